From an optimization exercise on the open Yosys and OpenROAD flow, aimed at small area and a short achievable clock period; shortcuts taken in it are not production practice. Function was checked by simulation only, so behaviour that the tests miss may differ from the original. Order is by start time. A run may have started before the one above it ended, and the first run may already hold edits. Not every run is shown, and edits may drop behaviour that the tests do not exercise. Power and IR drop assume default switching activity.

$ cat flow/config.mk
export PLATFORM = sky130hd
export DESIGN_NAME = alu_top
export DESIGN_NICKNAME = alu_top
export VERILOG_FILES = /design/flow/design.v
export SDC_FILE = /design/flow/constraint.sdc
export NUM_CORES = 4
export LEC_CHECK = 0
export CAP_MARGIN = 20
export CORE_MARGIN = 2
export CORE_UTILIZATION = 40
export SLEW_MARGIN = 20
$ cat flow/constraint.sdc
create_clock -name core_clock -period 6.0 [get_ports {clk}]
set_input_delay 1.2000 -clock core_clock [delete_from_list [all_inputs] [get_ports {clk}]]
set_output_delay 1.2000 -clock core_clock [all_outputs]
set_load 0.01 [all_outputs]
$ cat flow/design.v
module alu_top (
  input clk,
  input [2:0] op_code,
  input [31:0] a,
  input [31:0] b,
  output reg [31:0] y
);
  wire [31:0] alu_y;
  ALU alu_inst (
    .Op_code(op_code),
    .A(a),
    .B(b),
    .Y(alu_y)
  );
  always @(posedge clk)
    y <= alu_y;
endmodule

module ALU ( 
  input [2:0] Op_code,
  input [31:0] A, B,
  output reg [31:0] Y
);
always @(Op_code or A or B)
begin
case(Op_code) 
0 : Y <= A; 
1 : Y <= A+B; 
2 : Y <= A-B; 
3 : Y <= A&B; 
4 : Y <= A|B; 
5 : Y <= A+1; 
6 : Y <= A-1; 
7 : Y <=B; 
endcase 
end 
endmodule 
$ cat flow/run.sh
#!/bin/bash
# synth_recipe.tcl (not shown) runs the flow's synth.tcl, then flattens the netlist and writes it again
# the make line also repeats each setting of config.mk as NAME=value (left out here)
make -C /OpenROAD-flow-scripts/flow DESIGN_CONFIG=/design/flow/config.mk WORK_HOME=/design/flow/orfs CLKGATE_MAP_FILE= SYNTH_SCRIPT=/design/flow/synth_recipe.tcl finish
==> results.txt, run 1 <==
Rel. slew slack=0.3011; most frequent cells in the layout=clkdlybuf4s50_1 (99), nand2_1 (86), o21ai_0 (50), nor2_1 (50), a21oi_1 (44); CTS tree=built; Yosys reg bits=32; DIE HEIGHT=105.4 um; Hold Path Class=input pin to register; max incr delay on CP=0.49 ns; detailed-route via count=4868; Total Routing Usage GR=0.2560; Die ar.=11100 um2; DRC=0; worst setup path class=input pin to register; Total Wirelength=14.49 mm; Initial Util=0.4054; share of cells above drive strength 1=0.04790; Leak Pwr=2.221 nW; status=complete, no violations; GPL Wtd Cong=0.9270; commonest non-fill, non-tap cell in the layout=clkdlybuf4s50_1; Max Cap Viol=0; Finished Layout Cells=825; largest net degree at the start of global routing=36; Sink Count=32; cell mode on critical path=or3_1; Die X=105.4 um; Final min period=5.542 ns; post-CTS setup buffers=0; Synth cell types=54; Row Count=37; Max FO, Critical Path=6; Yosys warnings=2; RSZ-0062 raised after global routing=no; CTS HTree Levels=2; Buffers on Ports=99; Root Driver=clkbuf_8; hold buffer count at CTS=0; Worst Tran Pin Value=1.044 ns; drt first pass iters=6; Cell Area, Synth=4110 um2; PD cells=207.2 nW/um2; CP startpoint kind=input pin; Syn Inst Count=605; initial antenna violation count=0; first-pass GRT wire length=22.98 mm; clock buffer depth=2; Max Slew Vio Count=0; Largest Register=y; Detail Route Antenna Nets=0; vias per cell=5.901; HPWL after detailed placement=10.96 mm; post-synthesis sequential area ratio=0.1559; CP Cell Sequence=clkdlybuf4s50_1 -> nor4_2 -> nand2_1 -> or3_1 -> or3_1 -> or3_1 -> o21ai_0 -> a221oi_1 -> ha_1 -> and2_4 -> a21o_1 -> a31o_1 -> a221o_1 -> a211oi_2 -> xnor2_1 -> a222oi_1 -> inv_1; Worst Path Required=6.19 ns; slowest cell on the critical path=clkdlybuf4s50_1; setup ws final=0.4581 ns; Final Hold Fails=0; IR Drop Worst-Case VDD=0.0001053 V; DRT iter0 DRCs=425; period utilisation layout=0.9237; Top Registers=y x32; Post-synth EDFFs=0; Nets=793; CTS clk-pin slew, worst paths=0.09 ns; antenna cells=0; ys async rst share=0; io pins=100; max reg flops=32; # fillers=1038; via count of the first global-routing pass=4505; TNS Setup=0 ns; Final Setup Violations=0; Post-Syn Area per Cell=6.794 um2; syn nets=710; Worst Path Arrival=5.73 ns; ys flop type=dfxtp_1; P&R area growth vs syn=30.47%; Post-CTS Resized=0; grt total ovfl=0; Num CTS Buffers=5; Routed WL per cell=17.56 um; Cells after DPL=817; CP Capture Type=register; fmax=180.4 MHz; post-place setup slack=0.1969 ns; core area=10140 um2
[Yosys cell counts, types with 2 or more instances]
master	n	area, um2
o41ai_1	2	17.52
a221o_1	2	20.02
o31ai_1	4	30.03
or4_1	2	15.01
a221oi_1	26	227.7
nand4_1	10	62.56
nor4_1	4	25.02
ha_1	36	450.4
a222oi_1	19	190.2
o211ai_1	2	15.01
dfxtp_1	32	640.6
a31oi_1	3	18.77
or3_1	13	81.33
nand2_1	86	322.8
o21a_1	4	30.03
clkbuf_1	38	142.6
o21ai_1	7	35.03
a21o_1	15	112.6
xor2_1	6	52.55
a211oi_1	8	60.06
o21ai_0	50	250.2
nor3_1	17	85.08
a31o_1	2	17.52
nand3b_1	2	15.01
nor2_1	50	187.7
xnor2_1	21	183.9
inv_1	36	135.1
a21oi_1	44	220.2
nand3_1	20	100.1
o21bai_1	8	60.06
nand2b_1	5	31.28
a22oi_1	8	60.06
nor4_2	2	25.02
[layout make-up]
type,instances,area [um2],area share
clock buffers,6,72.57,0.01353
clock inverters,2,35.03,0.006533
inverters,36,135.1,0.02520
multi-input cells,497,3191,0.5950
flip-flops and latches,32,640.6,0.1195
well taps,136,170.2,0.03173
repair buffers,116,1119,0.2086
[layer usage]
metal	track usage	vias up	routed length, um	share of wire
met5	0	-	0	0
met4	0.04190	0	78	0.0054
met3	0.03711	8	1099	0.076
met2	0.4037	207	6288	0.43
met1	0.3734	2242	7020	0.48
li1	-	2411	-	-
[where the power goes]
group / total [mW] / internal [mW] / switching [mW]
Sequential: 0.274 / 0.260 / 0.0134
Clock: 0.223 / 0.124 / 0.0999
Combinational: 0.614 / 0.293 / 0.321
[metrics by stage]
step | hold WS (ns) | utilization | power, mW | cell area [um2]
2_1_floorplan | 1.315 | - | 0.6354 | 4110
3_3_place_gp | 1.863 | 0.5183 | 0.8814 | 5255
3_5_place_dp | 1.865 | 0.5183 | 0.8854 | 5255
4_1_cts | 1.554 | 0.5289 | 1.114 | 5363
5_1_grt | 1.578 | 0.5289 | 1.184 | 5363
6_report | 1.545 | 0.5289 | 1.111 | 5363
[critical path: cells and delay by family]
| family | cells | cell delay (ns) |
|---|---|---|
| AO/OA/AOI/OAI | 7 | 1.65 |
| AND/OR/NAND/NOR | 6 | 1.78 |
| buffers and inverters | 2 | 0.56 |
| adder cells (fa/ha/maj) | 1 | 0.39 |
| XOR/XNOR | 1 | 0.13 |
[cell families after synthesis]
| family | after synthesis | share of synthesized area |
|---|---|---|
| xor+xnor | 27 | 0.05754 |
| simple gates | 220 | 0.2478 |
| mux | 1 | 0.002435 |
| flops | 32 | 0.1559 |
| compound gates | 212 | 0.3504 |
| buf+inv | 76 | 0.07154 |
| fa+ha+maj | 37 | 0.1145 |
[path summary, 6_finish.rpt]
path | startpoint | slack (ns) | depth (start not counted) | end
setup / recovery | b[8] | 0.46 | 17 | y[19]$_DFF_P_
hold / removal | a[0] | 1.55 | 3 | y[0]$_DFF_P_
==> run 2, diff against run 1 <==
==> flow/design.v (replaced) <==
module alu_top (
  input clk,
  input [2:0] op_code,
  input [31:0] a,
  input [31:0] b,
  output reg [31:0] y
);
  wire [31:0] alu_y;
  ALU alu_inst (
    .Op_code(op_code),
    .A(a),
    .B(b),
    .Y(alu_y)
  );
  always @(posedge clk)
    y <= alu_y;
endmodule

module ALU (
  input [2:0] Op_code,
  input [31:0] A, B,
  output [31:0] Y
);
  reg [3:0] T;
  always @(*) begin
    case (Op_code)
      3'd0: T = 4'b1100;  
      3'd1: T = 4'b0110;  
      3'd2: T = 4'b1001;  
      3'd3: T = 4'b1000;  
      3'd4: T = 4'b1110;  
      3'd5: T = 4'b1100;  
      3'd6: T = 4'b0011;  
      default: T = 4'b1010;  
    endcase
  end
  wire arith = (Op_code == 3'd1) | (Op_code == 3'd2) | (Op_code == 3'd5) | (Op_code == 3'd6);
  wire cin = (Op_code == 3'd2) | (Op_code == 3'd5);
  wire [31:0] p;
  genvar i;
  generate
    for (i = 0; i < 32; i = i + 1) begin : bitwise
      assign p[i] = T[{A[i], B[i]}];
    end
  endgenerate
  wire [31:0] g = A & ~p & {32{arith}};
  wire [32:0] gg = {g, cin};
  wire [32:0] pp = {p, 1'b0};
  wire G_1_0 = gg[1] | (pp[1] & gg[0]);
  wire G_3_2 = gg[3] | (pp[3] & gg[2]);
  wire P_3_2 = pp[3] & pp[2];
  wire G_5_4 = gg[5] | (pp[5] & gg[4]);
  wire P_5_4 = pp[5] & pp[4];
  wire G_7_6 = gg[7] | (pp[7] & gg[6]);
  wire P_7_6 = pp[7] & pp[6];
  wire G_9_8 = gg[9] | (pp[9] & gg[8]);
  wire P_9_8 = pp[9] & pp[8];
  wire G_11_10 = gg[11] | (pp[11] & gg[10]);
  wire P_11_10 = pp[11] & pp[10];
  wire G_13_12 = gg[13] | (pp[13] & gg[12]);
  wire P_13_12 = pp[13] & pp[12];
  wire G_15_14 = gg[15] | (pp[15] & gg[14]);
  wire P_15_14 = pp[15] & pp[14];
  wire G_17_16 = gg[17] | (pp[17] & gg[16]);
  wire P_17_16 = pp[17] & pp[16];
  wire G_19_18 = gg[19] | (pp[19] & gg[18]);
  wire P_19_18 = pp[19] & pp[18];
  wire G_21_20 = gg[21] | (pp[21] & gg[20]);
  wire P_21_20 = pp[21] & pp[20];
  wire G_23_22 = gg[23] | (pp[23] & gg[22]);
  wire P_23_22 = pp[23] & pp[22];
  wire G_25_24 = gg[25] | (pp[25] & gg[24]);
  wire P_25_24 = pp[25] & pp[24];
  wire G_27_26 = gg[27] | (pp[27] & gg[26]);
  wire P_27_26 = pp[27] & pp[26];
  wire G_29_28 = gg[29] | (pp[29] & gg[28]);
  wire P_29_28 = pp[29] & pp[28];
  wire G_31_30 = gg[31] | (pp[31] & gg[30]);
  wire P_31_30 = pp[31] & pp[30];
  wire G_3_0 = G_3_2 | (P_3_2 & G_1_0);
  wire G_7_4 = G_7_6 | (P_7_6 & G_5_4);
  wire P_7_4 = P_7_6 & P_5_4;
  wire G_11_8 = G_11_10 | (P_11_10 & G_9_8);
  wire P_11_8 = P_11_10 & P_9_8;
  wire G_15_12 = G_15_14 | (P_15_14 & G_13_12);
  wire P_15_12 = P_15_14 & P_13_12;
  wire G_19_16 = G_19_18 | (P_19_18 & G_17_16);
  wire P_19_16 = P_19_18 & P_17_16;
  wire G_23_20 = G_23_22 | (P_23_22 & G_21_20);
  wire P_23_20 = P_23_22 & P_21_20;
  wire G_27_24 = G_27_26 | (P_27_26 & G_25_24);
  wire P_27_24 = P_27_26 & P_25_24;
  wire G_31_28 = G_31_30 | (P_31_30 & G_29_28);
  wire P_31_28 = P_31_30 & P_29_28;
  wire G_7_0 = G_7_4 | (P_7_4 & G_3_0);
  wire G_15_8 = G_15_12 | (P_15_12 & G_11_8);
  wire P_15_8 = P_15_12 & P_11_8;
  wire G_23_16 = G_23_20 | (P_23_20 & G_19_16);
  wire P_23_16 = P_23_20 & P_19_16;
  wire G_31_24 = G_31_28 | (P_31_28 & G_27_24);
  wire P_31_24 = P_31_28 & P_27_24;
  wire G_15_0 = G_15_8 | (P_15_8 & G_7_0);
  wire G_31_16 = G_31_24 | (P_31_24 & G_23_16);
  wire P_31_16 = P_31_24 & P_23_16;
  wire G_31_0 = G_31_16 | (P_31_16 & G_15_0);
  wire G_23_0 = G_23_16 | (P_23_16 & G_15_0);
  wire G_11_0 = G_11_8 | (P_11_8 & G_7_0);
  wire G_19_0 = G_19_16 | (P_19_16 & G_15_0);
  wire G_27_0 = G_27_24 | (P_27_24 & G_23_0);
  wire G_5_0 = G_5_4 | (P_5_4 & G_3_0);
  wire G_9_0 = G_9_8 | (P_9_8 & G_7_0);
  wire G_13_0 = G_13_12 | (P_13_12 & G_11_0);
  wire G_17_0 = G_17_16 | (P_17_16 & G_15_0);
  wire G_21_0 = G_21_20 | (P_21_20 & G_19_0);
  wire G_25_0 = G_25_24 | (P_25_24 & G_23_0);
  wire G_29_0 = G_29_28 | (P_29_28 & G_27_0);
  wire G_2_0 = gg[2] | (pp[2] & G_1_0);
  wire G_4_0 = gg[4] | (pp[4] & G_3_0);
  wire G_6_0 = gg[6] | (pp[6] & G_5_0);
  wire G_8_0 = gg[8] | (pp[8] & G_7_0);
  wire G_10_0 = gg[10] | (pp[10] & G_9_0);
  wire G_12_0 = gg[12] | (pp[12] & G_11_0);
  wire G_14_0 = gg[14] | (pp[14] & G_13_0);
  wire G_16_0 = gg[16] | (pp[16] & G_15_0);
  wire G_18_0 = gg[18] | (pp[18] & G_17_0);
  wire G_20_0 = gg[20] | (pp[20] & G_19_0);
  wire G_22_0 = gg[22] | (pp[22] & G_21_0);
  wire G_24_0 = gg[24] | (pp[24] & G_23_0);
  wire G_26_0 = gg[26] | (pp[26] & G_25_0);
  wire G_28_0 = gg[28] | (pp[28] & G_27_0);
  wire G_30_0 = gg[30] | (pp[30] & G_29_0);
  wire G_32_0 = gg[32] | (pp[32] & G_31_0);
  wire [31:0] c = {G_31_0, G_30_0, G_29_0, G_28_0, G_27_0, G_26_0, G_25_0, G_24_0, G_23_0, G_22_0, G_21_0, G_20_0, G_19_0, G_18_0, G_17_0, G_16_0, G_15_0, G_14_0, G_13_0, G_12_0, G_11_0, G_10_0, G_9_0, G_8_0, G_7_0, G_6_0, G_5_0, G_4_0, G_3_0, G_2_0, G_1_0, gg[0]};
  assign Y = p ^ c;
endmodule
==> flow/flow/run.sh (new file) <==
#!/bin/bash
# Standard ORFS layout with two changes:
#  - synthesis uses flow/my_synth.tcl: the standard flow's synthesis script with ABC running flow/abc.script
#    and without full/half-adder extraction (registers, names, flattening unchanged);
#  - port buffers are sky130_fd_sc_hd__buf_1 (every port still gets a buffer).
set -euo pipefail
here=$(pwd)
export MY_ABC_SCRIPT=$here/flow/abc.script
bash standard.sh SYNTH_SCRIPT=$here/flow/my_synth.tcl \
  "BUFFER_PORTS_ARGS=-buffer_cell sky130_fd_sc_hd__buf_1" finish > standard_make.log 2>&1
==> flow/flow/abc.script (new file) <==
strash
dch
map -B 0.9
topo
stime -c
buffer -c
upsize -c
dnsize -c
==> flow/flow/my_synth.tcl (new file) <==
# The standard flow's synthesis (synth_recipe.tcl) with a different ABC script and without full/half-adder extraction
proc synth {args} { yosys synth -nofsm -noshare {*}$args }
proc extract_fa {args} { puts "extract_fa skipped" }
proc abc {args} {
  set i [lsearch -exact $args -script]
  if { $i >= 0 } { set args [lreplace $args $i [expr {$i + 1}] -script $::env(MY_ABC_SCRIPT)] }
  set j [lsearch -exact $args -D]
  if { $j >= 0 && [info exists ::env(MY_ABC_D)] } { set args [lreplace $args $j [expr {$j + 1}] -D $::env(MY_ABC_D)] }
  puts "abc $args"
  yosys abc {*}$args
}
source $::env(SCRIPTS_DIR)/synth.tcl
# left out here: clear keep_hierarchy, flatten, clean up, hide names made inside functions, write 1_2_yosys.v
==> flow/standard.sh (new file) <==
#!/bin/bash
# synth_recipe.tcl (not shown) runs the flow's synth.tcl, then flattens the netlist and writes it again
# the make line also repeats each setting of config.mk as NAME=value (left out here)
make -C /OpenROAD-flow-scripts/flow DESIGN_CONFIG=/design/flow/config.mk WORK_HOME=/design/flow/orfs CLKGATE_MAP_FILE= SYNTH_SCRIPT=/design/flow/synth_recipe.tcl "${@:-finish}"
removed: flow/run.sh
==> run 2 against run 1 <==
Compared with the run above:
- flip-flop and latch count stayed put
- worst hold slack worse by 0.25 ns
- via count is 29% lower
- non-clock buffer count is 16 lower
- global-route usage is 5.5 points lower
- utilization is 5.7 points lower
- clock-buffer cell count is 2 higher
- die area is 23% lower
- critical endpoint is now y[31]$_DFF_P_
==> results.txt, run 2 <==
DIE HEIGHT=92.38 um; IR Drop Worst-Case VDD=0.00008208 V; Largest Register=y; WHS Path Cells=5; Final Setup Violations=0; post-synthesis sequential area ratio=0.2050; Cell Area, Synth=3124 um2; HPWL after detailed placement=6.521 mm; period utilisation layout=0.6452; Post-CTS Resized=0; fmax=258.3 MHz; status=complete, no violations; Die ar.=8533 um2; top cells by area, synth=dfxtp_1 (21%), nand2_1 (14%), inv_1 (9.0%); Yosys warnings=2; ys async rst share=0; Final min period=3.871 ns; Worst Path Required=6.19 ns; ys flop type=dfxtp_1; Post-Syn Area per Cell=6.066 um2; slowest cell on the critical path=inv_1; clock buffer depth=2; CTS clk-pin slew, worst paths=0.07 ns; cell mode on critical path=nand2_2; max reg flops=32; CTS HTree Levels=2; cell taking the most area after synthesis=dfxtp_1; Worst path depth=21; first-pass GRT wire length=13.88 mm; detailed-route via count=3452; count leader, synth=nand2_1; max incr delay on CP=0.54 ns; Die X=92.38 um; drt first pass iters=4; post-layout util=0.4715; Sink Count=32; GPL Wtd Cong=0.8371; most frequent cells in the layout=nand2_1 (118), buf_1 (99), inv_1 (75); antenna cells=0; Yosys reg bits=32; DRT iter0 DRCs=110; syn nets=583; Syn Inst Count=515; vias per cell=4.862; Routed WL per cell=12.28 um; Rel. slew slack=0.6247; Initial Util=0.4085; DRC=0; WP buf/inv=4; Top Registers=y x32; Leak Pwr=1.809 nW; via count of the first global-routing pass=3104; Worst Tran Pin Value=0.5623 ns; worst setup path class=input pin to register; share of the synthesized area in the top cell type=0.2050; Num CTS Buffers=5; cell family with most CP delay=simple AND/OR/NAND/NOR gates; Final Hold Fails=0; Root Driver=clkbuf_8; Worst Path Arrival=4.06 ns; P&R area growth vs syn=15.42%; io pins=100; Max Slew Vio Count=0; grt total ovfl=0; Detail Route Antenna Nets=0; Row Count=32; commonest non-fill, non-tap cell in the layout=nand2_1; CP Cell Sequence=buf_1 -> buf_4 -> inv_4 -> nand2_2 -> nand2_2 -> inv_1 -> nor2_1 -> a21oi_1 -> nand2_1 -> a21oi_2 -> nand2_4 -> nand2_2 -> nand2_2 -> nand2_2 -> nand2_2 -> nand2_2 -> nand2_2 -> nand2_1 -> nand2_1 -> nand2_1 -> nand2_1; Max Cap Viol=0; Post-synth EDFFs=0; hold buffer count at CTS=0; CP startpoint kind=input pin; core area=7647 um2; post-CTS setup buffers=0; share of cells above drive strength 1=0.1118; TNS Setup=0 ns; CP Capture Type=register; Nets=675; RSZ-0062 raised after global routing=no; initial antenna violation count=0; Total Wirelength=8.718 mm; CTS tree=built; top post-synthesis cells by count=nand2_1 (118), inv_1 (75), a21oi_1 (52); PD cells=214.5 nW/um2; # fillers=838; Hold Path Class=input pin to register; Total Routing Usage GR=0.2011; Max FO, Critical Path=21; Buffers on Ports=99; Synth cell types=42; largest net degree at the start of global routing=27
[run 2: worst paths after layout]
path                   endpoint        from  slack (ns)
hold / removal    y[22]$_DFF_P_       a[22]        1.29
setup / recovery  y[31]$_DFF_P_  op_code[1]        2.13
[run 2: layout make-up]
class                   count  area, um2  share of cell area
inverters                  85      321.6             0.08917
repair buffers            100      379.1              0.1051
multi-input cells         383       2047              0.5677
clock buffers               8      90.09             0.02498
flip-flops and latches     32      640.6              0.1777
well taps                 102      127.6             0.03539
[run 2: worst min-delay path, cell delays in order]
cell and delay, ns:
buf_1 0.07, inv_1 0.05, nand3_1 0.09, nand4_1 0.09, nand2_1 0.06
[run 2: cells by family (layout without fill, tap and decap cells)]
kind of cell | Yosys count | in the layout | share of synthesized area
DFF | 32 | 32 | 0.2050
and+or+nand+nor | 235 | 235 | 0.3480
xor gates and xnor gates | 29 | 29 | 0.08130
buffers and inverters | 100 | 193 | 0.1398
AOI/OAI and AO/OA | 119 | 119 | 0.2259
[run 2: metrics by stage]
step / total power, mW / hold slack (ns) / setup WS, ns / std cells / area [um2]
floorplan: 0.5051 / 1.421 / 2.869 / 515 / 3124
global placement: 0.5946 / 1.587 / 1.923 / 702 / 3516
detailed placement: 0.5967 / 1.585 / 1.844 / 702 / 3516
CTS: 0.7782 / 1.299 / 2.153 / 710 / 3606
global route: 0.8298 / 1.356 / 1.841 / 710 / 3606
finish: 0.7735 / 1.291 / 2.129 / 710 / 3606
[run 2: metal layers]
metal / up-vias / global-route usage / wire, um
li1: 1831 / - / -
met3: 6 / 0.03662 / 432
met2: 84 / 0.3564 / 4236
met4: 0 / 0.04726 / 100
met5: - / 0 / 0
met1: 1531 / 0.2520 / 3948
[run 2: power breakdown]
group / leakage [nW] / switching [mW] / internal, mW
sequential: 0.270 / 0.0117 / 0.262
combinational: 1.49 / 0.209 / 0.111
clock: 0.0455 / 0.0866 / 0.0937
total: 1.81 / 0.307 / 0.467
==> run 3, diff against run 2 <==
==> flow/design.v (replaced) <==
module alu_top (
  input clk,
  input [2:0] op_code,
  input [31:0] a,
  input [31:0] b,
  output reg [31:0] y
);
  wire [31:0] alu_y;
  ALU alu_inst (
    .Op_code(op_code),
    .A(a),
    .B(b),
    .Y(alu_y)
  );
  always @(posedge clk)
    y <= alu_y;
endmodule

module ALU (
  input [2:0] Op_code,
  input [31:0] A, B,
  output [31:0] Y
);
  reg [3:0] T;
  always @(*) begin
    case (Op_code)
      3'd0: T = 4'b1100;  
      3'd1: T = 4'b0110;  
      3'd2: T = 4'b1001;  
      3'd3: T = 4'b1000;  
      3'd4: T = 4'b1110;  
      3'd5: T = 4'b1100;  
      3'd6: T = 4'b0011;  
      default: T = 4'b1010;  
    endcase
  end
  wire arith = Op_code[0] ^ Op_code[1];   
  wire cin = arith & (Op_code[1] ^ Op_code[2]);   
  wire [31:0] L;
  genvar i;
  generate
    for (i = 0; i < 32; i = i + 1) begin : bitwise
      assign L[i] = T[{A[i], B[i]}];
    end
  endgenerate
  wire [30:0] g = A[30:0] & ~L[30:0] & {31{arith}};
  wire G_1_0 = g[0] | (L[0] & cin);
  wire G_3_2 = g[2] | (L[2] & g[1]);
  wire P_3_2 = L[2] & L[1];
  wire G_5_4 = g[4] | (L[4] & g[3]);
  wire P_5_4 = L[4] & L[3];
  wire G_7_6 = g[6] | (L[6] & g[5]);
  wire P_7_6 = L[6] & L[5];
  wire G_9_8 = g[8] | (L[8] & g[7]);
  wire P_9_8 = L[8] & L[7];
  wire G_11_10 = g[10] | (L[10] & g[9]);
  wire P_11_10 = L[10] & L[9];
  wire G_13_12 = g[12] | (L[12] & g[11]);
  wire P_13_12 = L[12] & L[11];
  wire G_15_14 = g[14] | (L[14] & g[13]);
  wire P_15_14 = L[14] & L[13];
  wire G_17_16 = g[16] | (L[16] & g[15]);
  wire P_17_16 = L[16] & L[15];
  wire G_19_18 = g[18] | (L[18] & g[17]);
  wire P_19_18 = L[18] & L[17];
  wire G_21_20 = g[20] | (L[20] & g[19]);
  wire P_21_20 = L[20] & L[19];
  wire G_23_22 = g[22] | (L[22] & g[21]);
  wire P_23_22 = L[22] & L[21];
  wire G_25_24 = g[24] | (L[24] & g[23]);
  wire P_25_24 = L[24] & L[23];
  wire G_27_26 = g[26] | (L[26] & g[25]);
  wire P_27_26 = L[26] & L[25];
  wire G_29_28 = g[28] | (L[28] & g[27]);
  wire P_29_28 = L[28] & L[27];
  wire G_31_30 = g[30] | (L[30] & g[29]);
  wire P_31_30 = L[30] & L[29];
  wire G_3_0 = G_3_2 | (P_3_2 & G_1_0);
  wire G_5_2 = G_5_4 | (P_5_4 & G_3_2);
  wire P_5_2 = P_5_4 & P_3_2;
  wire G_7_4 = G_7_6 | (P_7_6 & G_5_4);
  wire P_7_4 = P_7_6 & P_5_4;
  wire G_9_6 = G_9_8 | (P_9_8 & G_7_6);
  wire P_9_6 = P_9_8 & P_7_6;
  wire G_11_8 = G_11_10 | (P_11_10 & G_9_8);
  wire P_11_8 = P_11_10 & P_9_8;
  wire G_13_10 = G_13_12 | (P_13_12 & G_11_10);
  wire P_13_10 = P_13_12 & P_11_10;
  wire G_15_12 = G_15_14 | (P_15_14 & G_13_12);
  wire P_15_12 = P_15_14 & P_13_12;
  wire G_17_14 = G_17_16 | (P_17_16 & G_15_14);
  wire P_17_14 = P_17_16 & P_15_14;
  wire G_19_16 = G_19_18 | (P_19_18 & G_17_16);
  wire P_19_16 = P_19_18 & P_17_16;
  wire G_21_18 = G_21_20 | (P_21_20 & G_19_18);
  wire P_21_18 = P_21_20 & P_19_18;
  wire G_23_20 = G_23_22 | (P_23_22 & G_21_20);
  wire P_23_20 = P_23_22 & P_21_20;
  wire G_25_22 = G_25_24 | (P_25_24 & G_23_22);
  wire P_25_22 = P_25_24 & P_23_22;
  wire G_27_24 = G_27_26 | (P_27_26 & G_25_24);
  wire P_27_24 = P_27_26 & P_25_24;
  wire G_29_26 = G_29_28 | (P_29_28 & G_27_26);
  wire P_29_26 = P_29_28 & P_27_26;
  wire G_31_28 = G_31_30 | (P_31_30 & G_29_28);
  wire P_31_28 = P_31_30 & P_29_28;
  wire G_5_0 = G_5_2 | (P_5_2 & G_1_0);
  wire G_7_0 = G_7_4 | (P_7_4 & G_3_0);
  wire G_9_2 = G_9_6 | (P_9_6 & G_5_2);
  wire P_9_2 = P_9_6 & P_5_2;
  wire G_11_4 = G_11_8 | (P_11_8 & G_7_4);
  wire P_11_4 = P_11_8 & P_7_4;
  wire G_13_6 = G_13_10 | (P_13_10 & G_9_6);
  wire P_13_6 = P_13_10 & P_9_6;
  wire G_15_8 = G_15_12 | (P_15_12 & G_11_8);
  wire P_15_8 = P_15_12 & P_11_8;
  wire G_17_10 = G_17_14 | (P_17_14 & G_13_10);
  wire P_17_10 = P_17_14 & P_13_10;
  wire G_19_12 = G_19_16 | (P_19_16 & G_15_12);
  wire P_19_12 = P_19_16 & P_15_12;
  wire G_21_14 = G_21_18 | (P_21_18 & G_17_14);
  wire P_21_14 = P_21_18 & P_17_14;
  wire G_23_16 = G_23_20 | (P_23_20 & G_19_16);
  wire P_23_16 = P_23_20 & P_19_16;
  wire G_25_18 = G_25_22 | (P_25_22 & G_21_18);
  wire P_25_18 = P_25_22 & P_21_18;
  wire G_27_20 = G_27_24 | (P_27_24 & G_23_20);
  wire P_27_20 = P_27_24 & P_23_20;
  wire G_29_22 = G_29_26 | (P_29_26 & G_25_22);
  wire P_29_22 = P_29_26 & P_25_22;
  wire G_31_24 = G_31_28 | (P_31_28 & G_27_24);
  wire P_31_24 = P_31_28 & P_27_24;
  wire G_9_0 = G_9_2 | (P_9_2 & G_1_0);
  wire G_11_0 = G_11_4 | (P_11_4 & G_3_0);
  wire G_13_0 = G_13_6 | (P_13_6 & G_5_0);
  wire G_15_0 = G_15_8 | (P_15_8 & G_7_0);
  wire G_17_2 = G_17_10 | (P_17_10 & G_9_2);
  wire P_17_2 = P_17_10 & P_9_2;
  wire G_19_4 = G_19_12 | (P_19_12 & G_11_4);
  wire P_19_4 = P_19_12 & P_11_4;
  wire G_21_6 = G_21_14 | (P_21_14 & G_13_6);
  wire P_21_6 = P_21_14 & P_13_6;
  wire G_23_8 = G_23_16 | (P_23_16 & G_15_8);
  wire P_23_8 = P_23_16 & P_15_8;
  wire G_25_10 = G_25_18 | (P_25_18 & G_17_10);
  wire P_25_10 = P_25_18 & P_17_10;
  wire G_27_12 = G_27_20 | (P_27_20 & G_19_12);
  wire P_27_12 = P_27_20 & P_19_12;
  wire G_29_14 = G_29_22 | (P_29_22 & G_21_14);
  wire P_29_14 = P_29_22 & P_21_14;
  wire G_31_16 = G_31_24 | (P_31_24 & G_23_16);
  wire P_31_16 = P_31_24 & P_23_16;
  wire G_17_0 = G_17_2 | (P_17_2 & G_1_0);
  wire G_19_0 = G_19_4 | (P_19_4 & G_3_0);
  wire G_21_0 = G_21_6 | (P_21_6 & G_5_0);
  wire G_23_0 = G_23_8 | (P_23_8 & G_7_0);
  wire G_25_0 = G_25_10 | (P_25_10 & G_9_0);
  wire G_27_0 = G_27_12 | (P_27_12 & G_11_0);
  wire G_29_0 = G_29_14 | (P_29_14 & G_13_0);
  wire G_31_0 = G_31_16 | (P_31_16 & G_15_0);
  wire G_2_0 = g[1] | (L[1] & G_1_0);
  wire G_4_0 = g[3] | (L[3] & G_3_0);
  wire G_6_0 = g[5] | (L[5] & G_5_0);
  wire G_8_0 = g[7] | (L[7] & G_7_0);
  wire G_10_0 = g[9] | (L[9] & G_9_0);
  wire G_12_0 = g[11] | (L[11] & G_11_0);
  wire G_14_0 = g[13] | (L[13] & G_13_0);
  wire G_16_0 = g[15] | (L[15] & G_15_0);
  wire G_18_0 = g[17] | (L[17] & G_17_0);
  wire G_20_0 = g[19] | (L[19] & G_19_0);
  wire G_22_0 = g[21] | (L[21] & G_21_0);
  wire G_24_0 = g[23] | (L[23] & G_23_0);
  wire G_26_0 = g[25] | (L[25] & G_25_0);
  wire G_28_0 = g[27] | (L[27] & G_27_0);
  wire G_30_0 = g[29] | (L[29] & G_29_0);
  wire [31:0] c = {G_31_0, G_30_0, G_29_0, G_28_0, G_27_0, G_26_0, G_25_0, G_24_0, G_23_0, G_22_0, G_21_0, G_20_0, G_19_0, G_18_0, G_17_0, G_16_0, G_15_0, G_14_0, G_13_0, G_12_0, G_11_0, G_10_0, G_9_0, G_8_0, G_7_0, G_6_0, G_5_0, G_4_0, G_3_0, G_2_0, G_1_0, cin};
  assign Y = L ^ c;
endmodule
==> flow/flow/run.sh (replaced) <==
#!/bin/bash
# Layout flow: the standard ORFS flow (standard.sh) with two changes.
#  - Synthesis: flow/net2.py writes the gate-level netlist of alu_top (sky130hd cells, the
#    same parallel-prefix structure as rtl/AAC2M4H1.v, registers named and typed as the
#    standard synthesis names them), which ORFS reads through SYNTH_NETLIST_FILES.
#  - Port buffers are sky130_fd_sc_hd__buf_1 (every port still gets its buffer).
set -euo pipefail
here=$(pwd)
python3 flow/net2.py hc --dup 4 > netlist.v 2> net2.log
bash standard.sh SYNTH_NETLIST_FILES=$here/netlist.v \
  "BUFFER_PORTS_ARGS=-buffer_cell sky130_fd_sc_hd__buf_1" finish > standard_make.log 2>&1
==> flow/flow/net2.py (new file) <==
#!/usr/bin/env python3
"""Gate-level sky130hd netlist of alu_top (ALU + output register), with an explicit prefix adder.
usage: net.py KIND [options]  (KIND: sk, bk, ks, lf, hc, ripple)"""
import sys, argparse
ap = argparse.ArgumentParser()
ap.add_argument("kind")
ap.add_argument("--mux", default="mux4_2")
ap.add_argument("--dup", type=int, default=1)
ap.add_argument("--rtl", action="store_true")
args = ap.parse_args()
N = 32
cells = []
wires = set()
cnt = [0]
def new(pfx="n"):
    cnt[0] += 1
    w = f"{pfx}{cnt[0]}"
    wires.add(w)
    return w
def cell(typ, pins):
    cnt[0] += 1
    cells.append((typ, f"u{cnt[0]}", pins))
def inv(x):
    y = new(); cell("inv_2", dict(A=x, Y=y)); return y

# ---- decode (op_code -> globals), T inverted: Tn[k] = ~T[k]
o0, o1, o2 = "op_code[0]", "op_code[1]", "op_code[2]"
# T3 = ~(op==1 | op==6) -> Tn3 = (op==1)|(op==6)
# T2 = ~op1 -> Tn2 = op1
# T1 = ops{1,4,6,7} ; Tn1 = ops{0,2,3,5}
# T0 = ops{2,6} = op1 & ~op0 ; Tn0 = ~op1 | op0
# arith = op0 ^ op1 ; cin = (op0^op1) & (op1^op2)
def xor_(a, b):
    y = new(); cell("xor2_1", dict(A=a, B=b, X=y)); return y
def xnor_(a, b):
    y = new(); cell("xnor2_1", dict(A=a, B=b, Y=y)); return y
def decode():
    x01 = xor_(o0, o1)          # arith
    x12 = xor_(o1, o2)
    Tn3 = new(); cell("nor2b_1", dict(A=x12, B_N=x01, Y=Tn3))
    t = new(); cell("nor2b_1", dict(A=o1, B_N=o0, Y=t))  # ~o1 & o0
    Tn1 = xnor_(o2, t)
    Tn0 = new(); cell("nand2b_1", dict(A_N=o0, B=o1, Y=Tn0))
    return x01, x12, Tn3, Tn1, Tn0
decs = [decode() for _ in range(args.dup)]
Tn2 = o1
x01, x12 = decs[0][0], decs[0][1]
cin = new(); cell("and2_0", dict(A=x01, B=x12, X=cin))
cinn = new(); cell("nand2_1", dict(A=x01, B=x12, Y=cinn))
Ln = []; gn = []
for i in range(N):
    arith, _, Tn3, Tn1, Tn0 = decs[i * args.dup // N]
    l = new("ln"); cell(args.mux, dict(A0=Tn0, A1=Tn1, A2=Tn2, A3=Tn3, S0=f"b[{i}]", S1=f"a[{i}]", X=l))
    if i == N - 1:
        Ln.append(l); break
    g = new("gn"); cell("nand3_1", dict(A=f"a[{i}]", B=l, C=arith, Y=g))
    Ln.append(l); gn.append(g)

# ---- prefix network over positions 0..32 (0 = carry in), signals carry polarity: (net, inverted)
G = {}; P = {}
G[(0, 0)] = (cinn, True)
for k in range(1, N):
    G[(k, k)] = (gn[k - 1], True)
    P[(k, k)] = (Ln[k - 1], True)
def pol(sig, want_inv):
    net, isinv = sig
    if isinv == want_inv: return net
    return inv(net)
order = []; mids = {}
def combine(hs, ls):
    key = (hs[0], ls[1])
    if key in G: return key
    assert hs[1] == ls[0] + 1
    order.append(key); mids[key] = hs[1]
    gh, ph, gl = G[hs], P[hs], G[ls]
    # choose polarity: majority of inputs
    invs = [gh[1], ph[1], gl[1]]
    if sum(invs) >= 2:
        # inverted inputs -> o21ai (true out); gh may be true -> o21bai
        a1 = pol(ph, True); a2 = pol(gl, True)
        y = new("G")
        if gh[1]:
            cell("o21ai_1", dict(A1=a1, A2=a2, B1=gh[0], Y=y))
        else:
            cell("o21bai_1", dict(A1=a1, A2=a2, B1_N=gh[0], Y=y))
        G[key] = (y, False)
    else:
        a1 = pol(ph, False); a2 = pol(gl, False)
        y = new("G")
        if not gh[1]:
            cell("a21oi_1", dict(A1=a1, A2=a2, B1=gh[0], Y=y))
        else:
            cell("a21boi_1", dict(A1=a1, A2=a2, B1_N=gh[0], Y=y))
        G[key] = (y, True)
    if key[1] > 0:
        pl = P[ls]
        y = new("P")
        if ph[1] and pl[1]:
            cell("nor2_1", dict(A=ph[0], B=pl[0], Y=y)); P[key] = (y, False)
        elif not ph[1] and not pl[1]:
            cell("nand2_1", dict(A=ph[0], B=pl[0], Y=y)); P[key] = (y, True)
        else:
            t_, i_ = (ph, pl) if not ph[1] else (pl, ph)   # t_ true, i_ inverted
            cell("nand2b_1", dict(A_N=i_[0], B=t_[0], Y=y)); P[key] = (y, True)
    return key

M = N
span = {k: (k, k) for k in range(M)}
kind = args.kind
if kind == "ripple":
    for k in range(1, M):
        span[k] = combine(span[k], span[k-1])
elif kind == "ks":
    d = 1
    while d < M:
        new_ = dict(span)
        for k in range(d, M):
            if span[k][1] > 0:
                new_[k] = combine(span[k], span[k-d])
        span = new_; d *= 2
elif kind == "sk":
    d = 1
    while d < M:
        new_ = dict(span)
        for k in range(M):
            if (k // d) % 2 == 1:
                j = (k // d) * d - 1
                new_[k] = combine(span[k], span[j])
        span = new_; d *= 2
elif kind == "bk":
    d = 1
    while d < M:
        for k in range(2*d-1, M, 2*d):
            span[k] = combine(span[k], span[k-d])
        d *= 2
    d //= 2
    while d >= 1:
        for k in range(3*d-1, M, 2*d):
            if span[k][1] > 0:
                span[k] = combine(span[k], span[k-d])
        d //= 2
elif kind == "hc":
    # Han-Carlson: odd positions do KS, then even positions one final step
    for k in range(1, M, 2):
        span[k] = combine(span[k], span[k-1])
    d = 2
    while d < M:
        new_ = dict(span)
        for k in range(1, M, 2):
            if span[k][1] > 0 and k - d >= 0:
                new_[k] = combine(span[k], span[k-d])
        span = new_; d *= 2
    for k in range(2, M, 2):
        span[k] = combine(span[k], span[k-1])
else:
    raise SystemExit("unknown kind")
for k in range(M):
    assert span[k][1] == 0, (k, span[k])

if args.rtl:
    r = []
    w = r.append
    w("// 32-bit ALU: one shared parallel-prefix adder for +, -, +1 and -1.")
    w("// Generated by gen/net2.py (" + " ".join(sys.argv[1:]) + "); see gen/README.md.")
    w("module ALU (")
    w("  input [2:0] Op_code,")
    w("  input [31:0] A, B,")
    w("  output [31:0] Y")
    w(");")
    w("  // Bitwise part L[i] = T[{A[i], B[i]}], a truth table chosen by the op code.")
    w("  // For the arithmetic ops L is the adder's propagate A ^ bx, with bx = B, ~B, 0 or all ones.")
    w("  reg [3:0] T;")
    w("  always @(*) begin")
    w("    case (Op_code)")
    w("      3'd0: T = 4'b1100; // A")
    w("      3'd1: T = 4'b0110; // A + B : A ^ B")
    w("      3'd2: T = 4'b1001; // A - B : A ^ ~B, carry in 1")
    w("      3'd3: T = 4'b1000; // A & B")
    w("      3'd4: T = 4'b1110; // A | B")
    w("      3'd5: T = 4'b1100; // A + 1 : A ^ 0, carry in 1")
    w("      3'd6: T = 4'b0011; // A - 1 : A ^ 1")
    w("      default: T = 4'b1010; // B")
    w("    endcase")
    w("  end")
    w("  wire arith = Op_code[0] ^ Op_code[1];  // ops 1, 2, 5, 6")
    w("  wire cin = arith & (Op_code[1] ^ Op_code[2]);  // ops 2, 5")
    w("  wire [31:0] L;")
    w("  genvar i;")
    w("  generate")
    w("    for (i = 0; i < 32; i = i + 1) begin : bitwise")
    w("      assign L[i] = T[{A[i], B[i]}];")
    w("    end")
    w("  endgenerate")
    w("  // Adder generate: A & bx = A & ~(A ^ bx); zero for the bitwise ops, so every carry is 0 there.")
    w("  wire [30:0] g = A[30:0] & ~L[30:0] & {31{arith}};")
    w("  // Prefix network: position 0 is the carry in, position k (1..31) is bit k-1.")
    w("  // G_h_l / P_h_l: generate / propagate of positions l..h.")
    names = {}
    names[(0,0)] = ("cin", None)
    for k in range(1, M):
        names[(k,k)] = (f"g[{k-1}]", f"L[{k-1}]")
    for (h, l) in order:
        mid = mids[(h, l)]
        gh, ph = names[(h, mid)]; gl, pl = names[(mid - 1, l)]
        gn_ = f"G_{h}_{l}"
        w(f"  wire {gn_} = {gh} | ({ph} & {gl});")
        pn_ = None
        if l > 0:
            pn_ = f"P_{h}_{l}"
            w(f"  wire {pn_} = {ph} & {pl};")
        names[(h, l)] = (gn_, pn_)
    w("  // carry into bit i = generate of positions 0..i")
    w("  wire [31:0] c = {" + ", ".join(names[span[k]][0] for k in range(M - 1, -1, -1)) + "};")
    w("  assign Y = L ^ c;")
    w("endmodule")
    print("\n".join(r))
    sys.exit(0)

# ---- sum: Y[i] = L[i] ^ c[i], c[i] = G[i:0] (position i covers bits below i)
for i in range(N):
    c = G[span[i]]
    y = f"alu_Y{i}"
    wires.add(y)
    # L = ~Ln
    if c[1]:
        cell("xor2_1", dict(A=Ln[i], B=c[0], X=y))   # ~L ^ ~c = L ^ c
    else:
        cell("xnor2_1", dict(A=Ln[i], B=c[0], Y=y))  # ~(~L ^ c) = L ^ c
    cells.append(("dfxtp_1", f"\\y[{i}]$_DFF_P_ ", dict(CLK="clk", D=y, Q=f"y[{i}]")))

out = []
out.append("module alu_top (clk, op_code, a, b, y);")
out.append("  input clk;\n  input [2:0] op_code;\n  input [31:0] a;\n  input [31:0] b;\n  output [31:0] y;")
for w in sorted(wires):
    out.append(f"  wire {w};")
for typ, name, pins in cells:
    pl = ", ".join(f".{p}({n})" for p, n in pins.items())
    out.append(f"  sky130_fd_sc_hd__{typ} {name} ({pl});")
out.append("endmodule")
print("\n".join(out))
area = {}
--- a/flow/config.mk
+++ b/flow/config.mk
@@ -10,2 +10,3 @@
 export CORE_UTILIZATION = 40
+export SETUP_SLACK_MARGIN = 2.5
 export SLEW_MARGIN = 20
removed: flow/flow/abc.script
removed: flow/flow/my_synth.tcl
==> run 3 against run 2 <==
Compared with the run above:
- worst setup slack better by 0.49 ns
- area after synthesis down 16%
- sequential power is 7% higher
- worst hold slack got worse by 0.015 ns
- total power increased by 13%
- sequential share of layout area up 0.099 points
- synthesized cell count down 43%
- flip-flop and latch count is the same
- cell count shrank 31%
- via count down 22%
- global-route usage is 0.85 points higher
- largest cell class unchanged
==> results.txt, run 3 <==
placement-stage cell area=3113 um2; max reg flops=32; Root Driver=clkbuf_8; drt first pass iters=4; Top Registers=y x32; most frequent cells in the layout=buf_1 (96), o21ai_1 (42), mux4_2 (32), dfxtp_1 (32), nand3_1 (31); Final Setup Violations=0; Routed WL per cell=15.41 um; first-pass GRT wire length=12.07 mm; CTS tree=built; Finished Cell Area=3586 um2; syn nets=364; Max Cap Viol=0; CTS clk-pin slew, worst paths=0.07 ns; status=complete, no violations; HPWL after detailed placement=5.871 mm; Leak Pwr=1.137 nW; antenna cells=0; fmax=295.6 MHz; Worst Tran Pin Value=0.3801 ns; Final min period=3.383 ns; Cell Area, Synth=2621 um2; grt total ovfl=0; clock buffer depth=2; Sink Count=32; Die X=84.95 um; CP startpoint kind=input pin; detailed-route via count=2707; Num CTS Buffers=5; io pins=100; DIE HEIGHT=84.95 um; Total Wirelength=7.504 mm; Largest Register=y; Row Count=29; DRC=0; Nets=478; DRT iter0 DRCs=121; Die ar.=7217 um2; core area=6350 um2; Post-Syn Area per Cell=8.856 um2; Yosys warnings=0; vias per cell=5.559; RSZ-0062 raised after global routing=yes; GPL Wtd Cong=0.9419; Total Routing Usage GR=0.2096; largest net degree at the start of global routing=29; Buffers on Ports=99; CP Capture Type=register; IR Drop Worst-Case VDD=0.0001618 V; hold buffer count at CTS=0; Final Hold Fails=0; P&R area growth vs syn=36.80%; Worst Path Required=6.18 ns; TNS Setup=0 ns; Rel. slew slack=0.7454; PD cells=244.1 nW/um2; Detail Route Antenna Nets=0; initial antenna violation count=0; total power=0.8753 mW; worst setup path class=input pin to register; commonest non-fill, non-tap cell in the layout=buf_1; period utilisation layout=0.5638; Worst Path Arrival=3.57 ns; Max Slew Vio Count=0; via count of the first global-routing pass=2536; Max FO, Critical Path=28; share of cells above drive strength 1=0.2902; Hold Path Class=input pin to register; Syn Inst Count=296; Initial Util=0.4128; CTS HTree Levels=2; # fillers=604
[run 3: cell count changes in the layout (fill, tap and decap cells not counted), sizes merged, moves of 8 or more]
cell / before / now
nand2: 145 / 23
inv: 85 / 15
mux4: 0 / 32
a21oi: 58 / 27
xnor2: 9 / 30
o21ai: 34 / 53
nor2: 44 / 27
nor2b: 0 / 8
[run 3: path summary, 6_finish.rpt]
| path | startpoint | to | slack [ns] | cells after the start |
|---|---|---|---|---|
| worst min-delay path | a[31] | y[31]$_DFF_P_ | 1.28 | 3 |
| worst max-delay path | op_code[1] | y[20]$_DFF_P_ | 2.62 | 14 |
[run 3: stage by stage]
step                      utilization  hold slack (ns)  cells  setup WS, ns
after global routing           0.5647            1.293    487         2.464
after floorplan                     -            1.470    296         2.506
after CTS                      0.5344            1.275    481         2.509
after global placement         0.4902            1.585    473         1.430
final                          0.5647            1.277    487         2.617
after detailed placement       0.4902            1.585    473         1.355
[run 3: what timing repair did]
action | CTS | global route
endpoints found under the hold margin | 0 | 0
buffers inserted | 1 | 6
pin swaps | 0 | 2
endpoints found under the setup margin | 29 | 16
gates resized for setup | 40 | 35
[run 3: cell type report]
class,count,area (um2),area share
inverter,15,56.30,0.01570
tap,77,96.34,0.02687
timing repair buffer,107,476.7,0.1329
multi-input combinational,249,2238,0.6242
sequential,32,640.6,0.1786
clock inverter,1,5.005,0.001396
clock buffer,6,72.57,0.02024
[run 3: worst max-delay path, stage by stage]
cell and delay, ns:
clkbuf_16 0.21, buf_12 0.19, xor2_2 0.19, nor2b_4 0.08, mux4_2 0.54, nand3_1 0.14
o21ai_2 0.08, a21oi_1 0.23, o21ai_1 0.14, a21oi_1 0.21, o21ai_2 0.11, inv_2 0.05
o21ai_1 0.06, xnor2_1 0.13
[run 3: power breakdown]
part	switching (mW)	internal, mW
clock	0.0778	0.0787
combinational	0.248	0.177
sequential	0.0160	0.277
total	0.342	0.533
[run 3: metal layers]
metal / GRT usage / vias to the layer above / part of all wire
met5: 0 / - / 0
met2: 0.3267 / 96 / 0.47
met3: 0.03794 / 9 / 0.057
met4: 0.07071 / 0 / 0.016
met1: 0.2945 / 1286 / 0.46
li1: - / 1316 / -
==> run 4, diff against run 3 <==
--- a/flow/design.v
+++ b/flow/design.v
@@ -78,84 +78,38 @@
   wire G_3_0 = G_3_2 | (P_3_2 & G_1_0);
-  wire G_5_2 = G_5_4 | (P_5_4 & G_3_2);
-  wire P_5_2 = P_5_4 & P_3_2;
   wire G_7_4 = G_7_6 | (P_7_6 & G_5_4);
   wire P_7_4 = P_7_6 & P_5_4;
-  wire G_9_6 = G_9_8 | (P_9_8 & G_7_6);
-  wire P_9_6 = P_9_8 & P_7_6;
   wire G_11_8 = G_11_10 | (P_11_10 & G_9_8);
   wire P_11_8 = P_11_10 & P_9_8;
-  wire G_13_10 = G_13_12 | (P_13_12 & G_11_10);
-  wire P_13_10 = P_13_12 & P_11_10;
   wire G_15_12 = G_15_14 | (P_15_14 & G_13_12);
   wire P_15_12 = P_15_14 & P_13_12;
-  wire G_17_14 = G_17_16 | (P_17_16 & G_15_14);
-  wire P_17_14 = P_17_16 & P_15_14;
   wire G_19_16 = G_19_18 | (P_19_18 & G_17_16);
   wire P_19_16 = P_19_18 & P_17_16;
-  wire G_21_18 = G_21_20 | (P_21_20 & G_19_18);
-  wire P_21_18 = P_21_20 & P_19_18;
   wire G_23_20 = G_23_22 | (P_23_22 & G_21_20);
   wire P_23_20 = P_23_22 & P_21_20;
-  wire G_25_22 = G_25_24 | (P_25_24 & G_23_22);
-  wire P_25_22 = P_25_24 & P_23_22;
   wire G_27_24 = G_27_26 | (P_27_26 & G_25_24);
   wire P_27_24 = P_27_26 & P_25_24;
-  wire G_29_26 = G_29_28 | (P_29_28 & G_27_26);
-  wire P_29_26 = P_29_28 & P_27_26;
   wire G_31_28 = G_31_30 | (P_31_30 & G_29_28);
   wire P_31_28 = P_31_30 & P_29_28;
-  wire G_5_0 = G_5_2 | (P_5_2 & G_1_0);
   wire G_7_0 = G_7_4 | (P_7_4 & G_3_0);
-  wire G_9_2 = G_9_6 | (P_9_6 & G_5_2);
-  wire P_9_2 = P_9_6 & P_5_2;
-  wire G_11_4 = G_11_8 | (P_11_8 & G_7_4);
-  wire P_11_4 = P_11_8 & P_7_4;
-  wire G_13_6 = G_13_10 | (P_13_10 & G_9_6);
-  wire P_13_6 = P_13_10 & P_9_6;
   wire G_15_8 = G_15_12 | (P_15_12 & G_11_8);
   wire P_15_8 = P_15_12 & P_11_8;
-  wire G_17_10 = G_17_14 | (P_17_14 & G_13_10);
-  wire P_17_10 = P_17_14 & P_13_10;
-  wire G_19_12 = G_19_16 | (P_19_16 & G_15_12);
-  wire P_19_12 = P_19_16 & P_15_12;
-  wire G_21_14 = G_21_18 | (P_21_18 & G_17_14);
-  wire P_21_14 = P_21_18 & P_17_14;
   wire G_23_16 = G_23_20 | (P_23_20 & G_19_16);
   wire P_23_16 = P_23_20 & P_19_16;
-  wire G_25_18 = G_25_22 | (P_25_22 & G_21_18);
-  wire P_25_18 = P_25_22 & P_21_18;
-  wire G_27_20 = G_27_24 | (P_27_24 & G_23_20);
-  wire P_27_20 = P_27_24 & P_23_20;
-  wire G_29_22 = G_29_26 | (P_29_26 & G_25_22);
-  wire P_29_22 = P_29_26 & P_25_22;
   wire G_31_24 = G_31_28 | (P_31_28 & G_27_24);
   wire P_31_24 = P_31_28 & P_27_24;
-  wire G_9_0 = G_9_2 | (P_9_2 & G_1_0);
-  wire G_11_0 = G_11_4 | (P_11_4 & G_3_0);
-  wire G_13_0 = G_13_6 | (P_13_6 & G_5_0);
   wire G_15_0 = G_15_8 | (P_15_8 & G_7_0);
-  wire G_17_2 = G_17_10 | (P_17_10 & G_9_2);
-  wire P_17_2 = P_17_10 & P_9_2;
-  wire G_19_4 = G_19_12 | (P_19_12 & G_11_4);
-  wire P_19_4 = P_19_12 & P_11_4;
-  wire G_21_6 = G_21_14 | (P_21_14 & G_13_6);
-  wire P_21_6 = P_21_14 & P_13_6;
-  wire G_23_8 = G_23_16 | (P_23_16 & G_15_8);
-  wire P_23_8 = P_23_16 & P_15_8;
-  wire G_25_10 = G_25_18 | (P_25_18 & G_17_10);
-  wire P_25_10 = P_25_18 & P_17_10;
-  wire G_27_12 = G_27_20 | (P_27_20 & G_19_12);
-  wire P_27_12 = P_27_20 & P_19_12;
-  wire G_29_14 = G_29_22 | (P_29_22 & G_21_14);
-  wire P_29_14 = P_29_22 & P_21_14;
   wire G_31_16 = G_31_24 | (P_31_24 & G_23_16);
   wire P_31_16 = P_31_24 & P_23_16;
-  wire G_17_0 = G_17_2 | (P_17_2 & G_1_0);
-  wire G_19_0 = G_19_4 | (P_19_4 & G_3_0);
-  wire G_21_0 = G_21_6 | (P_21_6 & G_5_0);
-  wire G_23_0 = G_23_8 | (P_23_8 & G_7_0);
-  wire G_25_0 = G_25_10 | (P_25_10 & G_9_0);
-  wire G_27_0 = G_27_12 | (P_27_12 & G_11_0);
-  wire G_29_0 = G_29_14 | (P_29_14 & G_13_0);
   wire G_31_0 = G_31_16 | (P_31_16 & G_15_0);
+  wire G_23_0 = G_23_16 | (P_23_16 & G_15_0);
+  wire G_11_0 = G_11_8 | (P_11_8 & G_7_0);
+  wire G_19_0 = G_19_16 | (P_19_16 & G_15_0);
+  wire G_27_0 = G_27_24 | (P_27_24 & G_23_0);
+  wire G_5_0 = G_5_4 | (P_5_4 & G_3_0);
+  wire G_9_0 = G_9_8 | (P_9_8 & G_7_0);
+  wire G_13_0 = G_13_12 | (P_13_12 & G_11_0);
+  wire G_17_0 = G_17_16 | (P_17_16 & G_15_0);
+  wire G_21_0 = G_21_20 | (P_21_20 & G_19_0);
+  wire G_25_0 = G_25_24 | (P_25_24 & G_23_0);
+  wire G_29_0 = G_29_28 | (P_29_28 & G_27_0);
   wire G_2_0 = g[1] | (L[1] & G_1_0);
--- a/flow/flow/run.sh
+++ b/flow/flow/run.sh
@@ -2,3 +2,3 @@
 # Layout flow: the standard ORFS flow (standard.sh) with two changes.
-#  - Synthesis: flow/net2.py writes the gate-level netlist of alu_top (sky130hd cells, the
+#  - Synthesis: flow/net5.py writes the gate-level netlist of alu_top (sky130hd cells, the
 #    same parallel-prefix structure as rtl/AAC2M4H1.v, registers named and typed as the
@@ -8,3 +8,3 @@
 here=$(pwd)
-python3 flow/net2.py hc --dup 4 > netlist.v 2> net2.log
+python3 flow/net5.py bk --dup 4 --l1sz 4 --dsz 1 > netlist.v 2> net5.log
 bash standard.sh SYNTH_NETLIST_FILES=$here/netlist.v \
==> flow/flow/net5.py (new file) <==
#!/usr/bin/env python3
"""Gate-level sky130hd netlist of alu_top (ALU + output register), with an explicit prefix adder.
usage: net.py KIND [options]  (KIND: sk, bk, ks, lf, hc, ripple)"""
import sys, argparse
ap = argparse.ArgumentParser()
ap.add_argument("kind")
ap.add_argument("--mux", default="mux4_2")
ap.add_argument("--dup", type=int, default=1)
ap.add_argument("--rtl", action="store_true")
ap.add_argument("--dsz", type=int, default=2)
ap.add_argument("--l1sz", type=int, default=2)
ap.add_argument("--bufT", type=int, default=1)
ap.add_argument("--psz", type=int, default=99)
args = ap.parse_args()
N = 32
cells = []
wires = set()
cnt = [0]
def new(pfx="n"):
    cnt[0] += 1
    w = f"{pfx}{cnt[0]}"
    wires.add(w)
    return w
def cell(typ, pins):
    cnt[0] += 1
    cells.append((typ, f"u{cnt[0]}", pins))
def inv(x):
    y = new(); cell("inv_2", dict(A=x, Y=y)); return y

# ---- decode (op_code -> globals), T inverted: Tn[k] = ~T[k]
o0, o1, o2 = "op_code[0]", "op_code[1]", "op_code[2]"
# T3 = ~(op==1 | op==6) -> Tn3 = (op==1)|(op==6)
# T2 = ~op1 -> Tn2 = op1
# T1 = ops{1,4,6,7} ; Tn1 = ops{0,2,3,5}
# T0 = ops{2,6} = op1 & ~op0 ; Tn0 = ~op1 | op0
# arith = op0 ^ op1 ; cin = (op0^op1) & (op1^op2)
def xor_(a, b):
    y = new(); cell("xor2_1", dict(A=a, B=b, X=y)); return y
def xnor_(a, b):
    y = new(); cell("xnor2_1", dict(A=a, B=b, Y=y)); return y
def sz(base, n):
    # drive-strength variant name
    return f"{base}_{n}"
D2 = args.dsz
x01 = new(); cell("xor2_1", dict(A=o0, B=o1, X=x01))
x12 = new(); cell("xor2_1", dict(A=o1, B=o2, X=x12))
t = new(); cell("nor2b_1", dict(A=o1, B_N=o0, Y=t))  # ~o1 & o0
cinn = new(); cell("nand2_1", dict(A=x01, B=x12, Y=cinn))   # ~carry-in (ops 2, 5)
n1 = new(); cell(sz("inv", args.l1sz), dict(A=o1, Y=n1))
decs = []
for _ in range(args.dup):
    Tn3 = new(); cell(sz("nor2b", D2), dict(A=x12, B_N=x01, Y=Tn3))
    Tn1 = new(); cell(sz("xnor2", D2), dict(A=o2, B=t, Y=Tn1))
    Tn0 = new(); cell(sz("nand2b", D2), dict(A_N=o0, B=o1, Y=Tn0))
    Tn2 = new(); cell(sz("inv", D2), dict(A=n1, Y=Tn2))
    ar = new(); cell(sz("xor2", D2), dict(A=o0, B=o1, X=ar))   # arith = ops 1, 2, 5, 6
    decs.append((ar, Tn2, Tn3, Tn1, Tn0))
Ln = []; gn = []
for i in range(N):
    arith, Tn2, Tn3, Tn1, Tn0 = decs[i * args.dup // N]
    l = new("ln"); cell(args.mux, dict(A0=Tn0, A1=Tn1, A2=Tn2, A3=Tn3, S0=f"b[{i}]", S1=f"a[{i}]", X=l))
    if i == N - 1:
        Ln.append(l); break
    g = new("gn"); cell("nand3_1", dict(A=f"a[{i}]", B=l, C=arith, Y=g))
    Ln.append(l); gn.append(g)

# ---- prefix network over positions 0..32 (0 = carry in), signals carry polarity: (net, inverted)
G = {}; P = {}
G[(0, 0)] = (cinn, True)
for k in range(1, N):
    G[(k, k)] = (gn[k - 1], True)
    P[(k, k)] = (Ln[k - 1], True)
invcache = {}
def pol(sig, want_inv):
    net, isinv = sig
    if isinv == want_inv: return net
    if net not in invcache:
        invcache[net] = inv(net)
    return invcache[net]
order = []; mids = {}
def combine(hs, ls):
    key = (hs[0], ls[1])
    if key in G: return key
    assert hs[1] == ls[0] + 1
    order.append(key); mids[key] = hs[1]
    gh, ph, gl = G[hs], P[hs], G[ls]
    # choose polarity: majority of inputs
    invs = [gh[1], ph[1], gl[1]]
    if sum(invs) >= 2:
        # inverted inputs -> o21ai (true out); gh may be true -> o21bai
        a1 = pol(ph, True); a2 = pol(gl, True)
        y = new("G")
        if gh[1]:
            cell("o21ai_1", dict(A1=a1, A2=a2, B1=gh[0], Y=y))
        else:
            cell("o21bai_1", dict(A1=a1, A2=a2, B1_N=gh[0], Y=y))
        G[key] = (y, False)
    else:
        a1 = pol(ph, False); a2 = pol(gl, False)
        y = new("G")
        if not gh[1]:
            cell("a21oi_1", dict(A1=a1, A2=a2, B1=gh[0], Y=y))
        else:
            cell("a21boi_1", dict(A1=a1, A2=a2, B1_N=gh[0], Y=y))
        G[key] = (y, True)
    if key[1] > 0:
        pl = P[ls]
        y = new("P")
        if ph[1] and pl[1]:
            cell("nor2_1", dict(A=ph[0], B=pl[0], Y=y)); P[key] = (y, False)
        elif not ph[1] and not pl[1]:
            cell("nand2_1", dict(A=ph[0], B=pl[0], Y=y)); P[key] = (y, True)
        else:
            t_, i_ = (ph, pl) if not ph[1] else (pl, ph)   # t_ true, i_ inverted
            cell("nand2b_1", dict(A_N=i_[0], B=t_[0], Y=y)); P[key] = (y, True)
    return key

M = N
span = {k: (k, k) for k in range(M)}
kind = args.kind
if kind == "ripple":
    for k in range(1, M):
        span[k] = combine(span[k], span[k-1])
elif kind == "ks":
    d = 1
    while d < M:
        new_ = dict(span)
        for k in range(d, M):
            if span[k][1] > 0:
                new_[k] = combine(span[k], span[k-d])
        span = new_; d *= 2
elif kind == "sk":
    d = 1
    while d < M:
        new_ = dict(span)
        for k in range(M):
            if (k // d) % 2 == 1:
                j = (k // d) * d - 1
                new_[k] = combine(span[k], span[j])
        span = new_; d *= 2
elif kind == "bk":
    d = 1
    while d < M:
        for k in range(2*d-1, M, 2*d):
            span[k] = combine(span[k], span[k-d])
        d *= 2
    d //= 2
    while d >= 1:
        for k in range(3*d-1, M, 2*d):
            if span[k][1] > 0:
                span[k] = combine(span[k], span[k-d])
        d //= 2
elif kind == "hc":
    # Han-Carlson: odd positions do KS, then even positions one final step
    for k in range(1, M, 2):
        span[k] = combine(span[k], span[k-1])
    d = 2
    while d < M:
        new_ = dict(span)
        for k in range(1, M, 2):
            if span[k][1] > 0 and k - d >= 0:
                new_[k] = combine(span[k], span[k-d])
        span = new_; d *= 2
    for k in range(2, M, 2):
        span[k] = combine(span[k], span[k-1])
else:
    raise SystemExit("unknown kind")
for k in range(M):
    assert span[k][1] == 0, (k, span[k])

if args.rtl:
    r = []
    w = r.append
    w("// 32-bit ALU: one shared parallel-prefix adder for +, -, +1 and -1.")
    w("// Generated by gen/net2.py (" + " ".join(sys.argv[1:]) + "); see gen/README.md.")
    w("module ALU (")
    w("  input [2:0] Op_code,")
    w("  input [31:0] A, B,")
    w("  output [31:0] Y")
    w(");")
    w("  // Bitwise part L[i] = T[{A[i], B[i]}], a truth table chosen by the op code.")
    w("  // For the arithmetic ops L is the adder's propagate A ^ bx, with bx = B, ~B, 0 or all ones.")
    w("  reg [3:0] T;")
    w("  always @(*) begin")
    w("    case (Op_code)")
    w("      3'd0: T = 4'b1100; // A")
    w("      3'd1: T = 4'b0110; // A + B : A ^ B")
    w("      3'd2: T = 4'b1001; // A - B : A ^ ~B, carry in 1")
    w("      3'd3: T = 4'b1000; // A & B")
    w("      3'd4: T = 4'b1110; // A | B")
    w("      3'd5: T = 4'b1100; // A + 1 : A ^ 0, carry in 1")
    w("      3'd6: T = 4'b0011; // A - 1 : A ^ 1")
    w("      default: T = 4'b1010; // B")
    w("    endcase")
    w("  end")
    w("  wire arith = Op_code[0] ^ Op_code[1];  // ops 1, 2, 5, 6")
    w("  wire cin = arith & (Op_code[1] ^ Op_code[2]);  // ops 2, 5")
    w("  wire [31:0] L;")
    w("  genvar i;")
    w("  generate")
    w("    for (i = 0; i < 32; i = i + 1) begin : bitwise")
    w("      assign L[i] = T[{A[i], B[i]}];")
    w("    end")
    w("  endgenerate")
    w("  // Adder generate: A & bx = A & ~(A ^ bx); zero for the bitwise ops, so every carry is 0 there.")
    w("  wire [30:0] g = A[30:0] & ~L[30:0] & {31{arith}};")
    w("  // Prefix network: position 0 is the carry in, position k (1..31) is bit k-1.")
    w("  // G_h_l / P_h_l: generate / propagate of positions l..h.")
    names = {}
    names[(0,0)] = ("cin", None)
    for k in range(1, M):
        names[(k,k)] = (f"g[{k-1}]", f"L[{k-1}]")
    for (h, l) in order:
        mid = mids[(h, l)]
        gh, ph = names[(h, mid)]; gl, pl = names[(mid - 1, l)]
        gn_ = f"G_{h}_{l}"
        w(f"  wire {gn_} = {gh} | ({ph} & {gl});")
        pn_ = None
        if l > 0:
            pn_ = f"P_{h}_{l}"
            w(f"  wire {pn_} = {ph} & {pl};")
        names[(h, l)] = (gn_, pn_)
    w("  // carry into bit i = generate of positions 0..i")
    w("  wire [31:0] c = {" + ", ".join(names[span[k]][0] for k in range(M - 1, -1, -1)) + "};")
    w("  assign Y = L ^ c;")
    w("endmodule")
    print("\n".join(r))
    sys.exit(0)

# ---- sum: Y[i] = L[i] ^ c[i], c[i] = G[i:0] (position i covers bits below i)
for i in range(N):
    c = G[span[i]]
    y = f"alu_Y{i}"
    wires.add(y)
    # L = ~Ln
    if c[1]:
        cell("xor2_1", dict(A=Ln[i], B=c[0], X=y))   # ~L ^ ~c = L ^ c
    else:
        cell("xnor2_1", dict(A=Ln[i], B=c[0], Y=y))  # ~(~L ^ c) = L ^ c
    cells.append(("dfxtp_1", f"\\y[{i}]$_DFF_P_ ", dict(CLK="clk", D=y, Q=f"y[{i}]")))

# ---- size up cells by fanout
fo = {}
for typ, name, pins in cells:
    for p, n in pins.items():
        if p not in ("Y", "X", "Q"):
            fo[n] = fo.get(n, 0) + 1
up = {"a21oi_1": "a21oi_2", "o21ai_1": "o21ai_2", "nand2_1": "nand2_2", "nor2_1": "nor2_2",
      "o21bai_1": "o21bai_2", "a21boi_1": "a21boi_2", "nand2b_1": "nand2b_2", "nor2b_1": "nor2b_2", "inv_2": "inv_4"}
for idx, (typ, name, pins) in enumerate(cells):
    o = pins.get("Y", pins.get("X"))
    if typ in up and fo.get(o, 0) >= args.psz and not o.startswith(("alu_Y",)):
        cells[idx] = (up[typ], name, pins)
out = []
out.append("module alu_top (clk, op_code, a, b, y);")
out.append("  input clk;\n  input [2:0] op_code;\n  input [31:0] a;\n  input [31:0] b;\n  output [31:0] y;")
for w in sorted(wires):
    out.append(f"  wire {w};")
for typ, name, pins in cells:
    pl = ", ".join(f".{p}({n})" for p, n in pins.items())
    out.append(f"  sky130_fd_sc_hd__{typ} {name} ({pl});")
out.append("endmodule")
print("\n".join(out))
area = {}
--- a/flow/config.mk
+++ b/flow/config.mk
@@ -10,3 +10,3 @@
 export CORE_UTILIZATION = 40
-export SETUP_SLACK_MARGIN = 2.5
+export SETUP_SLACK_MARGIN = 2.0
 export SLEW_MARGIN = 20
removed: flow/flow/net2.py
==> run 4 against run 3 <==
Compared with the run above:
- worst hold slack better by 0.034 ns
- highest routed layer unchanged
- largest cell class unchanged
- total power down 7.0%
- critical path type unchanged
- clock power up 17%
==> results.txt, run 4 <==
status=complete, no violations; Buffers on Ports=99; via count of the first global-routing pass=1978; Max Slew Vio Count=0; Initial Util=0.4090; Worst Path Required=6.17 ns; Max FO, Critical Path=8; Gate power share=0.417; clock power share=0.225; max incr delay on CP=0.53 ns; detailed-route via count=2189; Finished Cell Area=3034 um2; Yosys warnings=0; Cell Area, Synth=2379 um2; WP buf/inv=2; antenna cells=0; worst hold start=a[31]; Final Hold Fails=0; IR Drop Worst-Case VDD=0.0001074 V; fmax=266.2 MHz; Die X=81.11 um; Post-Syn Area per Cell=9.788 um2; Total Routing Usage GR=0.1796; Routed WL per cell=13.42 um; cell mode on critical path=o21ai_1; cell family with most CP delay=compound AO/OA/AOI/OAI gates; syn nets=311; P&R area growth vs syn=27.56%; CP startpoint kind=input pin; commonest non-fill, non-tap cell in the layout=buf_1; Hold Path Class=input pin to register; slowest cell on the critical path=mux4_2; Die ar.=6579 um2; Worst path depth=15; Worst Tran Pin Value=0.6913 ns; largest net degree at the start of global routing=13; Total Wirelength=5.718 mm; placement-stage cell area=2858 um2; Nets=419; drt first pass iters=4; CTS tree=built; Hold EP=y[31]$_DFF_P_; io pins=100; TNS Setup=0 ns; Max Cap Viol=0; HPWL after detailed placement=4.515 mm; max reg flops=32; Num CTS Buffers=5; vias per cell=5.138; Top Registers=y x32; worst setup path class=input pin to register; Largest Register=y; DRC=0; most frequent cells in the layout=buf_1 (96), o21ai_1 (37), mux4_2 (32), dfxtp_1 (32), nand3_1 (31); Final Setup Violations=0; first-pass GRT wire length=8.942 mm; area of the multi-input gates=1759 um2; share of cells above drive strength 1=0.1880; core area=5816 um2; Worst Path Arrival=3.92 ns; CTS clk-pin slew, worst paths=0.06 ns; PD cells=268.2 nW/um2; GPL Wtd Cong=0.7888; initial antenna violation count=0; Final min period=3.756 ns; sequential power share=0.358; RSZ-0062 raised after global routing=no; Detail Route Antenna Nets=0; register area=640.6 um2; P_sw=0.2901 mW; # fillers=600; post-layout util=0.5217; Net Sw Frac=0.3565; DRT iter0 DRCs=101; Syn Inst Count=243; CTS HTree Levels=2; DIE HEIGHT=81.11 um; grt total ovfl=0; clock buffer depth=2; Rel. slew slack=0.5376; Sink Count=32; CP Cell Sequence=buf_2 -> xor2_2 -> nor2b_4 -> mux4_2 -> nand3_1 -> o21ai_1 -> a21oi_1 -> o21ai_2 -> a21oi_2 -> inv_2 -> a21oi_4 -> o21ai_1 -> a21oi_2 -> o21ai_1 -> xnor2_1; WHS Path Cells=3; CP Capture Type=register; Leak Pwr=1.022 nW; Row Count=28; internal power=0.5236 mW; period utilisation layout=0.6261; Root Driver=clkbuf_8
==> run 4: final cells by class <==
cell class | count | share of cell area
Inverter | 13 | 0.01691
Sequential cell | 32 | 0.2111
Tap cell | 75 | 0.03093
Timing Repair Buffer | 101 | 0.1295
Clock buffer | 7 | 0.03175
Multi-Input combinational cell | 198 | 0.5798
==> run 4: per-layer routing <==
layer  up-vias  GRT usage  wire length, um
met5         -          0                0
met4         0    0.06780               96
met3         9    0.03556              343
met2        76     0.3008             2808
met1       983     0.2295             2469
li1       1121          -                -
==> run 4: repair_timing <==
| action | 4_1_cts | 5_1_grt |
|---|---|---|
| resized for setup | 7 | 9 |
| hold buffers | 0 | 0 |
| endpoints found under the setup margin | 17 | 7 |
| gates cloned | 0 | 0 |
| pin swaps | 2 | 0 |
| setup buffers | 2 | 0 |
==> run 4: how the worst max path moves through the flow <==
| stage | from | end |
|---|---|---|
| finish | op_code[2] | y[30]$_DFF_P_ |
| floorplan | op_code[1] | y[30]$_DFF_P_ |
| detailed placement | op_code[1] | y[30]$_DFF_P_ |
| CTS | op_code[0] | y[30]$_DFF_P_ |
| global placement | op_code[1] | y[30]$_DFF_P_ |
| global route | op_code[1] | y[30]$_DFF_P_ |
==> run 4: power by group through the flow <==
stage | Sequential (mW) | Combinational [mW] | Clock, mW
after floorplan | 0.331 | 0.193 | 0
after global placement | 0.296 | 0.328 | 0
after detailed placement | 0.295 | 0.330 | 0
after CTS | 0.291 | 0.337 | 0.189
after global routing | 0.297 | 0.378 | 0.199
final | 0.291 | 0.339 | 0.183
==> run 4: metrics by stage <==
step | setup WS (ns) | hold slack, ns | std cells | total power [mW]
4_1_cts | 2.029 | 1.307 | 426 | 0.8168
5_1_grt | 2.025 | 1.324 | 426 | 0.8739
3_5_place_dp | 1.060 | 1.585 | 417 | 0.6250
6_report | 2.244 | 1.311 | 426 | 0.8136
2_1_floorplan | 2.023 | 1.469 | 243 | 0.5241
3_3_place_gp | 1.191 | 1.586 | 417 | 0.6245
==> run 5, diff against run 4 <==
--- a/flow/flow/run.sh
+++ b/flow/flow/run.sh
@@ -2,3 +2,3 @@
 # Layout flow: the standard ORFS flow (standard.sh) with two changes.
-#  - Synthesis: flow/net5.py writes the gate-level netlist of alu_top (sky130hd cells, the
+#  - Synthesis: flow/net6.py writes the gate-level netlist of alu_top (sky130hd cells, the
 #    same parallel-prefix structure as rtl/AAC2M4H1.v, registers named and typed as the
@@ -8,3 +8,3 @@
 here=$(pwd)
-python3 flow/net5.py bk --dup 4 --l1sz 4 --dsz 1 > netlist.v 2> net5.log
+python3 flow/net6.py bk --dup 4 --l1sz 4 --dsz 1 > netlist.v 2> net6.log
 bash standard.sh SYNTH_NETLIST_FILES=$here/netlist.v \
==> flow/flow/net6.py (new file) <==
#!/usr/bin/env python3
"""Gate-level sky130hd netlist of alu_top (ALU + output register), with an explicit prefix adder.
usage: net.py KIND [options]  (KIND: sk, bk, ks, lf, hc, ripple)"""
import sys, argparse
ap = argparse.ArgumentParser()
ap.add_argument("kind")
ap.add_argument("--mux", default="mux4_2")
ap.add_argument("--dup", type=int, default=1)
ap.add_argument("--rtl", action="store_true")
ap.add_argument("--dsz", type=int, default=2)
ap.add_argument("--l1sz", type=int, default=2)
ap.add_argument("--bufT", type=int, default=1)
ap.add_argument("--psz", type=int, default=99)
args = ap.parse_args()
N = 32
cells = []
wires = set()
cnt = [0]
def new(pfx="n"):
    cnt[0] += 1
    w = f"{pfx}{cnt[0]}"
    wires.add(w)
    return w
def cell(typ, pins):
    cnt[0] += 1
    cells.append((typ, f"u{cnt[0]}", pins))
def inv(x):
    y = new(); cell("inv_2", dict(A=x, Y=y)); return y

# ---- decode (op_code -> globals), T inverted: Tn[k] = ~T[k]
o0, o1, o2 = "op_code[0]", "op_code[1]", "op_code[2]"
# T3 = ~(op==1 | op==6) -> Tn3 = (op==1)|(op==6)
# T2 = ~op1 -> Tn2 = op1
# T1 = ops{1,4,6,7} ; Tn1 = ops{0,2,3,5}
# T0 = ops{2,6} = op1 & ~op0 ; Tn0 = ~op1 | op0
# arith = op0 ^ op1 ; cin = (op0^op1) & (op1^op2)
def xor_(a, b):
    y = new(); cell("xor2_1", dict(A=a, B=b, X=y)); return y
def xnor_(a, b):
    y = new(); cell("xnor2_1", dict(A=a, B=b, Y=y)); return y
def sz(base, n):
    # drive-strength variant name
    return f"{base}_{n}"
D2 = args.dsz
x01 = new(); cell("xor2_1", dict(A=o0, B=o1, X=x01))
x12 = new(); cell("xor2_1", dict(A=o1, B=o2, X=x12))
cinn = new(); cell("nand2_1", dict(A=x01, B=x12, Y=cinn))   # ~carry-in (ops 2, 5)
t = new(); cell("nor2b_1", dict(A=o1, B_N=o0, Y=t))     # o0 & ~o1
tn = new(); cell("nand2b_1", dict(A_N=o1, B=o0, Y=tn))  # ~o0 | o1
a12 = new(); cell("nand2_1", dict(A=o1, B=o2, Y=a12))   # ~(o1 & o2)
r12 = new(); cell("or2_0", dict(A=o1, B=o2, X=r12))     # o1 | o2
n1 = new(); cell(sz("inv", args.l1sz), dict(A=o1, Y=n1))
decs = []
for _ in range(args.dup):
    # Tn3 = ops 1, 6 = o0 ? ~o1 & ~o2 : o1 & o2
    Tn3 = new(); cell(sz("mux2i", D2), dict(A0=a12, A1=r12, S=o0, Y=Tn3))
    # Tn1 = ops 0, 2, 3, 5 = o2 ? o0 & ~o1 : ~o0 | o1
    Tn1 = new(); cell(sz("mux2i", D2), dict(A0=t, A1=tn, S=o2, Y=Tn1))
    Tn0 = new(); cell(sz("nand2b", D2), dict(A_N=o0, B=o1, Y=Tn0))
    Tn2 = new(); cell(sz("inv", D2 if D2 > 1 else 2), dict(A=n1, Y=Tn2))
    ar = new(); cell(sz("xor2", D2), dict(A=o0, B=o1, X=ar))   # arith = ops 1, 2, 5, 6
    decs.append((ar, Tn2, Tn3, Tn1, Tn0))
Ln = []; gn = []
for i in range(N):
    arith, Tn2, Tn3, Tn1, Tn0 = decs[i * args.dup // N]
    l = new("ln"); cell(args.mux, dict(A0=Tn0, A1=Tn1, A2=Tn2, A3=Tn3, S0=f"b[{i}]", S1=f"a[{i}]", X=l))
    if i == N - 1:
        Ln.append(l); break
    g = new("gn"); cell("nand3_1", dict(A=f"a[{i}]", B=l, C=arith, Y=g))
    Ln.append(l); gn.append(g)

# ---- prefix network over positions 0..32 (0 = carry in), signals carry polarity: (net, inverted)
G = {}; P = {}
G[(0, 0)] = (cinn, True)
for k in range(1, N):
    G[(k, k)] = (gn[k - 1], True)
    P[(k, k)] = (Ln[k - 1], True)
invcache = {}
def pol(sig, want_inv):
    net, isinv = sig
    if isinv == want_inv: return net
    if net not in invcache:
        invcache[net] = inv(net)
    return invcache[net]
order = []; mids = {}
def combine(hs, ls):
    key = (hs[0], ls[1])
    if key in G: return key
    assert hs[1] == ls[0] + 1
    order.append(key); mids[key] = hs[1]
    gh, ph, gl = G[hs], P[hs], G[ls]
    # choose polarity: majority of inputs
    invs = [gh[1], ph[1], gl[1]]
    if sum(invs) >= 2:
        # inverted inputs -> o21ai (true out); gh may be true -> o21bai
        a1 = pol(ph, True); a2 = pol(gl, True)
        y = new("G")
        if gh[1]:
            cell("o21ai_1", dict(A1=a1, A2=a2, B1=gh[0], Y=y))
        else:
            cell("o21bai_1", dict(A1=a1, A2=a2, B1_N=gh[0], Y=y))
        G[key] = (y, False)
    else:
        a1 = pol(ph, False); a2 = pol(gl, False)
        y = new("G")
        if not gh[1]:
            cell("a21oi_1", dict(A1=a1, A2=a2, B1=gh[0], Y=y))
        else:
            cell("a21boi_1", dict(A1=a1, A2=a2, B1_N=gh[0], Y=y))
        G[key] = (y, True)
    if key[1] > 0:
        pl = P[ls]
        y = new("P")
        if ph[1] and pl[1]:
            cell("nor2_1", dict(A=ph[0], B=pl[0], Y=y)); P[key] = (y, False)
        elif not ph[1] and not pl[1]:
            cell("nand2_1", dict(A=ph[0], B=pl[0], Y=y)); P[key] = (y, True)
        else:
            t_, i_ = (ph, pl) if not ph[1] else (pl, ph)   # t_ true, i_ inverted
            cell("nand2b_1", dict(A_N=i_[0], B=t_[0], Y=y)); P[key] = (y, True)
    return key

M = N
span = {k: (k, k) for k in range(M)}
kind = args.kind
if kind == "ripple":
    for k in range(1, M):
        span[k] = combine(span[k], span[k-1])
elif kind == "ks":
    d = 1
    while d < M:
        new_ = dict(span)
        for k in range(d, M):
            if span[k][1] > 0:
                new_[k] = combine(span[k], span[k-d])
        span = new_; d *= 2
elif kind == "sk":
    d = 1
    while d < M:
        new_ = dict(span)
        for k in range(M):
            if (k // d) % 2 == 1:
                j = (k // d) * d - 1
                new_[k] = combine(span[k], span[j])
        span = new_; d *= 2
elif kind == "bk":
    d = 1
    while d < M:
        for k in range(2*d-1, M, 2*d):
            span[k] = combine(span[k], span[k-d])
        d *= 2
    d //= 2
    while d >= 1:
        for k in range(3*d-1, M, 2*d):
            if span[k][1] > 0:
                span[k] = combine(span[k], span[k-d])
        d //= 2
elif kind == "hc":
    # Han-Carlson: odd positions do KS, then even positions one final step
    for k in range(1, M, 2):
        span[k] = combine(span[k], span[k-1])
    d = 2
    while d < M:
        new_ = dict(span)
        for k in range(1, M, 2):
            if span[k][1] > 0 and k - d >= 0:
                new_[k] = combine(span[k], span[k-d])
        span = new_; d *= 2
    for k in range(2, M, 2):
        span[k] = combine(span[k], span[k-1])
else:
    raise SystemExit("unknown kind")
for k in range(M):
    assert span[k][1] == 0, (k, span[k])

if args.rtl:
    r = []
    w = r.append
    w("// 32-bit ALU: one shared parallel-prefix adder for +, -, +1 and -1.")
    w("// Generated by gen/net6.py (" + " ".join(sys.argv[1:]) + "); see gen/README.md.")
    w("module ALU (")
    w("  input [2:0] Op_code,")
    w("  input [31:0] A, B,")
    w("  output [31:0] Y")
    w(");")
    w("  // Bitwise part L[i] = T[{A[i], B[i]}], a truth table chosen by the op code.")
    w("  // For the arithmetic ops L is the adder's propagate A ^ bx, with bx = B, ~B, 0 or all ones.")
    w("  reg [3:0] T;")
    w("  always @(*) begin")
    w("    case (Op_code)")
    w("      3'd0: T = 4'b1100; // A")
    w("      3'd1: T = 4'b0110; // A + B : A ^ B")
    w("      3'd2: T = 4'b1001; // A - B : A ^ ~B, carry in 1")
    w("      3'd3: T = 4'b1000; // A & B")
    w("      3'd4: T = 4'b1110; // A | B")
    w("      3'd5: T = 4'b1100; // A + 1 : A ^ 0, carry in 1")
    w("      3'd6: T = 4'b0011; // A - 1 : A ^ 1")
    w("      default: T = 4'b1010; // B")
    w("    endcase")
    w("  end")
    w("  wire arith = Op_code[0] ^ Op_code[1];  // ops 1, 2, 5, 6")
    w("  wire cin = arith & (Op_code[1] ^ Op_code[2]);  // ops 2, 5")
    w("  wire [31:0] L;")
    w("  genvar i;")
    w("  generate")
    w("    for (i = 0; i < 32; i = i + 1) begin : bitwise")
    w("      assign L[i] = T[{A[i], B[i]}];")
    w("    end")
    w("  endgenerate")
    w("  // Adder generate: A & bx = A & ~(A ^ bx); zero for the bitwise ops, so every carry is 0 there.")
    w("  wire [30:0] g = A[30:0] & ~L[30:0] & {31{arith}};")
    w("  // Prefix network: position 0 is the carry in, position k (1..31) is bit k-1.")
    w("  // G_h_l / P_h_l: generate / propagate of positions l..h.")
    names = {}
    names[(0,0)] = ("cin", None)
    for k in range(1, M):
        names[(k,k)] = (f"g[{k-1}]", f"L[{k-1}]")
    for (h, l) in order:
        mid = mids[(h, l)]
        gh, ph = names[(h, mid)]; gl, pl = names[(mid - 1, l)]
        gn_ = f"G_{h}_{l}"
        w(f"  wire {gn_} = {gh} | ({ph} & {gl});")
        pn_ = None
        if l > 0:
            pn_ = f"P_{h}_{l}"
            w(f"  wire {pn_} = {ph} & {pl};")
        names[(h, l)] = (gn_, pn_)
    w("  // carry into bit i = generate of positions 0..i")
    w("  wire [31:0] c = {" + ", ".join(names[span[k]][0] for k in range(M - 1, -1, -1)) + "};")
    w("  assign Y = L ^ c;")
    w("endmodule")
    print("\n".join(r))
    sys.exit(0)

# ---- sum: Y[i] = L[i] ^ c[i], c[i] = G[i:0] (position i covers bits below i)
for i in range(N):
    c = G[span[i]]
    y = f"alu_Y{i}"
    wires.add(y)
    # L = ~Ln
    if c[1]:
        cell("xor2_1", dict(A=Ln[i], B=c[0], X=y))   # ~L ^ ~c = L ^ c
    else:
        cell("xnor2_1", dict(A=Ln[i], B=c[0], Y=y))  # ~(~L ^ c) = L ^ c
    cells.append(("dfxtp_1", f"\\y[{i}]$_DFF_P_ ", dict(CLK="clk", D=y, Q=f"y[{i}]")))

# ---- size up cells by fanout
fo = {}
for typ, name, pins in cells:
    for p, n in pins.items():
        if p not in ("Y", "X", "Q"):
            fo[n] = fo.get(n, 0) + 1
up = {"a21oi_1": "a21oi_2", "o21ai_1": "o21ai_2", "nand2_1": "nand2_2", "nor2_1": "nor2_2",
      "o21bai_1": "o21bai_2", "a21boi_1": "a21boi_2", "nand2b_1": "nand2b_2", "nor2b_1": "nor2b_2", "inv_2": "inv_4"}
for idx, (typ, name, pins) in enumerate(cells):
    o = pins.get("Y", pins.get("X"))
    if typ in up and fo.get(o, 0) >= args.psz and not o.startswith(("alu_Y",)):
        cells[idx] = (up[typ], name, pins)
out = []
out.append("module alu_top (clk, op_code, a, b, y);")
out.append("  input clk;\n  input [2:0] op_code;\n  input [31:0] a;\n  input [31:0] b;\n  output [31:0] y;")
for w in sorted(wires):
    out.append(f"  wire {w};")
for typ, name, pins in cells:
    pl = ", ".join(f".{p}({n})" for p, n in pins.items())
    out.append(f"  sky130_fd_sc_hd__{typ} {name} ({pl});")
out.append("endmodule")
print("\n".join(out))
area = {}
--- a/flow/config.mk
+++ b/flow/config.mk
@@ -10,3 +10,3 @@
 export CORE_UTILIZATION = 40
-export SETUP_SLACK_MARGIN = 2.0
+export SETUP_SLACK_MARGIN = 2.3
 export SLEW_MARGIN = 20
removed: flow/flow/net5.py
==> run 5 against run 4 <==
Compared with the run above:
- still clean on timing, DRC and antenna
- utilization up 2.1 points
- final area up 5.2%
- worst hold slack worse by 0.011 ns
- critical path depth unchanged
- via count up 5.0%
- sequential share of layout area down 1.1 points
- wire length up 5.5%
- clock power down 16%
- worst setup slack better by 0.20 ns
- sequential power down 2%
- global-route usage up 0.33 points
- critical endpoint unchanged
- largest cell class unchanged
==> results.txt, run 5 <==
status=complete, no violations; GPL Wtd Cong=0.8568; PD cells=243.2 nW/um2; Num CTS Buffers=5; Gate power share=0.435; met3 Use GR=0.04615; CTS tree=built; share of cells above drive strength 1=0.2299; CP Cell Sequence=buf_12 -> nor2b_4 -> mux2i_4 -> mux4_2 -> nand3_1 -> o21ai_2 -> a21oi_2 -> o21ai_4 -> a21oi_4 -> inv_2 -> a21oi_4 -> o21ai_2 -> a21oi_2 -> o21ai_1 -> xnor2_1; detailed-route via count=2298; P_sw=0.2804 mW; placement-stage cell area=2920 um2; clock buffer depth=2; commonest non-fill, non-tap cell in the layout=buf_1; fmax=280.9 MHz; sequential power share=0.369; clock power share=0.196; Sink Count=32; Hold Path Class=input pin to register; WHS Path Cells=3; Final Setup Violations=0; drt first pass iters=4; io pins=100; CTS HTree Levels=2; largest net degree at the start of global routing=16; Most Crowded Layer GR=met2; DRT iter0 DRCs=53; Final Hold Fails=0; Worst Tran Pin Value=0.6111 ns; Total Routing Usage GR=0.1829; Row Count=28; M1 GR Usage=0.2437; Post-Syn Area per Cell=9.816 um2; slowest cell on the critical path=mux4_2; RSZ-0062 raised after global routing=no; Worst Path Required=6.18 ns; IR Drop Worst-Case VDD=0.0001101 V; Net Sw Frac=0.3611; TNS Setup=0 ns; Nets=431; HPWL after detailed placement=4.591 mm; total power=0.7766 mW; cell family with most CP delay=compound AO/OA/AOI/OAI gates; via count of the first global-routing pass=2075; antenna cells=0; Routed WL per cell=13.83 um; Largest Register=y; Worst Path Arrival=3.74 ns; Hold EP=y[31]$_DFF_P_; Top Registers=y x32; Root Driver=clkbuf_8; worst hold start=a[31]; Yosys warnings=0; Buffers on Ports=99; crit path launch=op_code[0]; max incr delay on CP=0.51 ns; Cell Area, Synth=2415 um2; Max FO, Critical Path=15; met2 Track Usage GR=0.2975; Worst path depth=15; Finished Cell Area=3193 um2; internal power=0.4962 mW; initial antenna violation count=0; Final min period=3.560 ns; Die X=81.70 um; vias per cell=5.271; CP startpoint kind=input pin; DRC=0; Max Slew Vio Count=0; P&R area growth vs syn=32.23%; Die ar.=6675 um2; grt total ovfl=0; Initial Util=0.4103; DIE HEIGHT=81.70 um; Detail Route Antenna Nets=0; first-pass GRT wire length=9.356 mm; Rel. slew slack=0.5809; period utilisation layout=0.5934; core area=5886 um2; Total Wirelength=6.031 mm; CP Capture Type=register; Max Cap Viol=0; worst setup path class=input pin to register; Syn Inst Count=246; WP buf/inv=2; CTS clk-pin slew, worst paths=0.07 ns; syn nets=314; max reg flops=32; Leak Pwr=1.081 nW; most frequent cells in the layout=buf_1 (96), o21ai_1 (36), mux4_2 (32), dfxtp_1 (32), nand3_1 (31)
run 5: cell type report:
class / instances / area (um2)
Fill cell: 562 / 2693
Multi-Input combinational cell: 201 / 1857
Sequential cell: 32 / 640.6
Timing Repair Buffer: 110 / 481.7
Tap cell: 75 / 93.84
Clock buffer: 5 / 68.82
Inverter: 13 / 51.30
run 5: worst max path at each step:
stage,slack (ns),end
finish,2.44,y[30]$_DFF_P_
global route,2.28,y[30]$_DFF_P_
CTS,2.32,y[30]$_DFF_P_
detailed placement,1.27,y[30]$_DFF_P_
global placement,1.39,y[30]$_DFF_P_
floorplan,2.33,y[30]$_DFF_P_
run 5: power by group through the flow:
stage	clock (mW)	sequential, mW	combinational, mW
6_report	0.153	0.286	0.338
5_1_grt	0.165	0.293	0.373
4_1_cts	0.156	0.287	0.321
3_5_place_dp	0	0.291	0.311
3_3_place_gp	0	0.292	0.310
2_1_floorplan	0	0.323	0.182
run 5: what timing repair did:
| action | 4_1_cts | 5_1_grt |
|---|---|---|
| endpoints found under the hold margin | 0 | 0 |
| hold buffers | 0 | 0 |
| pin swaps | 2 | 4 |
| buffers inserted | 2 | 9 |
| resized for setup | 14 | 14 |
| endpoints found under the setup margin | 22 | 7 |
run 5: metal layers:
layer / routed length (um) / part of all wire / vias up
met5: 0 / 0 / -
met3: 510 / 0.085 / 7
met1: 2579 / 0.43 / 1053
met2: 2882 / 0.48 / 84
met4: 59 / 0.0098 / 0
li1: - / - / 1154
run 5: stage by stage:
step,hold WS (ns),setup slack (ns),utilization,std cells
CTS,1.295,2.317,0.5196,427
global placement,1.587,1.392,0.4962,420
floorplan,1.430,2.335,-,246
detailed placement,1.585,1.268,0.4962,420
global route,1.320,2.280,0.5425,436
finish,1.300,2.440,0.5425,436

==> re-timing with driven ports <==
Ports are ideal in the flow. The routed layouts listed here were re-timed in OpenROAD. Step 1 assumes that a clkbuf_16 drives the clock port and a buf_2 every other input. Step 2 adds t to the input delays and takes it off the output delays; t is the mean of the earliest and latest rising clock arrival at the registers after step 1. Input paths then give back, and output paths get back, about the clock's delay inside the block. Slacks: ideal / step 1 / step 2; pairs: ideal / step 1.
run	t (ns)	setup slack, ns	worst setup path at the end
run 1	0.333	0.458 / 0.469 / 0.136	input to register
run 2	0.318	2.129 / 2.137 / 1.820	input to register
run 3	0.320	2.617 / 2.599 / 2.279	input to register
run 4	0.307	2.244 / 2.244 / 1.937	input to register
run 5	0.307	2.440 / 2.399 / 2.092	input to register
After both steps setup and hold are still met in every run listed. The setup slack of run 5, which loses most, moves by -0.041 ns with the drivers and by -0.348 ns with both steps.
